This is an optimization exercise on Yosys and OpenROAD, whose aim is small area, not a production implementation.
At most, simulation tests tie the RTL to the original design; equivalence was not proved.
Runs are listed by start time; runs that overlapped did not see each other's results, and the first one shown may already differ from the original design.
Not every run is shown, and edits may drop behaviour that the tests do not exercise.
Function not checked in run 11: the RTL went through the layout flow alone.
Power is estimated from default activity; no workload was simulated.

`design/flow/design.v`:
```
`timescale 1ns / 1ps
module clockdiv(
	input wire clk,		 
	input wire clr,		 
	output wire dclk,		 
	output wire segclk,	 
	output wire speed3,  
	output wire speed2,  
	output wire speed1,  
	output wire speed0   
	);
reg [10:0] q;
always @(posedge clk)
begin
	if (clr == 1)
		q <= 0;
	else
		q <= q + 1;
end
assign dclk   = (q[1:0]  == 2'b01);
assign segclk = (q[7:0]  == 8'b01111111);
assign speed3 = (q[7:0]  == 8'b01111111);
assign speed2 = (q[8:0]  == 9'b011111111);
assign speed1 = (q[9:0]  == 10'b0111111111);
assign speed0 = (q[10:0] == 11'b01111111111);
endmodule
`timescale 1ns / 1ps
module segdisplay(
	input wire clk,			 
	input wire segclk,		 
	input wire clr,			 
	output reg [6:0] seg,	 
	output reg [3:0] an		 
	);
parameter N = 7'b0001100;
parameter E = 7'b1000000;
parameter R = 7'b1001000;
parameter P = 7'b0010000;
parameter left = 2'b00;
parameter midleft = 2'b01;
parameter midright = 2'b10;
parameter right = 2'b11;
reg [1:0] state;
always @(posedge clk)
begin
	if (clr == 1)
	begin
		seg <= 7'b1111111;
		an <= 7'b1111;
		state <= left;
	end
	else if (segclk)
	begin
		case(state)
			left:
			begin
				seg <= N;
				an <= 4'b0111;
				state <= midleft;
			end
			midleft:
			begin
				seg <= E;
				an <= 4'b1011;
				state <= midright;
			end
			midright:
			begin
				seg <= R;
				an <= 4'b1101;
				state <= right;
			end
			right:
			begin
				seg <= P;
				an <= 4'b1110;
				state <= left;
			end
		endcase
	end
end
endmodule
`timescale 1ns / 1ps
module vga640x480(
	input wire clk,			 
	input wire dclk,			 
	input wire clr,			 
	input wire [6:0] score_l,
	input wire [6:0] score_r,
	input wire [9:0] ballx,
	input wire [9:0] bally,
	input wire [9:0] r_pos,
	input wire [9:0] l_pos,
	output wire hsync,		 
	output wire vsync,		 
	output reg [2:0] red,	 
	output reg [2:0] green,  
	output reg [1:0] blue	 
	);
parameter hpixels = 800; 
parameter vlines = 521;  
parameter hpulse = 96; 	 
parameter vpulse = 2; 	 
parameter hbp = 144; 	 
parameter hfp = 784; 	 
parameter vbp = 31; 		 
parameter vfp = 511; 	 
reg [9:0] hc;
reg [9:0] vc;
always @(posedge clk)
begin
	if (clr == 1)
	begin
		hc <= 0;
		vc <= 0;
	end
	else if (dclk)
	begin
		if (hc < hpixels - 1)
			hc <= hc + 1;
		else
		begin
			hc <= 0;
			if (vc < vlines - 1)
				vc <= vc + 1;
			else
				vc <= 0;
		end
	end
end
assign hsync = (hc < hpulse) ? 0:1;
assign vsync = (vc < vpulse) ? 0:1;
always @(*)
begin
	if (vc >= vbp && vc < vfp)
	begin
		if ( hc >= hbp + 40 && hc < (50 + hbp) && vc >= vbp+40 && vc < vbp+440)
		begin
			red = 3'b111;
			green = 3'b111;
			blue = 2'b11;
		end
		else if (hc >= (hbp+590) && hc < (hbp+600) && vc >= vbp+40 && vc < vbp+440)
		begin
			red = 3'b111;
			green = 3'b111;
			blue = 2'b11;
		end
		else if (vc >= vbp+40 && vc < vbp+50 && hc >= (hbp+50) && hc < (hbp+590))
		begin 
			red = 3'b111;
			green = 3'b111;
			blue = 2'b11;
		end
		else if (vc >= (vbp+430) && vc < (vbp+440) && hc >= (hbp+50) && hc < (hbp+590))
		begin
			red = 3'b111;
			green = 3'b111;
			blue = 2'b11;
		end
		else if (vc >= vbp+8 && vc < vbp+14 && hc >= (hbp+236) && hc < (hbp+249) && score_l[6] == 1)
		begin
			red = 3'b111;
			green = 3'b111;
			blue = 2'b11;
		end
		else if (vc >= vbp+8 && vc < vbp+26 && hc >= (hbp+249)  && hc < (hbp+255) && score_l[5] == 1)
		begin
			red = 3'b111;
			green = 3'b111;
			blue = 2'b11;
		end
		else if (vc >= vbp+8 && vc < vbp+26 && hc >= (hbp+230)  && hc < (hbp+236) && score_l[1] == 1)
		begin
			red = 3'b111;
			green = 3'b111;
			blue = 2'b11;
		end
		else if (vc >= vbp+20 && vc < vbp+26 && hc >= (hbp+236) && hc < (hbp+249) && score_l[0] == 1)
		begin
			red = 3'b111;
			green = 3'b111;
			blue = 2'b11;
		end
		else if (vc >= vbp+20 && vc < vbp+38 && hc >= (hbp+249) && hc < (hbp+255) && score_l[4] == 1)
		begin
			red = 3'b111;
			green = 3'b111;
			blue = 2'b11;
		end
		else if (vc >= vbp+20 && vc < vbp+38 && hc >= (hbp+230) && hc < (hbp+236) && score_l[2] == 1)
		begin
			red = 3'b111;
			green = 3'b111;
			blue = 2'b11;
		end
		else if (vc >= vbp+32 && vc < vbp+38 && hc >= (hbp+236) && hc < (hbp+249) && score_l[3] == 1)
		begin
			red = 3'b111;
			green = 3'b111;
			blue = 2'b11;
		end
		else if (vc >= vbp+8 && vc < vbp+14 && hc >= (hbp+392) && hc < (hbp+405) && score_r[6] == 1)
		begin
			red = 3'b111;
			green = 3'b111;
			blue = 2'b11;
		end
		else if (vc >= vbp+8 && vc < vbp+26 && hc >= (hbp+405) && hc < (hbp+411) && score_r[5] == 1)
		begin
			red = 3'b111;
			green = 3'b111;
			blue = 2'b11;
		end
		else if (vc >= vbp+8 && vc < vbp+26 && hc >= (hbp+386) && hc < (hbp+392) && score_r[1] == 1)
		begin
			red = 3'b111;
			green = 3'b111;
			blue = 2'b11;
		end
		else if (vc >= vbp+20 && vc < vbp+26 && hc >= (hbp+392) && hc < (hbp+405) && score_r[0] == 1)
		begin
			red = 3'b111;
			green = 3'b111;
			blue = 2'b11;
		end
		else if (vc >= vbp+20 && vc < vbp+38 && hc >= (hbp+405) && hc < (hbp+411) && score_r[4] == 1)
		begin
			red = 3'b111;
			green = 3'b111;
			blue = 2'b11;
		end
		else if (vc >= vbp+20 && vc < vbp+38 && hc >= (hbp+386) && hc < (hbp+392) && score_r[2] == 1)
		begin
			red = 3'b111;
			green = 3'b111;
			blue = 2'b11;
		end
		else if (vc >= vbp+32 && vc < vbp+38 && hc >= (hbp+392) && hc < (hbp+405) && score_r[3] == 1)
		begin
			red = 3'b111;
			green = 3'b111;
			blue = 2'b11;
		end
		else if (vc >= l_pos && vc < l_pos+100 && hc >= hbp+50 && hc < hbp+65)
		begin
			red = 3'b111;
			green = 3'b001;
			blue = 2'b01;
		end
		else if (vc >= r_pos && vc < r_pos+100 && hc >= hbp+575 && hc < hbp+590)
		begin
			red = 3'b001;
			green = 3'b111;
			blue = 2'b01;
		end
		else if (vc > bally-5 && vc <=bally+5 && hc > ballx-5 && hc <= ballx+5)
		begin
			red = 3'b111;
			green = 3'b111;
			blue = 2'b11;
		end
		else
		begin
			red = 0;
			green = 0;
			blue = 0;
		end
	end
	else
	begin
		red = 0;
		green = 0;
		blue = 0;
	end
end
endmodule
`timescale 1ns / 1ps
module gameplay(
					input wire clk,
					input wire dclk,
					input wire clr,
					input wire speed3,
					input wire speed2,
					input wire speed1,
					input wire speed0,
					input wire input_up,
					input wire input_down,
					output wire hsync,		 
					output wire vsync,		 
					output wire [2:0] red,	 
					output wire [2:0] green,  
					output wire [1:0] blue	 
					);
parameter hbp = 144; 	 
parameter hfp = 784; 	 
parameter vbp = 31; 		 
parameter vfp = 511; 	 
wire [6:0] score_l;
wire [6:0] score_r;
wire [9:0] l_pos;
wire [9:0] r_pos;
reg [9:0] r_lpos;
reg [9:0] r_rpos;
reg [3:0] lScore;
reg [3:0] rScore;
reg [6:0] r_score_l;
reg [6:0] r_score_r;
reg [9:0] ballx;
reg [9:0] bally;
integer rise;
integer run;
integer clk_choose;
reg [3:0] n_lScore;
reg [3:0] n_rScore;
reg [9:0] n_ballx;
reg [9:0] n_bally;
integer n_rise;
integer n_run;
reg [9:0] n_rpos;
reg [9:0] n_lpos;
assign score_l = r_score_l;
assign score_r = r_score_r;
assign l_pos = r_lpos;
assign r_pos = r_rpos;
wire b_clock;
wire [2:0] clocks;
assign clocks[2] = speed3;
assign clocks[1] = speed2;
assign clocks[0] = speed1;
assign b_clock = clocks[clk_choose];
wire e_clock;
wire [2:0] clocka;
assign clocka[2] = speed3;
assign clocka[1] = speed1;
assign clocka[0] = speed0;
assign e_clock = clocka[clk_choose];
always @(*)
begin
	case (lScore)
		4'b0000: r_score_l = 7'b1111110;
		4'b0001: r_score_l = 7'b0110000;
		4'b0010: r_score_l = 7'b1101101;
		4'b0011: r_score_l = 7'b1111001;
		4'b0100: r_score_l = 7'b0110011;
		4'b0101: r_score_l = 7'b1011011;
		4'b0110: r_score_l = 7'b1011111;
		4'b0111: r_score_l = 7'b1110000;
		4'b1000: r_score_l = 7'b1111111;
		4'b1001: r_score_l = 7'b1111011;
		default: r_score_l = 7'b1111011;
	endcase
	case (rScore)
		4'b0000: r_score_r = 7'b1111110;
		4'b0001: r_score_r = 7'b0110000;
		4'b0010: r_score_r = 7'b1101101;
		4'b0011: r_score_r = 7'b1111001;
		4'b0100: r_score_r = 7'b0110011;
		4'b0101: r_score_r = 7'b1011011;
		4'b0110: r_score_r = 7'b1011111;
		4'b0111: r_score_r = 7'b1110000;
		4'b1000: r_score_r = 7'b1111111;
		4'b1001: r_score_r = 7'b1111011;
		default: r_score_r = 7'b1111011;
	endcase
	if (rScore >= 4'd6)
		clk_choose = 2;
	else if (rScore >= 4'd3)
		clk_choose = 1;
	else
		clk_choose = 0;
end
always @(posedge clk)
begin
	n_lScore = lScore;
	n_rScore = rScore;
	n_ballx = ballx;
	n_bally = bally;
	n_rise = rise;
	n_run = run;
	if (clr == 1)
	begin
		lScore <= 4'b0000;
		rScore <= 4'b0000;
		ballx <= hbp + 320;
		bally <= vbp + 240;
		rise <= 1;
		run <= -1;
	end
	else if (b_clock)
	begin
	if (n_lScore == 4'b1010 || n_rScore == 4'b1010)
	begin
		n_lScore = 4'b0000;
		n_rScore = 4'b0000;
		n_ballx = hbp + 320;
		n_bally = vbp + 240;
	end
	if (n_ballx < hbp + 585 && n_ballx > hbp + 55 && n_bally < vbp+425 && n_bally > vbp+55)
	begin
		if (n_ballx <= hbp+70 && n_bally >= r_lpos && n_bally < r_lpos+100)
		begin
			if (n_bally < r_lpos+20)
				n_rise = -2;
			else if (n_bally >= r_lpos+20 && n_bally < r_lpos+40)
				n_rise = -1;
			else if (n_bally >= r_lpos+20 && n_bally < r_lpos+60)
				n_rise = 0;
			else if (n_bally >= r_lpos+20 && n_bally < r_lpos+80)
				n_rise = 1;
			else if (n_bally >= r_lpos+80 && n_bally < r_lpos+100)
				n_rise = 2;
			n_run = -n_run;
			n_ballx = n_ballx + n_run;
			n_bally = n_bally + n_rise;
		end
		else if (n_ballx >= hbp+570 && n_bally >= r_rpos && n_bally < r_rpos+100)
		begin
			if (n_bally < r_rpos+20)
				n_rise = -2;
			else if (n_bally >= r_rpos+20 && n_bally < r_rpos+40)
				n_rise = -1;
			else if (n_bally >= r_rpos+20 && n_bally < r_rpos+60)
				n_rise = 0;
			else if (n_bally >= r_rpos+20 && n_bally < r_rpos+80)
				n_rise = 1;
			else if (n_bally >= r_rpos+80 && n_bally < r_rpos+100)
				n_rise = 2;
			n_run = -n_run;
			n_ballx = n_ballx + n_run;
			n_bally = n_bally + n_rise;
		end
		else
		begin
			n_ballx = n_ballx + n_run;
			n_bally = n_bally + n_rise;
		end
	end
	else if (n_ballx >= hbp+585 && n_bally < vbp+425 && n_bally > vbp+55)
	begin 
		n_lScore = n_lScore + 1;
		n_run = -1;
		n_rise = 0;
		n_ballx = hbp + 320;
		n_bally = vbp + 240;
	end
	else if (n_ballx <= hbp+55 && n_bally < vbp+425 && n_bally > vbp+55)
	begin 
		n_rScore = n_rScore + 1;
		n_run = 1;
		n_rise = 0;
		n_ballx = hbp + 320;
		n_bally = vbp + 240;
	end
	else if (n_ballx < hbp+585 && n_ballx >= hbp+55 && (n_bally >= vbp+425 || n_bally <= vbp+55))
	begin
		n_rise = -n_rise;
		n_ballx = n_ballx + n_run;
		n_bally = n_bally + n_rise;
	end
	lScore <= n_lScore;
	rScore <= n_rScore;
	ballx <= n_ballx;
	bally <= n_bally;
	rise <= n_rise;
	run <= n_run;
	end
end
always @(posedge clk)
begin
	n_rpos = r_rpos;
	if (clr == 1)
		r_rpos <= vbp + 140;
	else if (speed2)
	begin
    if (lScore == 4'b1010 || rScore == 4'b1010)
        n_rpos = vbp + 140;
	if (input_up == 1 && n_rpos >= vbp+50)
	begin
		n_rpos = n_rpos - 1;
	end
	if (input_down == 1 && n_rpos < vbp+330)
	begin
		n_rpos = n_rpos + 1;
	end
	r_rpos <= n_rpos;
	end
end
always @(posedge clk)
begin
	n_lpos = r_lpos;
	if (clr == 1)
		r_lpos <= vbp + 140;
	else if (e_clock)
	begin
    if (lScore == 4'b1010 || rScore == 4'b1010)
        n_lpos = vbp + 140;
	if (n_lpos >= vbp+50 && n_lpos < vbp+330 && run == -1)
	begin
		if (bally > n_lpos+50)
			n_lpos = n_lpos + 1;
		else
			n_lpos = n_lpos - 1;
	end
	if (n_lpos == vbp+49)
	begin
		n_lpos = n_lpos + 1;
	end
	if(n_lpos == vbp+330)
	begin
		n_lpos = n_lpos - 1;
	end
	r_lpos <= n_lpos;
	end
end
vga640x480 disp(
	.clk(clk),
	.dclk(dclk),
	.clr(clr),
	.score_l(score_l),
	.score_r(score_r),
	.ballx(ballx),
	.bally(bally),
	.r_pos(r_pos),
	.l_pos(l_pos),
	.hsync(hsync),
	.vsync(vsync),
	.red(red),
	.green(green),
	.blue(blue)
	);
endmodule
`timescale 1ns / 1ps
module NERP_demo_top(
	input wire clk,			 
	input wire btns,			 
	input wire btnu,
	input wire btnd,
	output wire [7:0] seg,	 
	output wire [3:0] an,	 
	output wire dp,			 
	output wire [2:0] vgaRed,	 
	output wire [2:0] vgaGreen, 
	output wire [2:1] vgaBlue,	 
	output wire Hsync,		 
	output wire Vsync			 
	);
wire segclk;
wire dclk;
wire speed3;
wire speed2;
wire speed1;
wire speed0;
wire input_up;
wire input_down;
assign seg[7] = 1'b1;
assign dp = 1;
clockdiv U1(
	.clk(clk),
	.clr(btns),
	.segclk(segclk),
	.dclk(dclk),
	.speed3(speed3),
	.speed2(speed2),
	.speed1(speed1),
	.speed0(speed0)
	);
segdisplay U2(
	.clk(clk),
	.segclk(segclk),
	.clr(btns),
	.seg(seg[6:0]),
	.an(an)
	);
gameplay U3(
	.clk(clk),
	.dclk(dclk),
	.clr(btns),
	.speed3(speed3),
	.speed2(speed2),
	.speed1(speed1),
	.speed0(speed0),
	.input_up(btnu),
	.input_down(btnd),
	.hsync(Hsync),
	.vsync(Vsync),
	.red(vgaRed),
	.green(vgaGreen),
	.blue(vgaBlue)
	);
endmodule
```
`design/flow/run.sh`:
```
#!/bin/bash
# synth_recipe.tcl (not shown) runs the flow's synth.tcl, then flattens the netlist and writes it again
# the make line also repeats each setting of config.mk as NAME=value (left out here)
make -C /OpenROAD-flow-scripts/flow DESIGN_CONFIG=/design/flow/config.mk WORK_HOME=/design/flow/orfs CLKGATE_MAP_FILE= SYNTH_SCRIPT=/design/flow/synth_recipe.tcl finish
```
`design/flow/config.mk`:
```
export PLATFORM = sky130hd
export DESIGN_NAME = NERP_demo_top
export DESIGN_NICKNAME = NERP_demo_top
export VERILOG_FILES = /design/flow/design.v
export SDC_FILE = /design/flow/constraint.sdc
export NUM_CORES = 4
export LEC_CHECK = 0
export CAP_MARGIN = 20
export CORE_MARGIN = 2
export CORE_UTILIZATION = 40
export SLEW_MARGIN = 20
```
`design/flow/constraint.sdc`:
```
create_clock -name core_clock -period 10.0 [get_ports {clk}]
set_input_delay 2.0000 -clock core_clock [delete_from_list [all_inputs] [get_ports {clk}]]
set_output_delay 2.0000 -clock core_clock [all_outputs]
set_load 0.01 [all_outputs]
```
==> run notes, run 1 <==
status=no timing/DRC/antenna violations; Routed wire per std cell=19.2 um; hold-fix buffers at CTS=0; P per Cell Area=76.3 nW/um2; clock tree buffer depth=2; Area contributors post-synth=ha_1 20%, dfxtp_1 17%, xnor2_1 5.3%, a21oi_1 4.8%, nor2_1 4.3%; Setup crit start kind=flip-flop; Final Skew=0.0191 ns; first-pass GRT wire length=86.8 mm; reg2reg start=U3.lScore[2]$_SDFFE_PP0P_; Vias=16854; #FFs+latches synth=146; critical path's slowest cell=or4b_4; Antenna diodes=0; number of global-route vias before repair=15893; most frequent cells in the layout=280 x ha_1, 199 x nor2_1, 187 x nand2_1; ys flop type=dfxtp_1; max-cap viol count=0; top cell type's share of synthesized area=0.201; Vias/cell=5.94; final antenna-violating net count=0; most frequent CP cell=ha_1; final hold violation count=0; H-tree Lvls=4; Net count, final=2526; initial antenna violation count=0; Tot GR Track Use=0.243; Final setup violation count=0; DIE HEIGHT=213 um; worst-path fanout max=14; Worst-path clk slew=0.08 ns; Ys Warns=4; post-layout minimum cycle time=7.66 ns; Clock Latency Late Sink=0.49 ns; Slew headroom=0.305; crit-path max cell delay=0.52 ns; TritonCTS buffer count=17; crit path capture type=flip-flop; DP Wirelength=40.3 mm; Fillers=4324; Hold WC Path Type=flip-flop to flip-flop; io pins=27; unrepaired setup endpoints after global routing=false; First DRT Iteration DRCs=1354; clk root buf=clkbuf_16; Async SR Flop Fraction=0; pin count of the biggest net entering global routing=50; Post-CTS Resized=0; Crit path required time=10.33 ns; clock sink total=146; Worst-Margin Slew=1.04 ns; Synth area leader=ha_1; Min Hold Slack=0.477 ns; mapped cell area=17400 um2; Final period util=0.766; gr ovfl total=0; core area=43100 um2; EDFF count, synth=0; CTS tree=built; Leak=8.09 nW; critical path data arrival time=7.99 ns; HP Start=U2.an[3]$_SDFFE_PP1N_; cell count after synthesis=2296; Rows=76; DIE WIDTH=213 um; die footprint=45300 um2; Crit Path Category=flip-flop to flip-flop; Buffers on Ports=24; Slew Limit Fails=0; placer congestion estimate=0.942; Avg Cell Area, Syn=7.60 um2; most common cell after layout, fill and taps aside=ha_1; Routed WL=54.5 mm; setup TNS=0 ns; Seq/Total Area, Yosys=0.168; fmax=131 MHz; peak supply drop=0.115 mV; Initial Util=0.405; Residual DRC=0; Post-CTS Setup Inserts=0; layout cells sized above 1=0.0502; Worst Setup SP=U3.lScore[2]$_SDFFE_PP0P_; Area Overhead vs Synth=6.95%; drt first pass iters=5; Synth cell types=109
[path summary, 6_finish.rpt]
path / endpoint / slack (ns) / cells after the start
worst max-delay path: U3.r_lpos[3]$_SDFFE_PP1P_ / 2.34 / 29
worst min-delay path: U2.an[3]$_SDFFE_PP1N_ / 0.48 / 2
worst max register to register: U3.r_lpos[3]$_SDFFE_PP1P_ / 2.34 / 29
worst min register to register: U2.an[3]$_SDFFE_PP1N_ / 0.48 / 2
[critical path: cells and delay by family, from the launching register on]
family	cells	cell delay (ns)
flip-flops	1	0.43
AO/OA/AOI/OAI	9	1.79
buffers and inverters	1	0.12
multiplexers	2	0.44
adder cells (fa/ha/maj)	4	1.34
AND/OR/NAND/NOR	13	3.37
[registers in the layout, summed over array words and instances (netlist names)]
name / count
U1.q: 11
U2.an: 4
U2.seg: 5
U2.state: 2
U3.ballx: 10
U3.bally: 10
U3.disp.hc: 10
U3.disp.score_l: 7
U3.disp.score_r: 7
U3.disp.vc: 10
U3.lScore: 4
U3.rScore: 4
U3.r_lpos: 10
U3.r_rpos: 10
U3.rise: 10
U3.run: 32
[final cells by class]
type	instances	area (um2)	share of cell area
tap	585	732	0.0392
timing repair buffer	44	385	0.0207
clock buffer	17	425	0.0228
inverter	118	443	0.0237
multi-input combinational	1910	13600	0.727
clock inverter	15	180	0.00966
sequential	146	2920	0.157
[layer usage]
metal | vias to the layer above | global-route usage | part of all wire
li1 | 8292 | - | -
met1 | 7960 | 0.329 | 0.47
met2 | 505 | 0.381 | 0.44
met3 | 97 | 0.0446 | 0.063
met4 | 0 | 0.0960 | 0.032
met5 | - | 0 | 0
[cell usage after synthesis, types with 8 or more instances]
cell       instances
o311ai_0          10
a211oi_1          28
mux2i_1           14
o21a_1            26
or3_1             35
or2_2              9
and3_1            27
o31ai_1           10
o221ai_1           8
and2_1             9
o21bai_1          13
a21o_1            47
nand2_1          187
a221oi_1           9
nor4_1            25
a31oi_1           25
a22oi_1            8
buf_2             22
xnor2_1          105
a2111oi_0          9
nor2_1           200
o2111ai_1          9
nor3_1            71
dfxtp_1          146
o211ai_1          37
ha_1             280
inv_1            108
nand2b_1          23
o22ai_1           14
nand4_1           49
o21ai_0          143
a21oi_1          167
nand3_1           62
clkbuf_1          83
nor2b_1           23
xor2_1            66
o311ai_1           9
[logic make-up after synthesis]
logic type / after synthesis / share of synthesized area
AO/OA/AOI/OAI: 648 / 0.243
multiplexers: 20 / 0.0120
other: 1 / 0.000215
AND/OR/NAND/NOR: 784 / 0.228
buffers and inverters: 241 / 0.0567
XOR/XNOR: 171 / 0.0858
adder cells (fa/ha/maj): 285 / 0.207
flip-flops: 146 / 0.168
[power by group]
group | total [mW] | switching [mW] | internal, mW
clock network | 0.675 | 0.338 | 0.337
logic | 0.162 | 0.109 | 0.0526
registers | 0.587 | 0.00431 | 0.583
total | 1.42 | 0.451 | 0.973
[metrics by stage]
stage / cells / utilization / setup WS, ns / total power [mW] / instance area (um2)
floorplan: 2297 / - / 2.96 / 0.712 / 17500
global placement: 2803 / 0.419 / 2.66 / 0.755 / 18100
detailed placement: 2803 / 0.419 / 2.55 / 0.757 / 18100
CTS: 2835 / 0.433 / 2.48 / 1.43 / 18700
global route: 2835 / 0.433 / 1.58 / 1.47 / 18700
finish: 2835 / 0.433 / 2.34 / 1.42 / 18700
==> run 2: changes to the inputs <==
==> design/flow/design.v (replaced) <==
`timescale 1ns / 1ps
module NERP_demo_top(
	input wire clk,			 
	input wire btns,			 
	input wire btnu,
	input wire btnd,
	output wire [7:0] seg,	 
	output wire [3:0] an,	 
	output wire dp,			 
	output wire [2:0] vgaRed,
	output wire [2:0] vgaGreen,
	output wire [2:1] vgaBlue,
	output wire Hsync,
	output wire Vsync
	);
function ltc;
	input [9:0] x;
	input [9:0] k;
	integer i;
	reg r;
	begin
		r = 1'b0;
		for (i = 0; i < 10; i = i + 1)
			r = k[i] ? (~x[i] | r) : (~x[i] & r);
		ltc = r;
	end
endfunction
function inr;
	input [9:0] x;
	input [9:0] lo;
	input [9:0] hi;
	begin
		inr = ~ltc(x, lo) & ltc(x, hi);
	end
endfunction
function [9:0] sub10;
	input [9:0] a;
	input [9:0] b;
	integer i;
	reg c;
	begin
		c = 1'b1;
		for (i = 0; i < 10; i = i + 1)
		begin
			sub10[i] = a[i] ^ ~b[i] ^ c;
			c = (a[i] & ~b[i]) | (a[i] & c) | (~b[i] & c);
		end
	end
endfunction
function [9:0] step10;
	input [9:0] x;
	input en;
	input dn;
	integer i;
	reg t;
	begin
		t = en;
		for (i = 0; i < 10; i = i + 1)
		begin
			step10[i] = x[i] ^ t;
			t = t & (x[i] ^ dn);
		end
	end
endfunction
wire rst = btns;
reg [1:0] ph;		 
reg [3:0] qh;		 
reg [9:0] hc;		 
reg [9:0] vc;		 
wire h0 = (hc[4:0] == 5'd0);
wire dclk = ~ph[1] & ph[0];
wire tick = ph[1] & ph[0] & h0;		 
wire pre = ph[1] & ~ph[0] & h0;		 
wire sp3 = tick & ~qh[0];
wire sp2 = tick & ~qh[1] & qh[0];
wire sp1 = tick & ~qh[2] & qh[1] & qh[0];
wire sp0 = tick & ~qh[3] & qh[2] & qh[1] & qh[0];
wire hend = hc[9] & hc[8] & (hc[4:0] == 5'd31);	 
wire vend = vc[9] & vc[3];				 
always @(posedge clk)
begin
	ph <= rst ? 2'b00 : {ph[1] ^ ph[0], ~ph[0]};
	qh <= rst ? 4'd0 : step10({6'd0, qh}, tick, 1'b0);
	hc <= (rst | (dclk & hend)) ? 10'd0 : step10(hc, dclk, 1'b0);
	vc <= (rst | (dclk & hend & vend)) ? 10'd0 : step10(vc, dclk & hend, 1'b0);
end
reg st;
always @(posedge clk)
	st <= ~rst & (st | tick);
wire [1:0] sidx = {qh[2] ^ ~(qh[1] | qh[0]), ~(qh[1] ^ qh[0])};
reg [6:0] seg_r;
reg [3:0] an_r;
always @(*)
begin
	case (sidx)
		2'd0: begin seg_r = 7'b0001100; an_r = 4'b0111; end
		2'd1: begin seg_r = 7'b1000000; an_r = 4'b1011; end
		2'd2: begin seg_r = 7'b1001000; an_r = 4'b1101; end
		default: begin seg_r = 7'b0010000; an_r = 4'b1110; end
	endcase
	if (!st)
	begin
		seg_r = 7'b1111111;
		an_r = 4'b1111;
	end
end
assign seg = {1'b1, seg_r};
assign an = an_r;
assign dp = 1'b1;
reg [3:0] ls;		 
reg [3:0] rs;		 
reg [9:0] bx;		 
reg [8:0] by;		 
reg [2:0] rise;		 
reg runn;			 
reg [8:0] lp;		 
reg [8:0] rp;		 
reg below;			 
wire lvl2 = rs[3] | (rs[2] & rs[1]);			 
wire lvl1 = rs[3] | rs[2] | (rs[1] & rs[0]);	 
wire bclk = lvl2 ? sp3 : lvl1 ? sp2 : sp1;
wire eclk = lvl2 ? sp3 : lvl1 ? sp1 : sp0;
wire restart = (ls[3] & ls[1]) | (rs[3] & rs[1]);	 
wire nearl = ltc(bx, 10'd215);		 
wire nearr = ~ltc(bx, 10'd714);	 
wire win = ph[1] & h0;
wire usel = pre | (tick ? nearl : ~hc[9]);
wire [9:0] sa = win ? {1'b0, by} : vc;
wire [8:0] sb = usel ? lp : rp;
wire [9:0] d = sub10(sa, {1'b0, sb});
wire dpos = ~d[9];
wire din = dpos & ltc({1'b0, d[8:0]}, 10'd100);
wire yin = ~ltc({1'b0, by}, 10'd87) & ltc({1'b0, by}, 10'd456);
wire xge199 = ~ltc(bx, 10'd199);
wire xlt729 = ltc(bx, 10'd729);
wire xin = ~ltc(bx, 10'd200) & xlt729;
wire hit = ~restart & xin & yin & (nearl | nearr) & din;
wire [9:0] dz = {1'b0, d[8:0]};
wire [2:0] zone = ltc(dz, 10'd20) ? 3'b110 :
		ltc(dz, 10'd40) ? 3'b111 :
		ltc(dz, 10'd60) ? 3'b000 :
		ltc(dz, 10'd80) ? 3'b001 : 3'b010;
wire bounce = ~restart & ~yin & xge199 & xlt729;
wire fly = ~restart & xin & yin;
wire scl = ~restart & yin & ~xlt729;
wire scr = ~restart & yin & ltc(bx, 10'd200);
wire [2:0] rise_n = hit ? zone : bounce ? (3'd0 - rise) : rise;
wire runn_n = hit ? ~runn : runn;
wire bld = rst | (bclk & (restart | scl | scr));
wire bstep = ~rst & bclk & (restart | fly | bounce);
wire [9:0] bx0 = bld ? 10'd464 : bx;
wire [8:0] by0 = bld ? 9'd271 : by;
wire [2:0] dy = bstep ? rise_n : 3'd0;
always @(posedge clk)
begin
	bx <= step10(bx0, bstep, runn_n);
	by <= by0 + {{6{dy[2]}}, dy};
	if (rst | (bclk & restart))
	begin
		ls <= 0;
		rs <= 0;
	end
	else
	begin
		ls <= step10({6'd0, ls}, bclk & scl, 1'b0);
		rs <= step10({6'd0, rs}, bclk & scr, 1'b0);
	end
	if (rst)
	begin
		rise <= 3'd1;
		runn <= 1'b1;
	end
	else if (bclk & (scl | scr))
	begin
		rise <= 3'd0;
		runn <= scl;
	end
	else if (bstep)
	begin
		rise <= rise_n;
		runn <= runn_n;
	end
end
wire rpl = rst | (sp2 & restart);
wire [8:0] rp0 = rpl ? 9'd171 : rp;
wire upok = btnu & (rp0 != 9'd80);
wire rdec = upok & ~btnd;
wire rinc = ~upok & btnd & (rp0 != 9'd361);
always @(posedge clk)
	rp <= step10({1'b0, rp0}, ~rst & sp2 & (rinc | rdec), rdec);
always @(posedge clk)
	if (pre)
		below <= restart ? ~ltc({1'b0, by}, 10'd222) : (dpos & ~ltc({1'b0, d[8:0]}, 10'd51));
wire lpl = rst | (eclk & restart);
wire [8:0] lp0 = lpl ? 9'd171 : lp;
wire lmove = ~rst & eclk & runn & (below ? (lp0 != 9'd360) : (lp0 != 9'd81));
always @(posedge clk)
	lp <= step10({1'b0, lp0}, lmove, ~below);
assign Hsync = ~ltc(hc, 10'd96);
assign Vsync = ~ltc(vc, 10'd2);
wire vact = inr(vc, 10'd31, 10'd511);
wire vwall = inr(vc, 10'd71, 10'd471);
wire hwall = inr(vc, 10'd71, 10'd81) | inr(vc, 10'd461, 10'd471);
wire wall = (vwall & (inr(hc, 10'd184, 10'd194) | inr(hc, 10'd734, 10'd744)))
		| (hwall & inr(hc, 10'd194, 10'd734));
function [6:0] sevenseg;
	input [3:0] s;
	begin
		sevenseg[6] = s[3] | s[1] | ~(s[2] ^ s[0]);
		sevenseg[5] = ~(s[2] & (s[1] ^ s[0]));
		sevenseg[4] = s[3] | s[2] | ~s[1] | s[0];
		sevenseg[3] = s[3] | ~((~s[1] & (s[2] ^ s[0])) | (s[2] & s[1] & s[0]));
		sevenseg[2] = ~s[0] & ~(s[2] & ~s[1]) & ~(s[3] & s[1]);
		sevenseg[1] = s[3] | (~s[1] & ~s[0]) | (s[2] & ~(s[1] & s[0]));
		sevenseg[0] = s[3] | (s[2] ^ s[1]) | (s[1] & ~s[0]);
	end
endfunction
wire [6:0] sl = sevenseg(ls);
wire [6:0] sr = sevenseg(rs);
wire r_a = inr(vc, 10'd39, 10'd45);	 
wire r_g = inr(vc, 10'd51, 10'd57);	 
wire r_d = inr(vc, 10'd63, 10'd69);	 
wire r_u = inr(vc, 10'd39, 10'd57);	 
wire r_l = inr(vc, 10'd51, 10'd69);	 
wire cl_l = inr(hc, 10'd374, 10'd380);
wire cl_m = inr(hc, 10'd380, 10'd393);
wire cl_r = inr(hc, 10'd393, 10'd399);
wire cr_l = inr(hc, 10'd530, 10'd536);
wire cr_m = inr(hc, 10'd536, 10'd549);
wire cr_r = inr(hc, 10'd549, 10'd555);
wire digl = (r_a & cl_m & sl[6]) | (r_u & cl_r & sl[5]) | (r_u & cl_l & sl[1]) |
		(r_g & cl_m & sl[0]) | (r_l & cl_r & sl[4]) | (r_l & cl_l & sl[2]) |
		(r_d & cl_m & sl[3]);
wire digr = (r_a & cr_m & sr[6]) | (r_u & cr_r & sr[5]) | (r_u & cr_l & sr[1]) |
		(r_g & cr_m & sr[0]) | (r_l & cr_r & sr[4]) | (r_l & cr_l & sr[2]) |
		(r_d & cr_m & sr[3]);
wire white = wall | digl | digr;
wire lbar = din & inr(hc, 10'd194, 10'd209);
wire rbar = din & inr(hc, 10'd719, 10'd734);
wire [9:0] dby = sub10({1'b0, vc[8:0]}, {1'b0, by});
wire [9:0] dbx = sub10(hc, bx);
wire ball = ((dby[8:3] == 6'b111111 && dby[2]) || (dby[8:3] == 6'd0 && ltc({7'd0, dby[2:0]}, 10'd6))) &&
		((dbx[9:3] == 7'b1111111 && dbx[2]) || (dbx[9:3] == 7'd0 && ltc({7'd0, dbx[2:0]}, 10'd6)));
wire any = white | lbar | rbar | ball;
wire rhi = white | lbar | (ball & ~rbar);
wire ghi = white | rbar | (ball & ~lbar);
wire bhi = white | (ball & ~lbar & ~rbar);
assign vgaRed = vact ? {rhi, rhi, any} : 3'b000;
assign vgaGreen = vact ? {ghi, ghi, any} : 3'b000;
assign vgaBlue = vact ? {bhi, any} : 2'b00;
endmodule
==> run notes, run 2 <==
status=no timing/DRC/antenna violations; clock sink total=77; Slew headroom=0.459; initial antenna violation count=0; PnR worst setup slack=0.540 ns; hold-fix buffers at CTS=0; core area=16500 um2; Vias=5824; Synth cell types=90; post-layout minimum cycle time=9.46 ns; crit path capture type=output pin; Ys Warns=1; CTS tree=built; Post-CTS Setup Inserts=0; EDFF count, synth=1; DIE WIDTH=134 um; mapped cell area=6730 um2; gr ovfl total=0; Setup crit start kind=flip-flop; P per Cell Area=96.3 nW/um2; Slew Limit Fails=0; Post-CTS Resized=0; Area Overhead vs Synth=9.72%; Final Skew=0.00704 ns; Seq/Total Area, Yosys=0.230; Leak=2.96 nW; final antenna-violating net count=0; Crit path required time=8.00 ns; Post-Place Setup Slack=0.971 ns; Crit Path Category=flip-flop to output pin; Total Power=0.712 mW; pin count of the biggest net entering global routing=22; Worst-path clk slew=0.06 ns; Synth top cells by count=76 x dfxtp_1, 65 x nand2_1, 61 x nor2_1; sequential fraction of design power=0.443; max-cap viol count=0; Async SR Flop Fraction=0; crit-path max cell delay=0.58 ns; DP Wirelength=12.6 mm; most frequent CP cell=fa_1; most frequent cells in the layout=76 x dfxtp_1, 65 x nand2_1, 61 x nor2_1; io pins=27; placer congestion estimate=0.896; setup TNS=0 ns; Antenna diodes=0; Initial Util=0.407; ys flop type=dfxtp_1; H-tree Lvls=3; Logic pwr share=0.075; unrepaired setup endpoints after global routing=false; critical path data arrival time=7.46 ns; clock share of power=0.482; final hold violation count=0; Routed wire per std cell=16.4 um; first-pass GRT wire length=28.4 mm; Routed WL=16.9 mm; number of global-route vias before repair=5453; most common cell after layout, fill and taps aside=dfxtp_1; Psw=0.176 mW; Final period util=0.946; Worst-Margin Slew=0.806 ns; Net count, final=892; layout cells sized above 1=0.0727; Crit path max-delay family=adder cells; M1 wire length=8.02 mm; clock tree buffer depth=2; Final setup violation count=0; most frequent cell after synthesis=dfxtp_1; worst-path fanout max=10; clk root buf=clkbuf_16; internal power=0.536 mW; fmax=106 MHz; DIE HEIGHT=134 um; Rows=47; Synth area leader=dfxtp_1; Largest regs=bx: 10 flops, hc: 10 flops, vc: 10 flops; met3 routed WL=1.10 mm; Top Layer Used=met4; Residual DRC=0; die footprint=17900 um2; Buffers on Ports=24; critical path's slowest cell=clkdlybuf4s50_1; TritonCTS buffer count=9; Vias/cell=5.65; First DRT Iteration DRCs=370; Clock Latency Late Sink=0.35 ns; Hold WC Path Type=flip-flop to flip-flop; crit path buf inv count=6; Area contributors post-synth=dfxtp_1 23%, ha_1 11%, fa_1 7.1%, nand2_1 3.6%, a21oi_1 3.6%; Tot GR Track Use=0.198; peak supply drop=0.109 mV; drt first pass iters=5; met2 routed WL=7.51 mm; Avg Cell Area, Syn=8.33 um2; Net Sw Frac=0.247; top cell type's share of synthesized area=0.226; cell count after synthesis=808; Fillers=1660; #FFs+latches synth=77
## run 2: changes by cell type in the layout (fill, tap and decap cells not counted), moves of 43 or more
cell and delta:
nand2_1 -122, nor3_1 -45, a21oi_1 -119, nor2_1 -138, xnor2_1 -80, a21o_1 -43
o21ai_0 -114, inv_1 -62, xor2_1 -53, ha_1 -223, dfxtp_1 -70
## run 2: path summary, 6_finish.rpt
path                          from          endpoint  slack [ns]  cells after the start
setup / recovery  ph[1]$_SDFF_PP0_         vgaRed[0]        0.54                     29
hold / removal    ph[0]$_SDFF_PP0_  ph[0]$_SDFF_PP0_        0.46                      1
setup reg to reg  ph[1]$_SDFF_PP0_     by[8]$_DFF_P_        1.38                     36
hold reg to reg   ph[0]$_SDFF_PP0_  ph[0]$_SDFF_PP0_        0.46                      1
## run 2: layer usage
layer,vias to the layer above,GRT usage
li1,2898,-
met1,2727,0.275
met2,181,0.307
met3,18,0.0460
met4,0,0.0591
met5,-,0
## run 2: layout make-up
| cell class | count | area (um2) | area share |
|---|---|---|---|
| repair buffers | 31 | 293 | 0.0396 |
| inverters | 49 | 184 | 0.0249 |
| flip-flops and latches | 77 | 1550 | 0.210 |
| well taps | 220 | 275 | 0.0373 |
| clock buffers | 11 | 253 | 0.0342 |
| clock inverters | 4 | 46.3 | 0.00627 |
| multi-input cells | 639 | 4780 | 0.648 |
## run 2: metrics by stage
step | area [um2] | std cells | hold WS (ns) | util
3_3_place_gp | 7090 | 1016 | 0.438 | 0.429
5_1_grt | 7390 | 1031 | 0.469 | 0.447
2_1_floorplan | 6740 | 809 | 0.418 | -
3_5_place_dp | 7090 | 1016 | 0.440 | 0.429
6_report | 7390 | 1031 | 0.455 | 0.447
4_1_cts | 7390 | 1031 | 0.456 | 0.447
## run 2: cells by family (layout without fill, tap and decap cells)
family          Yosys count  count (layout)  share of synthesized area
fa+ha+maj                81              81                      0.177
mux                      21              21                     0.0346
simple gates            313             313                      0.249
buf+inv                  93              95                     0.0595
other cells               1               2                   0.000557
flops                    77              77                      0.230
xor+xnor                 40              40                     0.0559
compound gates          182             182                      0.192
## run 2: power by group through the flow
stage / combinational (mW) / sequential (mW) / clock, mW
5_1_grt: 0.0604 / 0.316 / 0.366
6_report: 0.0534 / 0.316 / 0.343
4_1_cts: 0.0533 / 0.315 / 0.353
3_5_place_dp: 0.0528 / 0.322 / 0
2_1_floorplan: 0.0406 / 0.319 / 0
3_3_place_gp: 0.0527 / 0.322 / 0
==> run 3: changes to the inputs <==
==> design/flow/flow/run.sh (new file) <==
#!/bin/bash
# Standard layout, unchanged; each tool's output goes to the ORFS logs.
set -e
bash standard.sh > standard.log 2>&1
==> design/flow/standard.sh (new file) <==
#!/bin/bash
# synth_recipe.tcl (not shown) runs the flow's synth.tcl, then flattens the netlist and writes it again
# the make line also repeats each setting of config.mk as NAME=value (left out here)
make -C /OpenROAD-flow-scripts/flow DESIGN_CONFIG=/design/flow/config.mk WORK_HOME=/design/flow/orfs CLKGATE_MAP_FILE= SYNTH_SCRIPT=/design/flow/synth_recipe.tcl "${@:-finish}"
removed: design/flow/run.sh
==> run notes, run 3 <==
status=no timing/DRC/antenna violations; Crit path required time=8.00 ns; P per Cell Area=96.3 nW/um2; most common cell after layout, fill and taps aside=dfxtp_1; fmax=106 MHz; Buffers on Ports=24; Logic pwr share=0.075; mapped cell area=6730 um2; top cell type's share of synthesized area=0.226; Routed wire per std cell=16.4 um; clk root buf=clkbuf_16; unrepaired setup endpoints after global routing=false; Routed WL=16.9 mm; Setup crit start kind=flip-flop; gr ovfl total=0; Final Skew=0.00704 ns; Antenna diodes=0; initial antenna violation count=0; critical path data arrival time=7.46 ns; most frequent cell after synthesis=dfxtp_1; Tot GR Track Use=0.198; first-pass GRT wire length=28.4 mm; Vias/cell=5.65; Crit Path Category=flip-flop to output pin; Net count, final=892; multi-input logic area=4780 um2; most frequent cells in the layout=76 x dfxtp_1, 65 x nand2_1, 61 x nor2_1; DIE HEIGHT=134 um; Reg area=1550 um2; crit-path max cell delay=0.58 ns; Fillers=1660; H-tree Lvls=3; Clock Latency Late Sink=0.35 ns; #FFs+latches synth=77; post-layout minimum cycle time=9.46 ns; peak supply drop=0.109 mV; Synth area leader=dfxtp_1; clock sink total=77; Synth top cells by count=76 x dfxtp_1, 65 x nand2_1, 61 x nor2_1; Initial Util=0.407; Post-CTS Resized=0; CTS tree=built; DP Wirelength=12.6 mm; Net Sw Frac=0.247; layout cells sized above 1=0.0727; clock share of power=0.482; Residual DRC=0; final hold violation count=0; First DRT Iteration DRCs=370; DIE WIDTH=134 um; cell count after synthesis=808; core area=16500 um2; sequential fraction of design power=0.443; hold-fix buffers at CTS=0; EDFF count, synth=1; Final Util=0.447; most frequent CP cell=fa_1; internal power=0.536 mW; Min Hold Slack=0.455 ns; setup TNS=0 ns; Largest regs=bx: 10 flops, hc: 10 flops, vc: 10 flops; R2R setup slack=1.38 ns; Area Overhead vs Synth=9.72%; Avg Cell Area, Syn=8.33 um2; ys flop type=dfxtp_1; Final setup violation count=0; Hold WC Path Type=flip-flop to flip-flop; Worst-path clk slew=0.06 ns; Worst-Margin Slew=0.806 ns; Slew headroom=0.459; Leak=2.96 nW; final antenna-violating net count=0; Post-CTS Setup Inserts=0; Synth cell types=90; TritonCTS buffer count=9; Ys Warns=1; Rows=47; drt first pass iters=5; Psw=0.176 mW; Seq/Total Area, Yosys=0.230; worst-path fanout max=10; Area contributors post-synth=dfxtp_1 23%, ha_1 11%, fa_1 7.1%, nand2_1 3.6%, a21oi_1 3.6%; die footprint=17900 um2; number of global-route vias before repair=5453; Async SR Flop Fraction=0; Vias=5824; io pins=27; Slew Limit Fails=0; crit path capture type=output pin; critical path's slowest cell=clkdlybuf4s50_1; max-cap viol count=0; pin count of the biggest net entering global routing=22; Final period util=0.946; clock tree buffer depth=2; placer congestion estimate=0.896
[run 3: cell counts after synthesis]
No cell type changed its count.
[run 3: power groups by stage]
stage          combinational (mW)  clock (mW)  sequential (mW)
2_1_floorplan              0.0406           0            0.319
3_3_place_gp               0.0527           0            0.322
3_5_place_dp               0.0528           0            0.322
4_1_cts                    0.0533       0.353            0.315
5_1_grt                    0.0604       0.366            0.316
6_report                   0.0534       0.343            0.316
[run 3: final cells by class]
cell class | instances | share of cell area
clock inverters | 4 | 0.00627
multi-input cells | 639 | 0.648
flip-flops and latches | 77 | 0.210
clock buffers | 11 | 0.0342
well taps | 220 | 0.0373
inverters | 49 | 0.0249
repair buffers | 31 | 0.0396
[run 3: kinds of logic after synthesis]
group                      Yosys count  share of synthesized area
adders and majority gates           81                      0.177
and+or+nand+nor                    313                      0.249
buffers and inverters               93                     0.0595
DFF                                 77                      0.230
muxes                               21                     0.0346
AOI/OAI and AO/OA                  182                      0.192
xor gates and xnor gates            40                     0.0559
other                                1                   0.000557
[run 3: final timing paths]
path         cells past startpoint              from               end
min                              1  ph[0]$_SDFF_PP0_  ph[0]$_SDFF_PP0_
max                             29  ph[1]$_SDFF_PP0_         vgaRed[0]
max reg2reg                     36  ph[1]$_SDFF_PP0_     by[8]$_DFF_P_
min reg2reg                      1  ph[0]$_SDFF_PP0_  ph[0]$_SDFF_PP0_
[run 3: metal layers]
layer  global-route usage  part of all wire  vias up
met2                0.307              0.44      181
met3               0.0460             0.065       18
met1                0.275              0.47     2727
li1                     -                 -     2898
met5                    0                 0        -
met4               0.0591             0.017        0
[run 3: worst max-delay path: cells and delay by family, from the launching register on]
kind | cells | cell delay [ns]
fa+ha+maj | 10 | 2.92
buf+inv | 6 | 1.01
simple gates | 9 | 1.76
flops | 1 | 0.40
mux | 1 | 0.36
compound gates | 3 | 0.65
[run 3: per-stage QoR]
step                instances  area [um2]  power (mW)  setup WS, ns
floorplan                 809        6740       0.360          1.62
global placement         1016        7090       0.375          1.08
detailed placement       1016        7090       0.375         0.971
CTS                      1031        7390       0.722         0.550
global route             1031        7390       0.743         0.103
finish                   1031        7390       0.712         0.540
==> run 4: changes to the inputs <==
--- a/design/flow/design.v
+++ b/design/flow/design.v
@@ -45,4 +45,18 @@
 			sub10[i] = a[i] ^ ~b[i] ^ c;
 			c = (a[i] & ~b[i]) | (a[i] & c) | (~b[i] & c);
+		end
+	end
+endfunction
+function [9:0] add10;
+	input [9:0] a;
+	input [9:0] b;
+	integer i;
+	reg c;
+	begin
+		c = 1'b0;
+		for (i = 0; i < 10; i = i + 1)
+		begin
+			add10[i] = a[i] ^ b[i] ^ c;
+			c = (a[i] & b[i]) | (a[i] & c) | (b[i] & c);
 		end
 	end
@@ -155,5 +169,5 @@
 begin
 	bx <= step10(bx0, bstep, runn_n);
-	by <= by0 + {{6{dy[2]}}, dy};
+	by <= add10({1'b0, by0}, {{7{dy[2]}}, dy});
 	if (rst | (bclk & restart))
 	begin
@@ -199,9 +213,18 @@
 assign Hsync = ~ltc(hc, 10'd96);
 assign Vsync = ~ltc(vc, 10'd2);
-wire vact = inr(vc, 10'd31, 10'd511);
 wire vwall = inr(vc, 10'd71, 10'd471);
 wire hwall = inr(vc, 10'd71, 10'd81) | inr(vc, 10'd461, 10'd471);
 wire wall = (vwall & (inr(hc, 10'd184, 10'd194) | inr(hc, 10'd734, 10'd744)))
 		| (hwall & inr(hc, 10'd194, 10'd734));
+wire lbar = din & inr(hc, 10'd194, 10'd209);
+wire rbar = din & inr(hc, 10'd719, 10'd734);
+wire drow = inr(vc, 10'd39, 10'd69);
+wire [9:0] bxs = drow ? (hc[9] ? 10'd530 : 10'd374) : bx;
+wire [8:0] bys = drow ? 9'd39 : by;
+wire [9:0] dbx = sub10(hc, bxs);
+wire [9:0] dby = sub10({1'b0, vc[8:0]}, {1'b0, bys});
+wire ball = ~drow &
+		((dby[8:3] == 6'b111111 && dby[2]) || (dby[8:3] == 6'd0 && ltc({7'd0, dby[2:0]}, 10'd6))) &&
+		((dbx[9:3] == 7'b1111111 && dbx[2]) || (dbx[9:3] == 7'd0 && ltc({7'd0, dbx[2:0]}, 10'd6)));
 function [6:0] sevenseg;
 	input [3:0] s;
@@ -216,36 +239,26 @@
 	end
 endfunction
-wire [6:0] sl = sevenseg(ls);
-wire [6:0] sr = sevenseg(rs);
-wire r_a = inr(vc, 10'd39, 10'd45);	 
-wire r_g = inr(vc, 10'd51, 10'd57);	 
-wire r_d = inr(vc, 10'd63, 10'd69);	 
-wire r_u = inr(vc, 10'd39, 10'd57);	 
-wire r_l = inr(vc, 10'd51, 10'd69);	 
-wire cl_l = inr(hc, 10'd374, 10'd380);
-wire cl_m = inr(hc, 10'd380, 10'd393);
-wire cl_r = inr(hc, 10'd393, 10'd399);
-wire cr_l = inr(hc, 10'd530, 10'd536);
-wire cr_m = inr(hc, 10'd536, 10'd549);
-wire cr_r = inr(hc, 10'd549, 10'd555);
-wire digl = (r_a & cl_m & sl[6]) | (r_u & cl_r & sl[5]) | (r_u & cl_l & sl[1]) |
-		(r_g & cl_m & sl[0]) | (r_l & cl_r & sl[4]) | (r_l & cl_l & sl[2]) |
-		(r_d & cl_m & sl[3]);
-wire digr = (r_a & cr_m & sr[6]) | (r_u & cr_r & sr[5]) | (r_u & cr_l & sr[1]) |
-		(r_g & cr_m & sr[0]) | (r_l & cr_r & sr[4]) | (r_l & cr_l & sr[2]) |
-		(r_d & cr_m & sr[3]);
-wire white = wall | digl | digr;
-wire lbar = din & inr(hc, 10'd194, 10'd209);
-wire rbar = din & inr(hc, 10'd719, 10'd734);
-wire [9:0] dby = sub10({1'b0, vc[8:0]}, {1'b0, by});
-wire [9:0] dbx = sub10(hc, bx);
-wire ball = ((dby[8:3] == 6'b111111 && dby[2]) || (dby[8:3] == 6'd0 && ltc({7'd0, dby[2:0]}, 10'd6))) &&
-		((dbx[9:3] == 7'b1111111 && dbx[2]) || (dbx[9:3] == 7'd0 && ltc({7'd0, dbx[2:0]}, 10'd6)));
+wire [6:0] sg = sevenseg(hc[9] ? rs : ls);
+wire [9:0] dr5 = {5'd0, dby[4:0]};	 
+wire r_a = ltc(dr5, 10'd6);			 
+wire r_g = inr(dr5, 10'd12, 10'd18);	 
+wire r_d = ~ltc(dr5, 10'd24);			 
+wire r_u = ltc(dr5, 10'd18);			 
+wire r_l = ~ltc(dr5, 10'd12);			 
+wire [9:0] dc5 = {5'd0, dbx[4:0]};
+wire cin = (dbx[9:5] == 5'd0);
+wire c_l = cin & ltc(dc5, 10'd6);
+wire c_m = cin & inr(dc5, 10'd6, 10'd19);
+wire c_r = cin & inr(dc5, 10'd19, 10'd25);
+wire digit = drow & ((r_a & c_m & sg[6]) | (r_u & c_r & sg[5]) | (r_u & c_l & sg[1]) |
+		(r_g & c_m & sg[0]) | (r_l & c_r & sg[4]) | (r_l & c_l & sg[2]) |
+		(r_d & c_m & sg[3]));
+wire white = wall | digit;
 wire any = white | lbar | rbar | ball;
 wire rhi = white | lbar | (ball & ~rbar);
 wire ghi = white | rbar | (ball & ~lbar);
 wire bhi = white | (ball & ~lbar & ~rbar);
-assign vgaRed = vact ? {rhi, rhi, any} : 3'b000;
-assign vgaGreen = vact ? {ghi, ghi, any} : 3'b000;
-assign vgaBlue = vact ? {bhi, any} : 2'b00;
+assign vgaRed = {rhi, rhi, any};
+assign vgaGreen = {ghi, ghi, any};
+assign vgaBlue = {bhi, any};
 endmodule
==> design/flow/flow/run.sh (replaced) <==
#!/bin/bash
# Layout flow: the standard synthesis (standard.sh), then the
# combinational gates are mapped again by ABC with stronger area scripts
# (flow/pp.sh keeps every register, adder cell and tie cell as it is and
# keeps a result only if yosys proves it equivalent), then the standard
# ORFS steps from floorplan to finish, with the port buffers made of
# sky130_fd_sc_hd__buf_1. Each tool's output goes to a log file here.
set -euo pipefail
W=$PWD
R=$W/orfs/results/sky130hd/NERP_demo_top/base
bash standard.sh $R/1_2_yosys.v > synth.log 2>&1
cp $R/1_2_yosys.v $W/synth_std.v
bash flow/pp.sh $W/synth_std.v $W/synth_pp.v $W/pp > pp.log 2>&1
cp $W/synth_pp.v $R/1_2_yosys.v
bash standard.sh BUFFER_PORTS_ARGS="-buffer_cell sky130_fd_sc_hd__buf_1" finish > layout.log 2>&1
==> design/flow/flow/pp.sh (new file) <==
#!/bin/bash
# Re-optimise the combinational logic of a mapped netlist with ABC.
# usage: pp.sh in.v out.v workdir
# Registers, adder cells and tie cells are kept as they are (same instance
# names and cell types); the remaining gates are flattened to logic and
# mapped again with several ABC scripts, keeping the smallest result that
# yosys proves equivalent to the input.
set -uo pipefail
IN=$1; OUT=$2; WD=$3
mkdir -p $WD
FH=${FLOW_HOME:-/OpenROAD-flow-scripts/flow}
YOSYS=${YOSYS_EXE:-$FH/../tools/install/yosys/bin/yosys}
LIB=$FH/platforms/sky130hd/lib/sky130_fd_sc_hd__tt_025C_1v80.lib
KEEP=$(grep -o "sky130_fd_sc_hd__[a-z0-9_]*" $IN | sort -u | grep -E "__(df|edf|sdf|fa_|ha_|conb)" | tr '\n' ' ')
DU=""
for c in $(sed -n '/DONT_USE_CELLS/,/^$/p' $FH/platforms/sky130hd/config.mk | grep -o "sky130_fd_sc_hd__[a-z0-9_]*"); do DU="$DU -dont_use $c"; done
SCRIPTS=(
"strash;&get,-n;&dch,-f;&nf,-R,1000;&put"
"strash;dc2;&get,-n;&dch,-f;&nf,-R,1000;&put"
"strash;&get,-n;&deepsyn,-T,20;&put;dch,-f;amap"
"strash;&get,-n;&deepsyn,-T,20;&dch,-f;&nf,-R,1000;&put"
"strash;ifraig;dc2;dch,-f;map,-a;strash;dch,-f;map,-a"
)
best=""; besta=1e18
i=0
for S in "${SCRIPTS[@]}"; do
  i=$((i+1))
  cat > $WD/pp$i.ys <<EOY
read_liberty -ignore_miss_func $LIB
setattr -mod -set keep_hierarchy 1 $KEEP
read_verilog $IN
hierarchy -top NERP_demo_top
flatten
opt_clean
abc -liberty $LIB $DU -script +$S
opt_clean -purge
splitnets
insbuf -buf sky130_fd_sc_hd__buf_1 A X
opt_clean -purge
hierarchy -top NERP_demo_top
blackbox $KEEP
tee -o $WD/stat$i.txt stat -liberty $LIB
write_verilog -noattr -nohex -nodec $WD/out$i.v
EOY
  rm -f $WD/out$i.v $WD/stat$i.txt
  timeout 300 $YOSYS -q -l $WD/pp$i.log $WD/pp$i.ys > /dev/null 2>&1 || { echo "script $i failed"; continue; }
  a=$(grep "Chip area" $WD/stat$i.txt | awk '{print $NF}')
  # equivalence with the input netlist
  cat > $WD/eq$i.ys <<EOY
read_liberty -ignore_miss_func $LIB
read_verilog $IN
rename NERP_demo_top gold
read_verilog $WD/out$i.v
rename NERP_demo_top gate
hierarchy -check
flatten
opt_clean
equiv_make gold gate eq
hierarchy -top eq
equiv_simple -seq 2
equiv_induct -seq 2
equiv_status -assert
EOY
  if timeout 600 $YOSYS -q -l $WD/eq$i.log $WD/eq$i.ys > /dev/null 2>&1; then
    echo "script $i: area $a, equivalent"
    if python3 -c "import sys; sys.exit(0 if $a < $besta else 1)"; then best=$i; besta=$a; fi
  else
    echo "script $i: area $a, NOT proven equivalent"
  fi
done
if [ -n "$best" ]; then cp $WD/out$best.v $OUT; echo "chose script $best: $besta"; else cp $IN $OUT; echo "kept input"; fi
==> run notes, run 4 <==
status=no timing/DRC/antenna violations; Worst-Margin Slew=0.801 ns; max-cap viol count=0; P per Cell Area=116 nW/um2; crit path capture type=output pin; Net count, final=829; crit path buf inv count=7; First DRT Iteration DRCs=390; TritonCTS buffer count=9; Largest regs=bx: 10 flops, hc: 10 flops, vc: 10 flops; clock sink total=77; Routed WL=13.9 mm; initial antenna violation count=0; pin count of the biggest net entering global routing=17; most frequent CP cell=fa_1; drt first pass iters=6; Total Power=0.722 mW; post-layout minimum cycle time=9.25 ns; Clock Latency Late Sink=0.35 ns; Initial Util=0.404; final antenna-violating net count=0; die footprint=14800 um2; placer congestion estimate=0.913; Crit path required time=8.00 ns; layout cells sized above 1=0.0279; critical path data arrival time=7.25 ns; met1 global-route usage=0.251; unrepaired setup endpoints after global routing=false; cell count after synthesis=716; met3 Resource Use GR=0.0276; Slew Limit Fails=0; crit-path max cell delay=0.63 ns; clk root buf=clkbuf_16; Tot GR Track Use=0.199; Crit path max-delay family=adder cells; worst-path fanout max=13; Routed wire per std cell=14.9 um; number of global-route vias before repair=4842; gr ovfl total=0; Worst-path clk slew=0.06 ns; critical path's slowest cell=dfxtp_1; core area=13700 um2; most common cell after layout, fill and taps aside=clkinv_1; Slew headroom=0.460; clock tree buffer depth=2; Area after DPL=5870 um2; Final Skew=0.00817 ns; most frequent cells in the layout=116 x clkinv_1, 95 x nor2_1, 76 x dfxtp_1; mapped cell area=5550 um2; Residual DRC=0; final instance area=6210 um2; first-pass GRT wire length=23.0 mm; met2 Use GR=0.336; Final period util=0.925; GR peak layer=met2; Final setup violation count=0; DP Wirelength=11.2 mm; Area Overhead vs Synth=11.9%; io pins=27; H-tree Lvls=3; setup TNS=0 ns; fmax=108 MHz; Leak=2.36 nW; Avg Cell Area, Syn=7.74 um2; DIE HEIGHT=122 um; Buffers on Ports=24; Rows=43; peak supply drop=0.0838 mV; Setup crit start kind=flip-flop; final hold violation count=0; Antenna diodes=0; Vias=5083; Vias/cell=5.44; Hold WC Path Type=flip-flop to flip-flop; DIE WIDTH=122 um; Ys Warns=1; Crit Path Category=flip-flop to output pin; CTS tree=built
==> run 4: cell types whose count changed in the layout (fill, tap and decap cells not counted), sizes merged, moves of 15 or more <==
cell / change
o22ai: +20
nand3: -17
or2: +15
inv: -49
a21oi: -22
clkinv: +114
nor2: +34
buf: +21
xnor2: -25
and2: -32
clkdlybuf4s50: -24
==> run 4: cell type report <==
cell class | instances | area, um2
Fill cell | 1376 | 7510
Tap cell | 180 | 225
Inverter | 116 | 435
Sequential cell | 77 | 1550
Timing Repair Buffer | 28 | 120
Clock inverter | 5 | 83.8
Clock buffer | 11 | 243
Multi-Input combinational cell | 517 | 3550
==> run 4: path summary, 6_finish.rpt <==
path / start / end / slack [ns] / cells after the start
worst max-delay path: hc[9]$_SDFF_PP0_ / vgaRed[0] / 0.75 / 28
worst min-delay path: ph[0]$_SDFF_PP0_ / ph[0]$_SDFF_PP0_ / 0.47 / 1
worst max register to register: hc[9]$_SDFF_PP0_ / by[8]$_DFF_P_ / 1.16 / 34
worst min register to register: ph[0]$_SDFF_PP0_ / ph[0]$_SDFF_PP0_ / 0.47 / 1
==> run 4: per-layer routing <==
metal  vias to the layer above  routed length, um
met3                        33                667
li1                       2567                  -
met5                         -                  0
met4                         0                439
met1                      2325               6260
met2                       158               6540
==> run 4: timing repair <==
item | in CTS | in global routing
setup buffers | 0 | 0
hold buffers | 0 | 0
endpoints found under the setup margin | 0 | 3
gates resized for setup | 0 | 2
==> run 4: worst reg2reg max path: cells and delay by family (launching register included) <==
| family | cells | cell delay (ns) |
|---|---|---|
| adder cells (fa/ha/maj) | 12 | 4.22 |
| buffers and inverters | 8 | 1.60 |
| AO/OA/AOI/OAI | 7 | 1.30 |
| AND/OR/NAND/NOR | 6 | 0.82 |
| flip-flops | 1 | 0.63 |
| XOR/XNOR | 1 | 0.20 |
==> run 4: metrics by stage <==
stage	utilization	instances	hold slack (ns)	worst slack [ns]
global route	0.452	934	0.501	0.161
CTS	0.452	934	0.472	0.489
detailed placement	0.428	918	0.456	0.885
global placement	0.428	918	0.450	1.13
floorplan	-	717	0.432	0.956
finish	0.452	934	0.467	0.745
==> run 4: report_power, final <==
part | switching [mW] | internal, mW
registers | 0.00250 | 0.310
logic | 0.0328 | 0.0162
clock network | 0.134 | 0.226
total | 0.170 | 0.552
==> run 5: changes to the inputs <==
==> design/flow/run.sh (new file) <==
#!/bin/bash
# synth_recipe.tcl (not shown) runs the flow's synth.tcl, then flattens the netlist and writes it again
# the make line also repeats each setting of config.mk as NAME=value (left out here)
make -C /OpenROAD-flow-scripts/flow DESIGN_CONFIG=/design/flow/config.mk WORK_HOME=/design/flow/orfs CLKGATE_MAP_FILE= SYNTH_SCRIPT=/design/flow/synth_recipe.tcl finish
--- a/design/flow/config.mk
+++ b/design/flow/config.mk
@@ -9,3 +9,4 @@
 export CORE_MARGIN = 2
 export CORE_UTILIZATION = 40
+export CTS_BUF_LIST = sky130_fd_sc_hd__clkbuf_8
 export SLEW_MARGIN = 20
removed: design/flow/flow/run.sh
removed: design/flow/flow/pp.sh
removed: design/flow/standard.sh
==> run notes, run 5 <==
Residual DRC=0; Hold WC Path Type=flip-flop to flip-flop; clk root buf=clkbuf_8; clock tree buffer depth=2; Net count, final=832; most frequent cells in the layout=76 x dfxtp_1, 59 x nand2_1, 51 x nor2_1; P per Cell Area=87.5 nW/um2; reg2reg start=ph[1]$_SDFF_PP0_; Worst-path clk slew=0.09 ns; io pins=27; Ys Warns=1; most frequent CP cell=fa_1; Slew headroom=0.367; HP Start=ph[0]$_SDFF_PP0_; critical path's slowest cell=nor4_1; Initial Util=0.410; critical path data arrival time=7.41 ns; most frequent cell after synthesis=dfxtp_1; CTS tree=built; Min Hold Slack=0.479 ns; most common cell after layout, fill and taps aside=dfxtp_1; Avg Cell Area, Syn=8.58 um2; Synth area leader=dfxtp_1; Largest regs=bx: 10 flops, hc: 10 flops, vc: 10 flops; Final period util=0.941; Crit path max-delay family=adder cells; initial antenna violation count=0; final hold violation count=0; #FFs+latches synth=77; Area contributors post-synth=dfxtp_1 23%, fa_1 9.2%, ha_1 8.8%, nand2_1 3.4%, and2_1 3.2%; Final setup violation count=0; die footprint=17300 um2; DP Wirelength=12.1 mm; fmax=106 MHz; top cell type's share of synthesized area=0.233; RR Endpoint=by[8]$_DFF_P_; First DRT Iteration DRCs=433; Routed WL=15.7 mm; max-cap viol count=0; Tot GR Track Use=0.184; DIE HEIGHT=132 um; peak supply drop=0.0687 mV; Hold Crit Depth=1; clock sink total=77; Async SR Flop Fraction=0; worst-path fanout max=10; drt first pass iters=5; Synth cell types=80; Post-CTS Resized=0; unrepaired setup endpoints after global routing=false; Final Skew=0.0139 ns; Buffers on Ports=24; EDFF count, synth=1; Clock Latency Late Sink=0.38 ns; Crit path required time=8.00 ns; cell count after synthesis=760; first-pass GRT wire length=25.9 mm; setup TNS=0 ns; R2R setup slack=0.77 ns; Setup crit start kind=flip-flop; TritonCTS buffer count=9; Worst Hold Path EP=ph[0]$_SDFF_PP0_; placer congestion estimate=0.949; Area Overhead vs Synth=7.87%; pin count of the biggest net entering global routing=21; Slew Limit Fails=0; Fillers=1574; crit-path max cell delay=0.58 ns; reg2reg path depth=33; layout cells sized above 1=0.0713; gr ovfl total=0; Vias=5453; Rows=46; crit path capture type=output pin; core area=15900 um2; Leak=2.92 nW; Vias/cell=5.60; crit path buf inv count=4; DIE WIDTH=132 um; Post-CTS Setup Inserts=0; final instance area=7030 um2; Seq/Total Area, Yosys=0.238; post-layout minimum cycle time=9.41 ns; Area after DPL=6830 um2; Routed wire per std cell=16.2 um; ys flop type=dfxtp_1; Worst-Margin Slew=0.948 ns; mapped cell area=6520 um2; H-tree Lvls=3; final antenna-violating net count=0; Antenna diodes=0; Crit Path Category=flip-flop to output pin; status=no timing/DRC/antenna violations; hold-fix buffers at CTS=0; number of global-route vias before repair=5138; Synth top cells by count=76 x dfxtp_1, 59 x nand2_1, 51 x nor2_1
## run 5: area by class of cell
| type | instances | area, um2 | share of cell area |
|---|---|---|---|
| Multi-Input combinational cell | 584 | 4530 | 0.645 |
| Clock buffer | 10 | 138 | 0.0196 |
| Sequential cell | 77 | 1550 | 0.221 |
| Tap cell | 216 | 270 | 0.0384 |
| Clock inverter | 6 | 62.6 | 0.00890 |
| Inverter | 49 | 184 | 0.0262 |
| Timing Repair Buffer | 31 | 293 | 0.0416 |
## run 5: report_power, final
part	internal (mW)	switching, mW
combinational	0.0224	0.0331
sequential	0.310	0.00436
clock	0.122	0.124
total	0.454	0.162
## run 5: per-layer routing
layer	wire length [um]	part of all wire	vias up	global-route usage
met3	670	0.043	24	0.0285
met4	351	0.022	0	0.0658
met1	7320	0.47	2631	0.246
met5	0	0	-	0
li1	-	-	2676	-
met2	7390	0.47	122	0.300
## run 5: worst max path at each step
stage | to | startpoint | slack (ns) | depth (start not counted)
floorplan | by[8]$_DFF_P_ | ph[1]$_SDFF_PP0_ | 1.53 | 37
global placement | by[8]$_DFF_P_ | bx[5]$_DFF_P_ | 1.13 | 29
detailed placement | by[8]$_DFF_P_ | ph[1]$_SDFF_PP0_ | 0.78 | 33
CTS | vgaGreen[1] | ph[1]$_SDFF_PP0_ | 0.65 | 25
global route | vgaRed[1] | ph[1]$_SDFF_PP0_ | 0.10 | 25
finish | vgaRed[2] | ph[1]$_SDFF_PP0_ | 0.59 | 25
## run 5: kinds of logic (layout without fill, tap and decap cells)
kind of cell / count (synthesis) / after routing / synth area share
buffers and inverters: 100 / 96 / 0.0672
AOI/OAI and AO/OA: 156 / 156 / 0.172
muxes: 35 / 35 / 0.0568
adders and majority gates: 77 / 77 / 0.182
DFF: 77 / 77 / 0.238
xor gates and xnor gates: 34 / 34 / 0.0486
and+or+nand+nor: 280 / 280 / 0.235
other: 1 / 2 / 0.000575
## run 5: metrics by stage
step | instances | power, mW | setup slack, ns | util
final | 973 | 0.615 | 0.588 | 0.443
after global routing | 973 | 0.641 | 0.104 | 0.443
after CTS | 973 | 0.621 | 0.646 | 0.443
after detailed placement | 957 | 0.376 | 0.783 | 0.430
after global placement | 957 | 0.375 | 1.13 | 0.430
after floorplan | 761 | 0.360 | 1.53 | -
==> run 6: changes to the inputs <==
==> design/flow/flow/run.sh (new file) <==
#!/bin/bash
# Layout flow: the standard synthesis (standard.sh), then the
# combinational gates are mapped again by ABC with stronger area scripts
# (flow/pp.sh keeps every register and tie cell as it is and
# keeps a result only if yosys proves it equivalent), then the standard
# ORFS steps from floorplan to finish, with the port buffers made of
# sky130_fd_sc_hd__buf_1. Each tool's output goes to a log file here.
set -euo pipefail
W=$PWD
R=$W/orfs/results/sky130hd/NERP_demo_top/base
bash standard.sh $R/1_2_yosys.v > synth.log 2>&1
cp $R/1_2_yosys.v $W/synth_std.v
bash flow/pp.sh $W/synth_std.v $W/synth_pp.v $W/pp > pp.log 2>&1
cp $W/synth_pp.v $R/1_2_yosys.v
bash standard.sh BUFFER_PORTS_ARGS="-buffer_cell sky130_fd_sc_hd__buf_1" finish > layout.log 2>&1
==> design/flow/flow/pp.sh (new file) <==
#!/bin/bash
# Re-optimise the combinational logic of a mapped netlist with ABC.
# usage: pp.sh in.v out.v workdir
# Registers and tie cells are kept as they are (same instance names and
# cell types); all other gates are flattened to logic and mapped again
# with several ABC scripts run side by side. The smallest result that
# yosys proves equivalent to the input is kept (else the input itself).
set -uo pipefail
IN=$1; OUT=$2; WD=$3
mkdir -p $WD
FH=${FLOW_HOME:-/OpenROAD-flow-scripts/flow}
YOSYS=${YOSYS_EXE:-$FH/../tools/install/yosys/bin/yosys}
LIB=$FH/platforms/sky130hd/lib/sky130_fd_sc_hd__tt_025C_1v80.lib
KEEP=$(grep -o "sky130_fd_sc_hd__[a-z0-9_]*" $IN | sort -u | grep -E "__(df|edf|sdf|conb)" | tr '\n' ' ')
DU=""
for c in $(sed -n '/DONT_USE_CELLS/,/^$/p' $FH/platforms/sky130hd/config.mk | grep -o "sky130_fd_sc_hd__[a-z0-9_]*"); do DU="$DU -dont_use $c"; done
R="strash;dch,-f;amap"
SCRIPTS=(
"strash;&get,-n;&deepsyn,-T,30;&put;dch,-f;amap;$R;$R;$R;$R"
"strash;&get,-n;&deepsyn,-T,30,-S,7;&put;dch,-f;amap;$R;$R;$R;$R"
"strash;&get,-n;&deepsyn,-T,30,-S,13;&put;dch,-f;amap;$R;$R;$R;$R"
"strash;&get,-n;&dch,-f;&nf,-R,1000;&put"
)
run_one() {
  local i=$1 S=$2
  cat > $WD/pp$i.ys <<EOY
read_liberty -ignore_miss_func $LIB
setattr -mod -set keep_hierarchy 1 $KEEP
read_verilog $IN
hierarchy -top NERP_demo_top
flatten
opt_clean
abc -liberty $LIB $DU -script +$S
opt_clean -purge
splitnets
insbuf -buf sky130_fd_sc_hd__buf_1 A X
opt_clean -purge
hierarchy -top NERP_demo_top
blackbox $KEEP
tee -o $WD/stat$i.txt stat -liberty $LIB
write_verilog -noattr -nohex -nodec $WD/out$i.v
EOY
  rm -f $WD/out$i.v $WD/stat$i.txt
  timeout 600 $YOSYS -q -l $WD/pp$i.log $WD/pp$i.ys > /dev/null 2>&1 || { echo "script $i failed" > $WD/res$i; return; }
  local a=$(grep "Chip area" $WD/stat$i.txt | awk '{print $NF}')
  cat > $WD/eq$i.ys <<EOY
read_liberty -ignore_miss_func $LIB
read_verilog $IN
rename NERP_demo_top gold
read_verilog $WD/out$i.v
rename NERP_demo_top gate
hierarchy -check
flatten
opt_clean
equiv_make gold gate eq
hierarchy -top eq
equiv_simple -seq 2
equiv_induct -seq 2
equiv_status -assert
EOY
  if timeout 900 $YOSYS -q -l $WD/eq$i.log $WD/eq$i.ys > /dev/null 2>&1; then
    echo "$a $i equivalent" > $WD/res$i
  else
    echo "script $i: area $a, NOT proven equivalent" > $WD/res$i
  fi
}
i=0
for S in "${SCRIPTS[@]}"; do
  i=$((i+1))
  echo "script $i: $S"
  run_one $i "$S" &
done
wait
cat $WD/res*
best=$(cat $WD/res* | grep " equivalent$" | sort -g | head -1 | awk '{print $2}')
if [ -n "$best" ]; then cp $WD/out$best.v $OUT; echo "chose script $best"; else cp $IN $OUT; echo "kept input"; fi
==> design/flow/standard.sh (new file) <==
#!/bin/bash
# synth_recipe.tcl (not shown) runs the flow's synth.tcl, then flattens the netlist and writes it again
# the make line also repeats each setting of config.mk as NAME=value (left out here)
make -C /OpenROAD-flow-scripts/flow DESIGN_CONFIG=/design/flow/config.mk WORK_HOME=/design/flow/orfs CLKGATE_MAP_FILE= SYNTH_SCRIPT=/design/flow/synth_recipe.tcl "${@:-finish}"
--- a/design/flow/config.mk
+++ b/design/flow/config.mk
@@ -8,5 +8,5 @@
 export CAP_MARGIN = 20
 export CORE_MARGIN = 2
-export CORE_UTILIZATION = 40
+export CORE_UTILIZATION = 60
 export CTS_BUF_LIST = sky130_fd_sc_hd__clkbuf_8
 export SLEW_MARGIN = 20
removed: design/flow/run.sh
==> run notes, run 6 <==
status=no timing/DRC/antenna violations; first-pass GRT wire length=25.5 mm; reg2reg path depth=42; Area after DPL=5550 um2; Leak=1.88 nW; post-layout minimum cycle time=8.79 ns; Hold WC Path Type=flip-flop to flip-flop; Post-Place Cells=990; Setup crit start kind=flip-flop; Slew Limit Fails=0; Initial Util=0.615; Antenna diodes=0; post-route insts no fill=1006; Vias/cell=6.15; H-tree Lvls=3; drt first pass iters=5; Hold Crit Depth=1; io pins=27; Final period util=0.879; most common cell after layout, fill and taps aside=nor2_1; setup TNS=0 ns; core area=8680 um2; mapped cell area=5340 um2; unrepaired setup endpoints after global routing=false; TritonCTS buffer count=9; DIE HEIGHT=98.3 um; Crit path required time=8.00 ns; Worst-path clk slew=0.09 ns; Slew headroom=0.348; peak supply drop=0.0806 mV; Largest regs=bx: 10 flops, hc: 10 flops, vc: 10 flops; Crit Path Category=flip-flop to output pin; final hold violation count=0; P per Cell Area=110 nW/um2; Net count, final=897; Buffers on Ports=24; clock sink total=77; DP Wirelength=11.5 mm; Final setup violation count=0; layout cells sized above 1=0.0223; number of global-route vias before repair=5614; cell count after synthesis=862; Routed WL=15.1 mm; clk root buf=clkbuf_8; most frequent cells in the layout=191 x nor2_1, 117 x clkinv_1, 90 x o21ai_0; Tot GR Track Use=0.317; Vias=6191; worst-path fanout max=12; pin count of the biggest net entering global routing=18; Min Hold Slack=0.472 ns; final antenna-violating net count=0; Routed wire per std cell=15.0 um; Area Overhead vs Synth=8.63%; Clock Latency Late Sink=0.36 ns; Avg Cell Area, Syn=6.19 um2; Final Skew=0.0130 ns; fmax=114 MHz; Worst-Margin Slew=0.967 ns; die footprint=9660 um2; max-cap viol count=0; Rows=34; DIE WIDTH=98.3 um; initial antenna violation count=0; placer congestion estimate=0.950; Post-CTS Setup Inserts=0; critical path data arrival time=6.79 ns; Residual DRC=0; gr ovfl total=0; Ys Warns=1; CTS tree=built; clock tree buffer depth=2; critical path's slowest cell=o22ai_2; crit-path max cell delay=0.43 ns; crit path capture type=output pin; First DRT Iteration DRCs=453; final instance area=5800 um2
## run 6: layout make-up
| cell class | instances | area, um2 |
|---|---|---|
| Multi-Input combinational cell | 662 | 3330 |
| Tap cell | 108 | 135 |
| Inverter | 117 | 439 |
| Clock buffer | 10 | 138 |
| Sequential cell | 77 | 1550 |
| Clock inverter | 6 | 93.8 |
| Fill cell | 803 | 2880 |
| Timing Repair Buffer | 26 | 105 |
## run 6: final timing paths
kind | start | endpoint | slack (ns)
worst min register to register | qh[3]$_SDFF_PP0_ | qh[3]$_SDFF_PP0_ | 0.47
worst max-delay path | hc[1]$_SDFF_PP0_ | vgaRed[2] | 1.21
worst max register to register | hc[1]$_SDFF_PP0_ | by[8]$_DFF_P_ | 2.09
worst min-delay path | qh[3]$_SDFF_PP0_ | qh[3]$_SDFF_PP0_ | 0.47
## run 6: metal layers
layer	global-route usage	share of wire	vias up
met1	0.431	0.45	2758
met4	0.140	0.030	0
met2	0.492	0.44	251
li1	-	-	3144
met3	0.0573	0.076	38
met5	0	0	-
## run 6: timing repair
item | 4_1_cts | 5_1_grt
resized for setup | 0 | 1
hold buffers | 0 | 0
setup endpoints to repair | 0 | 5
hold endpoints to repair | 0 | 0
## run 6: critical path: cells and delay by family, from the launching register on
kind	cells	cell delay, ns
simple gates	15	2.76
flops	1	0.36
compound gates	13	2.41
buf+inv	4	0.89
## run 6: stage by stage
step                      setup WS, ns  utilization  power [mW]
after detailed placement          1.45        0.640       0.359
after global placement            1.88        0.640       0.358
after CTS                         1.04        0.667       0.634
final                             1.21        0.668       0.635
after floorplan                   2.28            -       0.348
after global routing             0.243        0.668       0.652
## run 6: power breakdown
part / switching (mW) / leakage, nW / internal [mW]
logic: 0.0308 / 1.15 / 0.0124
clock network: 0.132 / 0.113 / 0.149
registers: 0.00199 / 0.624 / 0.309
total: 0.164 / 1.88 / 0.470
==> run 7: changes to the inputs <==
--- a/design/flow/flow/run.sh
+++ b/design/flow/flow/run.sh
@@ -5,5 +5,6 @@
 # keeps a result only if yosys proves it equivalent), then the standard
 # ORFS steps from floorplan to finish, with the port buffers made of
-# sky130_fd_sc_hd__buf_1. Each tool's output goes to a log file here.
+# sky130_fd_sc_hd__buf_1 and a clock tree of sky130_fd_sc_hd__clkbuf_8
+# without dummy loads. Each tool's output goes to a log file here.
 set -euo pipefail
 W=$PWD
@@ -13,3 +14,4 @@
 bash flow/pp.sh $W/synth_std.v $W/synth_pp.v $W/pp > pp.log 2>&1
 cp $W/synth_pp.v $R/1_2_yosys.v
-bash standard.sh BUFFER_PORTS_ARGS="-buffer_cell sky130_fd_sc_hd__buf_1" finish > layout.log 2>&1
+export CTS_ARGS="-sink_clustering_enable -repair_clock_nets -buf_list sky130_fd_sc_hd__clkbuf_8 -dont_use_dummy_load"
+bash standard.sh BUFFER_PORTS_ARGS="-buffer_cell sky130_fd_sc_hd__buf_1" "CTS_ARGS=$CTS_ARGS" finish > layout.log 2>&1
--- a/design/flow/flow/pp.sh
+++ b/design/flow/flow/pp.sh
@@ -17,7 +17,7 @@
 R="strash;dch,-f;amap"
 SCRIPTS=(
-"strash;&get,-n;&deepsyn,-T,30;&put;dch,-f;amap;$R;$R;$R;$R"
-"strash;&get,-n;&deepsyn,-T,30,-S,7;&put;dch,-f;amap;$R;$R;$R;$R"
-"strash;&get,-n;&deepsyn,-T,30,-S,13;&put;dch,-f;amap;$R;$R;$R;$R"
+"strash;&get,-n;&deepsyn,-T,60;&put;dch,-f;amap;$R;$R;$R;$R"
+"strash;&get,-n;&deepsyn,-T,60,-S,7;&put;dch,-f;amap;$R;$R;$R;$R"
+"strash;&get,-n;&deepsyn,-T,60,-S,13;&put;dch,-f;amap;$R;$R;$R;$R"
 "strash;&get,-n;&dch,-f;&nf,-R,1000;&put"
 )
==> run notes, run 7 <==
first-pass GRT wire length=25.1 mm; sequential fraction of design power=0.574; Logic pwr share=0.079; clock tree buffer depth=2; Final Skew=0.0240 ns; number of global-route vias before repair=5530; drt first pass iters=6; clk root buf=clkbuf_8; clock share of power=0.347; Worst-Margin Slew=0.984 ns; Hold WC Path Type=flip-flop to flip-flop; Crit path max-delay family=simple AND/OR/NAND/NOR gates; Antenna diodes=0; fmax=114 MHz; unrepaired setup endpoints after global routing=false; Routed wire per std cell=15.0 um; clock sink total=77; Worst-path clk slew=0.09 ns; H-tree Lvls=3; Worst Hold Path EP=qh[3]$_SDFF_PP0_; layout cells sized above 1=0.0146; Leak=1.83 nW; Hold Crit Depth=1; internal power=0.402 mW; Final setup violation count=0; io pins=27; placer congestion estimate=0.950; post-layout minimum cycle time=8.79 ns; crit path capture type=output pin; reg2reg start=hc[1]$_SDFF_PP0_; Slew Limit Fails=0; final hold violation count=0; Net count, final=897; R2R setup slack=2.13 ns; Setup crit start kind=flip-flop; WP depth=32; cell count after synthesis=862; setup TNS=0 ns; RR Endpoint=by[8]$_DFF_P_; Clock Latency Late Sink=0.36 ns; CTS tree=built; Post-Place Setup Slack=1.45 ns; Crit Path Category=flip-flop to output pin; pin count of the biggest net entering global routing=18; Routed WL=14.9 mm; TritonCTS buffer count=9; Final period util=0.879; DIE HEIGHT=98.3 um; Residual DRC=0; DIE WIDTH=98.3 um; reg2reg path depth=42; core area=8680 um2; most common cell after layout, fill and taps aside=nor2_1; Net Sw Frac=0.258; P per Cell Area=95.3 nW/um2; max-cap viol count=0; Tot GR Track Use=0.312; most frequent cells in the layout=191 x nor2_1, 117 x clkinv_1, 90 x o21ai_0; peak supply drop=0.0558 mV; Rows=34; Vias/cell=6.18; final antenna-violating net count=0; Crit path required time=8.00 ns; Vias=6176; HP Start=qh[3]$_SDFF_PP0_; critical path data arrival time=6.79 ns; gr ovfl total=0; initial antenna violation count=0; Slew headroom=0.337; Avg Cell Area, Syn=6.19 um2; Largest regs=bx: 10 flops, hc: 10 flops, vc: 10 flops; Post-CTS Setup Inserts=0; Ys Warns=1; die footprint=9660 um2; First DRT Iteration DRCs=400; worst-path fanout max=12; critical path's slowest cell=o22ai_2; crit path buf inv count=4; mapped cell area=5340 um2; Area Overhead vs Synth=6.61%; DP Wirelength=11.5 mm; PnR worst setup slack=1.21 ns; Psw=0.140 mW; Initial Util=0.615; Buffers on Ports=24; crit-path max cell delay=0.42 ns; status=no timing/DRC/antenna violations
[run 7: area by class of cell]
| type | instances | area, um2 |
|---|---|---|
| Inverter | 117 | 439 |
| Sequential cell | 77 | 1550 |
| Fill cell | 827 | 2990 |
| Timing Repair Buffer | 26 | 105 |
| Multi-Input combinational cell | 662 | 3330 |
| Tap cell | 108 | 135 |
| Clock buffer | 9 | 124 |
[run 7: how the worst max path moves through the flow]
stage	end	from	slack, ns
detailed placement	vgaBlue[1]	hc[1]$_SDFF_PP0_	1.45
CTS	vgaBlue[1]	hc[1]$_SDFF_PP0_	1.07
floorplan	vgaGreen[0]	hc[1]$_SDFF_PP0_	2.28
global placement	vgaBlue[1]	hc[3]$_SDFF_PP0_	1.88
global route	vgaRed[2]	hc[1]$_SDFF_PP0_	0.26
finish	vgaRed[2]	hc[1]$_SDFF_PP0_	1.21
[run 7: power by group through the flow]
stage | clock [mW] | combinational [mW] | sequential, mW
floorplan | 0 | 0.0311 | 0.317
global placement | 0 | 0.0399 | 0.318
detailed placement | 0 | 0.0412 | 0.318
CTS | 0.190 | 0.0414 | 0.311
global route | 0.199 | 0.0485 | 0.311
finish | 0.188 | 0.0429 | 0.311
[run 7: routing by layer]
metal / vias to the layer above / routed length [um] / track usage
met4: 0 / 462 / 0.136
met2: 261 / 6560 / 0.480
met1: 2731 / 6880 / 0.434
met5: - / 0 / 0
met3: 49 / 1050 / 0.0494
li1: 3135 / - / -
[run 7: worst register-to-register path, delay by kind of cell, from the launching register on]
kind,cells,cell delay (ns)
compound gates,17,3.39
simple gates,20,2.97
buf+inv,5,1.03
flops,1,0.36
[run 7: timing repair]
| action | in CTS | in global routing |
|---|---|---|
| setup endpoints to repair | 0 | 5 |
| resized for setup | 0 | 1 |
| hold endpoints to repair | 0 | 0 |
| hold buffers | 0 | 0 |
[run 7: per-stage QoR]
stage | cell area, um2 | hold WS (ns) | instances | util | total power, mW
3_5_place_dp | 5550 | 0.456 | 990 | 0.640 | 0.359
4_1_cts | 5680 | 0.473 | 999 | 0.654 | 0.543
5_1_grt | 5690 | 0.488 | 999 | 0.655 | 0.559
3_3_place_gp | 5550 | 0.449 | 990 | 0.640 | 0.358
2_1_floorplan | 5340 | 0.430 | 863 | - | 0.348
6_report | 5690 | 0.471 | 999 | 0.655 | 0.542
==> run 8: changes to the inputs <==
--- a/design/flow/design.v
+++ b/design/flow/design.v
@@ -124,5 +124,5 @@
 reg [3:0] ls;		 
 reg [3:0] rs;		 
-reg [9:0] bx;		 
+reg [9:0] bxm;		 
 reg [8:0] by;		 
 reg [2:0] rise;		 
@@ -136,6 +136,6 @@
 wire eclk = lvl2 ? sp3 : lvl1 ? sp1 : sp0;
 wire restart = (ls[3] & ls[1]) | (rs[3] & rs[1]);	 
-wire nearl = ltc(bx, 10'd215);		 
-wire nearr = ~ltc(bx, 10'd714);	 
+wire nearl = ltc(bxm, 10'd211);		 
+wire nearr = ~ltc(bxm, 10'd710);	 
 wire win = ph[1] & h0;
 wire usel = pre | (tick ? nearl : ~hc[9]);
@@ -146,7 +146,7 @@
 wire din = dpos & ltc({1'b0, d[8:0]}, 10'd100);
 wire yin = ~ltc({1'b0, by}, 10'd87) & ltc({1'b0, by}, 10'd456);
-wire xge199 = ~ltc(bx, 10'd199);
-wire xlt729 = ltc(bx, 10'd729);
-wire xin = ~ltc(bx, 10'd200) & xlt729;
+wire xge199 = ~ltc(bxm, 10'd195);	 
+wire xlt729 = ltc(bxm, 10'd725);	 
+wire xin = ~ltc(bxm, 10'd196) & xlt729;	 
 wire hit = ~restart & xin & yin & (nearl | nearr) & din;
 wire [9:0] dz = {1'b0, d[8:0]};
@@ -158,15 +158,15 @@
 wire fly = ~restart & xin & yin;
 wire scl = ~restart & yin & ~xlt729;
-wire scr = ~restart & yin & ltc(bx, 10'd200);
+wire scr = ~restart & yin & ltc(bxm, 10'd196);
 wire [2:0] rise_n = hit ? zone : bounce ? (3'd0 - rise) : rise;
 wire runn_n = hit ? ~runn : runn;
 wire bld = rst | (bclk & (restart | scl | scr));
 wire bstep = ~rst & bclk & (restart | fly | bounce);
-wire [9:0] bx0 = bld ? 10'd464 : bx;
+wire [9:0] bx0 = bld ? 10'd460 : bxm;
 wire [8:0] by0 = bld ? 9'd271 : by;
 wire [2:0] dy = bstep ? rise_n : 3'd0;
 always @(posedge clk)
 begin
-	bx <= step10(bx0, bstep, runn_n);
+	bxm <= step10(bx0, bstep, runn_n);
 	by <= add10({1'b0, by0}, {{7{dy[2]}}, dy});
 	if (rst | (bclk & restart))
@@ -220,5 +220,5 @@
 wire rbar = din & inr(hc, 10'd719, 10'd734);
 wire drow = inr(vc, 10'd39, 10'd69);
-wire [9:0] bxs = drow ? (hc[9] ? 10'd530 : 10'd374) : bx;
+wire [9:0] bxs = drow ? (hc[9] ? 10'd530 : 10'd374) : bxm;
 wire [8:0] bys = drow ? 9'd39 : by;
 wire [9:0] dbx = sub10(hc, bxs);
@@ -226,5 +226,5 @@
 wire ball = ~drow &
 		((dby[8:3] == 6'b111111 && dby[2]) || (dby[8:3] == 6'd0 && ltc({7'd0, dby[2:0]}, 10'd6))) &&
-		((dbx[9:3] == 7'b1111111 && dbx[2]) || (dbx[9:3] == 7'd0 && ltc({7'd0, dbx[2:0]}, 10'd6)));
+		(dbx[9:4] == 6'd0) && ltc({6'd0, dbx[3:0]}, 10'd10);
 function [6:0] sevenseg;
 	input [3:0] s;
--- a/design/flow/flow/pp.sh
+++ b/design/flow/flow/pp.sh
@@ -2,6 +2,6 @@
 # Re-optimise the combinational logic of a mapped netlist with ABC.
 # usage: pp.sh in.v out.v workdir
-# Registers and tie cells are kept as they are (same instance names and
-# cell types); all other gates are flattened to logic and mapped again
+# Registers and tie cells (and, for some scripts, full-adder cells) are
+# kept as they are (same instance names and cell types); all other gates are flattened to logic and mapped again
 # with several ABC scripts run side by side. The smallest result that
 # yosys proves equivalent to the input is kept (else the input itself).
@@ -12,16 +12,19 @@
 YOSYS=${YOSYS_EXE:-$FH/../tools/install/yosys/bin/yosys}
 LIB=$FH/platforms/sky130hd/lib/sky130_fd_sc_hd__tt_025C_1v80.lib
-KEEP=$(grep -o "sky130_fd_sc_hd__[a-z0-9_]*" $IN | sort -u | grep -E "__(df|edf|sdf|conb)" | tr '\n' ' ')
 DU=""
 for c in $(sed -n '/DONT_USE_CELLS/,/^$/p' $FH/platforms/sky130hd/config.mk | grep -o "sky130_fd_sc_hd__[a-z0-9_]*"); do DU="$DU -dont_use $c"; done
 R="strash;dch,-f;amap"
+D="&put;dch,-f;amap;$R;$R;$R;$R"
+# each entry: which cells to keep besides registers and tie cells | ABC script
 SCRIPTS=(
-"strash;&get,-n;&deepsyn,-T,60;&put;dch,-f;amap;$R;$R;$R;$R"
-"strash;&get,-n;&deepsyn,-T,60,-S,7;&put;dch,-f;amap;$R;$R;$R;$R"
-"strash;&get,-n;&deepsyn,-T,60,-S,13;&put;dch,-f;amap;$R;$R;$R;$R"
-"strash;&get,-n;&dch,-f;&nf,-R,1000;&put"
+"|strash;&get,-n;&deepsyn,-T,60;$D"
+"fa_|strash;&get,-n;&deepsyn,-T,60;$D"
+"fa_|strash;&get,-n;&deepsyn,-T,60,-S,7;$D"
+"|strash;&get,-n;&deepsyn,-T,60,-S,7;$D"
+"|strash;&get,-n;&dch,-f;&nf,-R,1000;&put"
 )
 run_one() {
-  local i=$1 S=$2
+  local i=$1 K=${2%%|*} S=${2#*|}
+  local KEEP=$(grep -o "sky130_fd_sc_hd__[a-z0-9_]*" $IN | sort -u | grep -E "__(df|edf|sdf|conb${K:+|$K})" | tr '\n' ' ')
   cat > $WD/pp$i.ys <<EOY
 read_liberty -ignore_miss_func $LIB
==> run notes, run 8 <==
drt first pass iters=5; post-layout minimum cycle time=8.86 ns; max-cap viol count=0; clk root buf=clkbuf_8; Vias=5941; Post-Place Setup Slack=1.70 ns; Final period util=0.886; Routed wire per std cell=15.5 um; Post-CTS Setup Inserts=0; clock sink total=77; crit-path max cell delay=0.58 ns; Routed WL=14.8 mm; Buffers on Ports=24; worst-path fanout max=13; Fillers=757; Clock Latency Late Sink=0.36 ns; Hold Crit Depth=1; P per Cell Area=99.8 nW/um2; Avg Cell Area, Syn=6.32 um2; Antenna diodes=0; crit path capture type=output pin; status=no timing/DRC/antenna violations; clock tree buffer depth=2; unrepaired setup endpoints after global routing=false; post-route insts no fill=950; TritonCTS buffer count=9; Crit path required time=8.00 ns; Slew headroom=0.317; Residual DRC=0; CTS tree=built; Final setup violation count=0; first-pass GRT wire length=24.1 mm; Min Hold Slack=0.462 ns; Worst Hold Path EP=ph[0]$_SDFF_PP0_; Area Overhead vs Synth=6.55%; pin count of the biggest net entering global routing=18; most frequent cells in the layout=197 x nor2_1, 107 x clkinv_1, 81 x nand2_1; DP Wirelength=11.4 mm; Worst-path clk slew=0.07 ns; Final Util=0.665; peak supply drop=0.0536 mV; fmax=113 MHz; Post-CTS Resized=0; Rows=33; H-tree Lvls=3; Largest regs=bxm: 10 flops, hc: 10 flops, vc: 10 flops; Leak=1.82 nW; First DRT Iteration DRCs=396; layout cells sized above 1=0.0130; final hold violation count=0; reg2reg start=hc[1]$_SDFF_PP0_; Hold WC Path Type=flip-flop to flip-flop; core area=8260 um2; Worst Setup SP=hc[1]$_SDFF_PP0_; final antenna-violating net count=0; hold-fix buffers at CTS=0; gr ovfl total=0; most common cell after layout, fill and taps aside=nor2_1; setup TNS=0 ns; Ys Warns=1; critical path data arrival time=6.86 ns; Crit Path Category=flip-flop to output pin; reg2reg path depth=42; HP Start=ph[0]$_SDFF_PP0_; Setup crit start kind=flip-flop; io pins=27; DIE HEIGHT=96.7 um; die footprint=9350 um2; placer congestion estimate=0.934; RR Endpoint=by[8]$_DFF_P_; DIE WIDTH=96.7 um; number of global-route vias before repair=5222; Vias/cell=6.25; Initial Util=0.624; Final Skew=0.0286 ns; R2R setup slack=1.91 ns; Net count, final=851; Tot GR Track Use=0.309; initial antenna violation count=0; mapped cell area=5150 um2; Post-Place Cells=941; Slew Limit Fails=0; cell count after synthesis=816; Worst-Margin Slew=1.01 ns; PnR worst setup slack=1.14 ns; critical path's slowest cell=o22ai_1
run 8: through the flow:
stage | area [um2] | total power, mW
finish | 5490 | 0.548
global route | 5490 | 0.570
CTS | 5490 | 0.548
detailed placement | 5370 | 0.368
global placement | 5370 | 0.366
floorplan | 5160 | 0.356
run 8: how the worst max path moves through the flow:
stage,cells after the start,to
3_5_place_dp,34,vgaGreen[0]
4_1_cts,34,vgaGreen[0]
5_1_grt,34,vgaGreen[0]
6_report,34,vgaGreen[0]
2_1_floorplan,33,vgaGreen[0]
3_3_place_gp,34,vgaRed[0]
run 8: per-layer routing:
| metal | track usage | wire, um | up-vias |
|---|---|---|---|
| met5 | 0 | 0 | - |
| met4 | 0.103 | 318 | 0 |
| met3 | 0.0462 | 1090 | 28 |
| met2 | 0.513 | 6810 | 271 |
| met1 | 0.412 | 6540 | 2674 |
| li1 | - | - | 2968 |
run 8: area by class of cell:
type                            count  area, um2  share of cell area
Clock buffer                        9        124              0.0226
Inverter                          107        402              0.0731
Multi-Input combinational cell    626       3180               0.579
Sequential cell                    77       1550               0.282
Tap cell                          105        131              0.0239
Timing Repair Buffer               26        105              0.0191
run 8: power breakdown:
group / total [mW] / switching [mW] / leakage (nW) / internal [mW]
Combinational: 0.0508 / 0.0364 / 1.13 / 0.0145
Clock: 0.185 / 0.105 / 0.0647 / 0.0805
Sequential: 0.312 / 0.00277 / 0.624 / 0.309
run 8: critical path: cells and delay by family, from the launching register on:
family,cells,cell delay (ns)
and+or+nand+nor,21,3.21
AOI/OAI and AO/OA,9,2.04
buffers and inverters,4,0.92
DFF,1,0.34
==> run 9: changes to the inputs <==
--- a/design/flow/design.v
+++ b/design/flow/design.v
@@ -150,5 +150,5 @@
 wire xin = ~ltc(bxm, 10'd196) & xlt729;	 
 wire hit = ~restart & xin & yin & (nearl | nearr) & din;
-wire [9:0] dz = {1'b0, d[8:0]};
+wire [9:0] dz = {3'b0, d[6:0]};	 
 wire [2:0] zone = ltc(dz, 10'd20) ? 3'b110 :
 		ltc(dz, 10'd40) ? 3'b111 :
@@ -198,7 +198,7 @@
 wire rpl = rst | (sp2 & restart);
 wire [8:0] rp0 = rpl ? 9'd171 : rp;
-wire upok = btnu & (rp0 != 9'd80);
+wire upok = btnu & ~(~rp0[8] & ~rp0[7] & ~rp0[5] & ~rp0[3] & ~rp0[2] & ~rp0[1] & ~rp0[0]);
 wire rdec = upok & ~btnd;
-wire rinc = ~upok & btnd & (rp0 != 9'd361);
+wire rinc = ~upok & btnd & ~(rp0[8] & rp0[6] & rp0[5] & rp0[3] & rp0[0]);
 always @(posedge clk)
 	rp <= step10({1'b0, rp0}, ~rst & sp2 & (rinc | rdec), rdec);
@@ -208,5 +208,6 @@
 wire lpl = rst | (eclk & restart);
 wire [8:0] lp0 = lpl ? 9'd171 : lp;
-wire lmove = ~rst & eclk & runn & (below ? (lp0 != 9'd360) : (lp0 != 9'd81));
+wire lmove = ~rst & eclk & runn & (below ? ~(lp0[8] & lp0[6] & lp0[5] & lp0[3]) :
+		~(~lp0[8] & ~lp0[7] & ~lp0[5] & ~lp0[3] & ~lp0[2] & ~lp0[1]));
 always @(posedge clk)
 	lp <= step10({1'b0, lp0}, lmove, ~below);
--- a/design/flow/flow/run.sh
+++ b/design/flow/flow/run.sh
@@ -5,5 +5,5 @@
 # keeps a result only if yosys proves it equivalent), then the standard
 # ORFS steps from floorplan to finish, with the port buffers made of
-# sky130_fd_sc_hd__buf_1 and a clock tree of sky130_fd_sc_hd__clkbuf_8
+# sky130_fd_sc_hd__buf_1 and a clock tree of sky130_fd_sc_hd__clkbuf_4 (root clkbuf_8)
 # without dummy loads. Each tool's output goes to a log file here.
 set -euo pipefail
@@ -14,4 +14,4 @@
 bash flow/pp.sh $W/synth_std.v $W/synth_pp.v $W/pp > pp.log 2>&1
 cp $W/synth_pp.v $R/1_2_yosys.v
-export CTS_ARGS="-sink_clustering_enable -repair_clock_nets -buf_list sky130_fd_sc_hd__clkbuf_8 -dont_use_dummy_load"
+export CTS_ARGS="-sink_clustering_enable -repair_clock_nets -buf_list sky130_fd_sc_hd__clkbuf_4 -root_buf sky130_fd_sc_hd__clkbuf_8 -dont_use_dummy_load"
 bash standard.sh BUFFER_PORTS_ARGS="-buffer_cell sky130_fd_sc_hd__buf_1" "CTS_ARGS=$CTS_ARGS" finish > layout.log 2>&1
--- a/design/flow/config.mk
+++ b/design/flow/config.mk
@@ -8,5 +8,5 @@
 export CAP_MARGIN = 20
 export CORE_MARGIN = 2
-export CORE_UTILIZATION = 60
+export CORE_UTILIZATION = 75
 export CTS_BUF_LIST = sky130_fd_sc_hd__clkbuf_8
 export SLEW_MARGIN = 20
==> run notes, run 9 <==
final hold violation count=0; Worst-Margin Slew=0.914 ns; Net Sw Frac=0.251; DIE HEIGHT=86.5 um; Routed wire per std cell=16.8 um; Buffers on Ports=24; Final setup violation count=0; sequential fraction of design power=0.580; Psw=0.135 mW; Residual DRC=0; Routed WL=13.9 mm; Worst Setup SP=bxm[7]$_DFF_P_; RR Endpoint=by[8]$_DFF_P_; number of global-route vias before repair=4841; status=no timing/DRC/antenna violations; Leak=1.79 nW; most frequent cells in the layout=145 x nor2_1, 122 x clkinv_1, 76 x dfxtp_1; initial antenna violation count=0; Ys Warns=1; most frequent CP cell=fa_1; clock sink total=77; Crit path required time=8.00 ns; mapped cell area=5100 um2; Total Power=0.537 mW; clock share of power=0.345; Slew headroom=0.389; layout cells sized above 1=0.0228; Avg Cell Area, Syn=7.13 um2; fmax=106 MHz; Rows=30; setup TNS=0 ns; Net count, final=783; P per Cell Area=98.5 nW/um2; pin count of the biggest net entering global routing=16; Clock Latency Late Sink=0.36 ns; Area after DPL=5290 um2; Antenna diodes=0; first-pass GRT wire length=22.4 mm; io pins=27; Vias=5402; hold-fix buffers at CTS=0; drt first pass iters=8; Final period util=0.944; R2R setup slack=0.61 ns; internal power=0.402 mW; critical path's slowest cell=nor4_1; reg2reg start=bxm[7]$_DFF_P_; reg2reg path depth=42; Logic pwr share=0.075; critical path data arrival time=7.44 ns; Tot GR Track Use=0.382; Initial Util=0.764; crit path capture type=output pin; Setup crit start kind=flip-flop; Final Util=0.816; final antenna-violating net count=0; gr ovfl total=0; CTS tree=built; Hold WC Path Type=flip-flop to flip-flop; Worst-path clk slew=0.08 ns; die footprint=7480 um2; clk root buf=clkbuf_8; core area=6680 um2; Crit Path Category=flip-flop to output pin; cell count after synthesis=716; Largest regs=bxm: 10 flops, hc: 10 flops, vc: 10 flops; peak supply drop=0.105 mV; Slew Limit Fails=0; max-cap viol count=0; TritonCTS buffer count=9; Vias/cell=6.53; DP Wirelength=10.6 mm; final instance area=5460 um2; most common cell after layout, fill and taps aside=nor2_1; H-tree Lvls=3; Final Skew=0.0163 ns; Area Overhead vs Synth=6.86%; clock tree buffer depth=2; DIE WIDTH=86.5 um; First DRT Iteration DRCs=611; placer congestion estimate=1.01; Min Hold Slack=0.447 ns; worst-path fanout max=10; post-layout minimum cycle time=9.44 ns; crit-path max cell delay=0.58 ns; worst setup path endpoint=vgaBlue[1]
-- run 9: power by group through the flow --
stage / sequential (mW) / clock (mW) / combinational, mW
floorplan: 0.318 / 0 / 0.0273
finish: 0.312 / 0.185 / 0.0404
global placement: 0.318 / 0 / 0.0361
detailed placement: 0.319 / 0 / 0.0379
CTS: 0.312 / 0.182 / 0.0384
global route: 0.312 / 0.199 / 0.0447
-- run 9: worst min-delay path by stage --
stage                      from                to  slack (ns)  cells past startpoint
2_1_floorplan  ph[0]$_SDFF_PP0_  ph[0]$_SDFF_PP0_        0.40                      1
3_3_place_gp   ph[0]$_SDFF_PP0_  ph[0]$_SDFF_PP0_        0.42                      1
3_5_place_dp   ph[0]$_SDFF_PP0_  ph[0]$_SDFF_PP0_        0.43                      1
4_1_cts        ph[0]$_SDFF_PP0_  ph[0]$_SDFF_PP0_        0.45                      1
5_1_grt        ph[0]$_SDFF_PP0_  ph[0]$_SDFF_PP0_        0.47                      1
6_report       ph[0]$_SDFF_PP0_  ph[0]$_SDFF_PP0_        0.45                      1
-- run 9: through the flow --
stage	cells	worst slack, ns
global route	827	-0.0379
CTS	825	0.0804
finish	827	0.560
global placement	816	0.574
floorplan	717	1.04
detailed placement	816	-0.152
-- run 9: repair_timing --
item,in CTS,in global routing
gates cloned,0,0
setup endpoints to repair,2,10
gates resized for setup,1,4
buffers inserted,0,2
pin swaps,0,1
-- run 9: final cells by class --
class | count | area, um2
multi-input combinational | 510 | 3090
fill | 479 | 1230
timing repair buffer | 28 | 120
clock buffer | 9 | 124
sequential | 77 | 1550
inverter | 123 | 465
tap | 80 | 100
-- run 9: worst max-delay path: cells and delay by family, from the launching register on --
kind            cells  cell delay [ns]
flops               1             0.36
buf+inv             6             0.85
fa+ha+maj           8             2.48
compound gates      9             1.78
simple gates        6             1.58
-- run 9: per-layer routing --
layer | up-vias | global-route usage | wire (um)
met4 | 0 | 0.125 | 510
met3 | 71 | 0.112 | 1500
li1 | 2537 | - | -
met1 | 2430 | 0.504 | 5570
met2 | 364 | 0.606 | 6280
met5 | - | 0 | 0
==> run 10: changes to the inputs <==
--- a/design/flow/flow/run.sh
+++ b/design/flow/flow/run.sh
@@ -14,4 +14,4 @@
 bash flow/pp.sh $W/synth_std.v $W/synth_pp.v $W/pp > pp.log 2>&1
 cp $W/synth_pp.v $R/1_2_yosys.v
-export CTS_ARGS="-sink_clustering_enable -repair_clock_nets -buf_list sky130_fd_sc_hd__clkbuf_4 -root_buf sky130_fd_sc_hd__clkbuf_8 -dont_use_dummy_load"
+export CTS_ARGS="-sink_clustering_enable -sink_clustering_size 80 -sink_clustering_max_diameter 1000 -repair_clock_nets -buf_list sky130_fd_sc_hd__clkbuf_16 -root_buf sky130_fd_sc_hd__clkbuf_16 -dont_use_dummy_load"
 bash standard.sh BUFFER_PORTS_ARGS="-buffer_cell sky130_fd_sc_hd__buf_1" "CTS_ARGS=$CTS_ARGS" finish > layout.log 2>&1
--- a/design/flow/flow/pp.sh
+++ b/design/flow/flow/pp.sh
@@ -22,4 +22,6 @@
 "fa_|strash;&get,-n;&deepsyn,-T,60,-S,7;$D"
 "|strash;&get,-n;&deepsyn,-T,60,-S,7;$D"
+"fa_|strash;&get,-n;&deepsyn,-T,60,-S,13;$D"
+"fa_|strash;&get,-n;&deepsyn,-T,60,-S,21;$D"
 "|strash;&get,-n;&dch,-f;&nf,-R,1000;&put"
 )
==> run notes, run 10 <==
DIE WIDTH=86.5 um; Final Util=0.834; critical path's slowest cell=fa_1; Vias/cell=6.60; number of global-route vias before repair=4975; Slew Limit Fails=0; Ys Warns=1; initial antenna violation count=0; Crit path required time=10.22 ns; first-pass GRT wire length=23.0 mm; Antenna diodes=0; crit path buf inv count=6; DIE HEIGHT=86.5 um; Crit Path Category=flip-flop to flip-flop; Hold WC Path Type=flip-flop to flip-flop; clock sink total=77; Routed wire per std cell=17.3 um; critical path data arrival time=9.64 ns; Routed WL=14.3 mm; layout cells sized above 1=0.0254; Slew headroom=0.365; most frequent cells in the layout=145 x nor2_1, 122 x clkinv_1, 76 x dfxtp_1; peak supply drop=0.112 mV; Rows=30; post-route insts no fill=829; Psw=0.148 mW; Worst-Margin Slew=0.949 ns; most common cell after layout, fill and taps aside=nor2_1; Leak=1.84 nW; Vias=5474; Final Skew=0.0112 ns; hold-fix buffers at CTS=0; First DRT Iteration DRCs=724; P per Cell Area=113 nW/um2; clock share of power=0.437; setup TNS=0 ns; Setup crit start kind=flip-flop; Clock Latency Late Sink=0.34 ns; Total Power=0.628 mW; mapped cell area=5100 um2; H-tree Lvls=3; Area Overhead vs Synth=9.09%; worst-path fanout max=9; Tot GR Track Use=0.393; most frequent CP cell=fa_1; fmax=106 MHz; sequential fraction of design power=0.497; crit path capture type=flip-flop; cell count after synthesis=716; gr ovfl total=0; TritonCTS buffer count=9; crit-path max cell delay=0.41 ns; post-layout minimum cycle time=9.42 ns; internal power=0.480 mW; io pins=27; Largest regs=bxm: 10 flops, hc: 10 flops, vc: 10 flops; Post-Place Cells=816; Logic pwr share=0.065; placer congestion estimate=1.01; final antenna-violating net count=0; CTS tree=built; DP Wirelength=10.6 mm; Worst-path clk slew=0.06 ns; Initial Util=0.764; final hold violation count=0; clk root buf=clkbuf_16; Final setup violation count=0; core area=6680 um2; Net Sw Frac=0.235; Crit path max-delay family=adder cells; Buffers on Ports=24; max-cap viol count=0; pin count of the biggest net entering global routing=16; clock tree buffer depth=2; drt first pass iters=7; Avg Cell Area, Syn=7.13 um2; die footprint=7480 um2; status=no timing/DRC/antenna violations; Final period util=0.942; Net count, final=785; Residual DRC=0
run 10: cell count changes in the layout (fill, tap and decap cells not counted):
cell,before,now
clkbuf_16,0,9
clkbuf_8,9,0
buf_4,4,5
clkbuf_2,0,1
run 10: layer usage:
layer,wire [um],vias up,part of all wire,global-route usage
met5,0,-,0,0
met4,623,0,0.043,0.149
met3,1680,88,0.12,0.114
met2,6440,395,0.45,0.619
met1,5600,2452,0.39,0.515
li1,-,2539,-,-
run 10: path summary, 6_finish.rpt:
kind | from | to | slack (ns) | cells after the start
worst max-delay path | bxm[7]$_DFF_P_ | by[8]$_DFF_P_ | 0.58 | 42
worst min-delay path | ph[0]$_SDFF_PP0_ | ph[0]$_SDFF_PP0_ | 0.44 | 1
worst max register to register | bxm[7]$_DFF_P_ | by[8]$_DFF_P_ | 0.58 | 42
worst min register to register | ph[0]$_SDFF_PP0_ | ph[0]$_SDFF_PP0_ | 0.44 | 1
run 10: cell type report:
class                      instances  area [um2]
multi-input combinational        510        3090
sequential                        77        1550
fill                             456        1110
inverter                         123         465
clock buffer                       9         225
timing repair buffer              30         133
tap                               80         100
run 10: what timing repair did:
action | in CTS | in global routing
pin swaps | 0 | 2
resized for setup | 1 | 4
endpoints found under the setup margin | 2 | 9
endpoints found under the hold margin | 0 | 0
setup buffers | 0 | 4
run 10: power groups by stage:
stage	clock [mW]	sequential (mW)	combinational (mW)
2_1_floorplan	0	0.318	0.0273
3_3_place_gp	0	0.318	0.0361
3_5_place_dp	0	0.319	0.0379
4_1_cts	0.271	0.312	0.0387
5_1_grt	0.287	0.312	0.0454
6_report	0.275	0.312	0.0411
run 10: through the flow:
step	setup WS (ns)	instance area [um2]	hold WS [ns]
after detailed placement	-0.152	5290	0.435
after global placement	0.574	5290	0.417
after floorplan	1.04	5110	0.402
after CTS	0.0193	5520	0.441
after global routing	-0.00779	5570	0.467
final	0.583	5570	0.443
==> run 11: changes to the inputs <==
--- a/design/flow/design.v
+++ b/design/flow/design.v
@@ -126,5 +126,6 @@
 reg [9:0] bxm;		 
 reg [8:0] by;		 
-reg [2:0] rise;		 
+reg rneg;			 
+reg [1:0] rmag;		 
 reg runn;			 
 reg [8:0] lp;		 
@@ -151,13 +152,15 @@
 wire hit = ~restart & xin & yin & (nearl | nearr) & din;
 wire [9:0] dz = {3'b0, d[6:0]};	 
-wire [2:0] zone = ltc(dz, 10'd20) ? 3'b110 :
-		ltc(dz, 10'd40) ? 3'b111 :
-		ltc(dz, 10'd60) ? 3'b000 :
-		ltc(dz, 10'd80) ? 3'b001 : 3'b010;
+wire zneg = ltc(dz, 10'd40);
+wire [1:0] zmag = ltc(dz, 10'd20) ? 2'd2 :
+		ltc(dz, 10'd40) ? 2'd1 :
+		ltc(dz, 10'd60) ? 2'd0 :
+		ltc(dz, 10'd80) ? 2'd1 : 2'd2;
 wire bounce = ~restart & ~yin & xge199 & xlt729;
 wire fly = ~restart & xin & yin;
 wire scl = ~restart & yin & ~xlt729;
 wire scr = ~restart & yin & ltc(bxm, 10'd196);
-wire [2:0] rise_n = hit ? zone : bounce ? (3'd0 - rise) : rise;
+wire rneg_n = hit ? zneg : (bounce ^ rneg);
+wire [1:0] rmag_n = hit ? zmag : rmag;
 wire runn_n = hit ? ~runn : runn;
 wire bld = rst | (bclk & (restart | scl | scr));
@@ -165,9 +168,15 @@
 wire [9:0] bx0 = bld ? 10'd460 : bxm;
 wire [8:0] by0 = bld ? 9'd271 : by;
-wire [2:0] dy = bstep ? rise_n : 3'd0;
+wire [9:0] dyc;
+assign dyc[0] = bstep & rmag_n[0];
+assign dyc[1] = (bstep & rmag_n[1]) | (dyc[0] & (by0[0] ^ rneg_n));
+genvar yi;
+generate for (yi = 1; yi < 9; yi = yi + 1) begin : ych
+	assign dyc[yi+1] = dyc[yi] & (by0[yi] ^ rneg_n);
+end endgenerate
 always @(posedge clk)
 begin
 	bxm <= step10(bx0, bstep, runn_n);
-	by <= add10({1'b0, by0}, {{7{dy[2]}}, dy});
+	by <= by0 ^ dyc[8:0];
 	if (rst | (bclk & restart))
 	begin
@@ -182,15 +191,18 @@
 	if (rst)
 	begin
-		rise <= 3'd1;
+		rneg <= 1'b0;
+		rmag <= 2'd1;
 		runn <= 1'b1;
 	end
 	else if (bclk & (scl | scr))
 	begin
-		rise <= 3'd0;
+		rneg <= 1'b0;
+		rmag <= 2'd0;
 		runn <= scl;
 	end
 	else if (bstep)
 	begin
-		rise <= rise_n;
+		rneg <= rneg_n;
+		rmag <= rmag_n;
 		runn <= runn_n;
 	end
--- a/design/flow/flow/run.sh
+++ b/design/flow/flow/run.sh
@@ -14,4 +14,4 @@
 bash flow/pp.sh $W/synth_std.v $W/synth_pp.v $W/pp > pp.log 2>&1
 cp $W/synth_pp.v $R/1_2_yosys.v
-export CTS_ARGS="-sink_clustering_enable -sink_clustering_size 80 -sink_clustering_max_diameter 1000 -repair_clock_nets -buf_list sky130_fd_sc_hd__clkbuf_16 -root_buf sky130_fd_sc_hd__clkbuf_16 -dont_use_dummy_load"
+export CTS_ARGS="-sink_clustering_enable -repair_clock_nets -buf_list sky130_fd_sc_hd__clkbuf_4 -root_buf sky130_fd_sc_hd__clkbuf_8 -dont_use_dummy_load"
 bash standard.sh BUFFER_PORTS_ARGS="-buffer_cell sky130_fd_sc_hd__buf_1" "CTS_ARGS=$CTS_ARGS" finish > layout.log 2>&1
==> run notes, run 11 <==
Leak=1.83 nW; Tot GR Track Use=0.370; post-layout minimum cycle time=9.62 ns; Routed WL=13.4 mm; First DRT Iteration DRCs=438; max-cap viol count=0; P per Cell Area=101 nW/um2; R2R setup slack=1.02 ns; Net Sw Frac=0.258; crit-path max cell delay=0.56 ns; met1 global-route usage=0.436; io pins=27; final antenna-violating net count=0; Worst-Margin Slew=0.954 ns; most frequent CP cell=fa_1; Vias/cell=6.33; H-tree Lvls=3; number of global-route vias before repair=4962; Crit Path Category=flip-flop to output pin; gr ovfl total=0; met2 Use GR=0.634; Ys Warns=1; Worst-path clk slew=0.07 ns; layout cells sized above 1=0.0286; Setup crit start kind=flip-flop; Final setup violation count=0; most common cell after layout, fill and taps aside=nor2_1; Slew headroom=0.357; Clock Latency Late Sink=0.36 ns; Slew Limit Fails=0; met3 Resource Use GR=0.105; Vias=5376; internal power=0.410 mW; cell count after synthesis=732; fmax=104 MHz; Final period util=0.962; CTS tree=built; Final Skew=0.0219 ns; Logic pwr share=0.097; clock share of power=0.335; Residual DRC=0; Initial Util=0.761; Antenna diodes=0; Total Power=0.552 mW; pin count of the biggest net entering global routing=20; DIE HEIGHT=86.4 um; GR peak layer=met2; final hold violation count=0; TritonCTS buffer count=9; die footprint=7460 um2; DIE WIDTH=86.4 um; Largest regs=bxm: 10 flops, hc: 10 flops, vc: 10 flops; Avg Cell Area, Syn=6.95 um2; drt first pass iters=6; unrepaired setup endpoints after global routing=false; placer congestion estimate=1.00; Hold WC Path Type=flip-flop to flip-flop; clk root buf=clkbuf_8; Net count, final=798; Psw=0.142 mW; Rows=30; Area Overhead vs Synth=7.67%; critical path's slowest cell=or4_1; clock tree buffer depth=2; first-pass GRT wire length=22.0 mm; Crit path required time=8.00 ns; status=no timing/DRC/antenna violations; hold-fix buffers at CTS=0; worst-path fanout max=12; mapped cell area=5090 um2; most frequent cells in the layout=155 x nor2_1, 116 x clkinv_1, 76 x dfxtp_1; initial antenna violation count=0; crit path capture type=output pin; setup TNS=0 ns; core area=6680 um2; Routed wire per std cell=15.8 um; DP Wirelength=10.2 mm; critical path data arrival time=7.62 ns; peak supply drop=0.0747 mV; clock sink total=77; Buffers on Ports=24; sequential fraction of design power=0.568
## run 11: what timing repair did
action,CTS,global route
setup buffers,0,4
endpoints found under the setup margin,0,7
resized for setup,0,5
## run 11: final timing paths
kind | end | depth (start not counted) | from
max | vgaBlue[1] | 31 | hc[3]$_SDFF_PP0_
min | rmag[1]$_SDFFE_PP0P_ | 2 | rmag[1]$_SDFFE_PP0P_
max reg2reg | by[8]$_DFF_P_ | 35 | hc[3]$_SDFF_PP0_
min reg2reg | rmag[1]$_SDFFE_PP0P_ | 2 | rmag[1]$_SDFFE_PP0P_
## run 11: power by group through the flow
stage,sequential [mW],combinational (mW),clock (mW)
2_1_floorplan,0.319,0.0362,0
3_3_place_gp,0.320,0.0472,0
3_5_place_dp,0.320,0.0487,0
4_1_cts,0.313,0.0491,0.183
5_1_grt,0.313,0.0582,0.200
6_report,0.313,0.0537,0.185
## run 11: critical path, delay by kind of cell (launching register included)
family,cells,cell delay [ns]
adders and majority gates,8,2.58
and+or+nand+nor,12,2.90
DFF,1,0.38
buffers and inverters,6,0.76
AOI/OAI and AO/OA,5,0.62
## run 11: per-layer routing
metal / wire length [um] / share of wire / up-vias
met5: 0 / 0 / -
met4: 470 / 0.035 / 0
met3: 1160 / 0.087 / 57
met2: 6530 / 0.49 / 284
met1: 5220 / 0.39 / 2411
li1: - / - / 2624
## run 11: per-stage QoR
stage	instance area [um2]	util	hold slack (ns)	worst slack (ns)	cells
floorplan	5090	-	0.430	0.684	733
global placement	5300	0.793	0.452	0.759	836
detailed placement	5300	0.793	0.467	0.490	836
CTS	5420	0.812	0.475	0.0916	845
global route	5480	0.820	0.508	0.0140	849
finish	5480	0.820	0.476	0.381	849
## run 11: final cells by class
type                       count  area, um2
clock buffer                   9        124
fill                         460       1200
inverter                     117        443
multi-input combinational    532       3090
sequential                    77       1550
tap                           80        100
timing repair buffer          34        165
==> run 12: changes to the inputs <==
--- a/design/flow/design.v
+++ b/design/flow/design.v
@@ -124,11 +124,14 @@
 reg [3:0] ls;		 
 reg [3:0] rs;		 
-reg [9:0] bxm;		 
-reg [8:0] by;		 
-reg rneg;			 
-reg [1:0] rmag;		 
+reg [9:0] bxm_n;		 
+wire [9:0] bxm = ~bxm_n;
+reg [8:0] by_n;		 
+wire [8:0] by = ~by_n;
+reg [2:0] rise;		 
 reg runn;			 
-reg [8:0] lp;		 
-reg [8:0] rp;		 
+reg [8:0] lp_n;		 
+wire [8:0] lp = ~lp_n;
+reg [8:0] rp_n;		 
+wire [8:0] rp = ~rp_n;
 reg below;			 
 wire lvl2 = rs[3] | (rs[2] & rs[1]);			 
@@ -152,15 +155,13 @@
 wire hit = ~restart & xin & yin & (nearl | nearr) & din;
 wire [9:0] dz = {3'b0, d[6:0]};	 
-wire zneg = ltc(dz, 10'd40);
-wire [1:0] zmag = ltc(dz, 10'd20) ? 2'd2 :
-		ltc(dz, 10'd40) ? 2'd1 :
-		ltc(dz, 10'd60) ? 2'd0 :
-		ltc(dz, 10'd80) ? 2'd1 : 2'd2;
+wire [2:0] zone = ltc(dz, 10'd20) ? 3'b110 :
+		ltc(dz, 10'd40) ? 3'b111 :
+		ltc(dz, 10'd60) ? 3'b000 :
+		ltc(dz, 10'd80) ? 3'b001 : 3'b010;
 wire bounce = ~restart & ~yin & xge199 & xlt729;
 wire fly = ~restart & xin & yin;
 wire scl = ~restart & yin & ~xlt729;
 wire scr = ~restart & yin & ltc(bxm, 10'd196);
-wire rneg_n = hit ? zneg : (bounce ^ rneg);
-wire [1:0] rmag_n = hit ? zmag : rmag;
+wire [2:0] rise_n = hit ? zone : bounce ? (3'd0 - rise) : rise;
 wire runn_n = hit ? ~runn : runn;
 wire bld = rst | (bclk & (restart | scl | scr));
@@ -168,15 +169,9 @@
 wire [9:0] bx0 = bld ? 10'd460 : bxm;
 wire [8:0] by0 = bld ? 9'd271 : by;
-wire [9:0] dyc;
-assign dyc[0] = bstep & rmag_n[0];
-assign dyc[1] = (bstep & rmag_n[1]) | (dyc[0] & (by0[0] ^ rneg_n));
-genvar yi;
-generate for (yi = 1; yi < 9; yi = yi + 1) begin : ych
-	assign dyc[yi+1] = dyc[yi] & (by0[yi] ^ rneg_n);
-end endgenerate
+wire [2:0] dy = bstep ? rise_n : 3'd0;
 always @(posedge clk)
 begin
-	bxm <= step10(bx0, bstep, runn_n);
-	by <= by0 ^ dyc[8:0];
+	bxm_n <= ~(step10(bx0, bstep, runn_n));
+	by_n <= ~(add10({1'b0, by0}, {{7{dy[2]}}, dy}));
 	if (rst | (bclk & restart))
 	begin
@@ -191,18 +186,15 @@
 	if (rst)
 	begin
-		rneg <= 1'b0;
-		rmag <= 2'd1;
+		rise <= 3'd1;
 		runn <= 1'b1;
 	end
 	else if (bclk & (scl | scr))
 	begin
-		rneg <= 1'b0;
-		rmag <= 2'd0;
+		rise <= 3'd0;
 		runn <= scl;
 	end
 	else if (bstep)
 	begin
-		rneg <= rneg_n;
-		rmag <= rmag_n;
+		rise <= rise_n;
 		runn <= runn_n;
 	end
@@ -214,5 +206,5 @@
 wire rinc = ~upok & btnd & ~(rp0[8] & rp0[6] & rp0[5] & rp0[3] & rp0[0]);
 always @(posedge clk)
-	rp <= step10({1'b0, rp0}, ~rst & sp2 & (rinc | rdec), rdec);
+	rp_n <= ~(step10({1'b0, rp0}, ~rst & sp2 & (rinc | rdec), rdec));
 always @(posedge clk)
 	if (pre)
@@ -223,5 +215,5 @@
 		~(~lp0[8] & ~lp0[7] & ~lp0[5] & ~lp0[3] & ~lp0[2] & ~lp0[1]));
 always @(posedge clk)
-	lp <= step10({1'b0, lp0}, lmove, ~below);
+	lp_n <= ~(step10({1'b0, lp0}, lmove, ~below));
 assign Hsync = ~ltc(hc, 10'd96);
 assign Vsync = ~ltc(vc, 10'd2);
==> run notes, run 12 <==
Initial Util=0.786; Final period util=0.956; unrepaired setup endpoints after global routing=false; H-tree Lvls=3; DIE WIDTH=86.3 um; Rows=29; Worst-Margin Slew=0.902 ns; critical path data arrival time=7.56 ns; post-layout minimum cycle time=9.56 ns; initial antenna violation count=0; Buffers on Ports=24; Routed wire per std cell=16.6 um; met3 routed WL=1.42 mm; cell count after synthesis=712; clock sink total=77; hold-fix buffers at CTS=0; multi-input logic area=3090 um2; Vias=5382; most frequent cells in the layout=146 x nor2_1, 111 x clkinv_1, 76 x dfxtp_1; TritonCTS buffer count=9; pin count of the biggest net entering global routing=18; Final setup violation count=0; clock share of power=0.341; P per Cell Area=99.4 nW/um2; Final Util=0.835; drt first pass iters=6; Fillers=440; Area Overhead vs Synth=6.26%; Residual DRC=0; DIE HEIGHT=86.3 um; Ys Warns=1; fmax=105 MHz; Vias/cell=6.57; placer congestion estimate=0.984; Crit Path Category=flip-flop to output pin; gr ovfl total=0; worst-path fanout max=15; sequential fraction of design power=0.582; die footprint=7440 um2; Avg Cell Area, Syn=7.13 um2; Worst-path clk slew=0.07 ns; critical path's slowest cell=dfxtp_1; status=no timing/DRC/antenna violations; post-route insts no fill=819; Leak=1.76 nW; Min Hold Slack=0.464 ns; Crit path required time=8.00 ns; Post-CTS Resized=0; Slew Limit Fails=0; layout cells sized above 1=0.0189; CTS tree=built; peak supply drop=0.0981 mV; most frequent CP cell=fa_1; core area=6460 um2; final hold violation count=0; max-cap viol count=0; Setup crit start kind=flip-flop; Post-Place Cells=809; Net count, final=778; crit-path max cell delay=0.45 ns; number of global-route vias before repair=4944; first-pass GRT wire length=22.4 mm; Total Power=0.536 mW; Net Sw Frac=0.250; Antenna diodes=0; met2 routed WL=6.10 mm; Slew headroom=0.392; Tot GR Track Use=0.381; internal power=0.402 mW; Final Skew=0.0163 ns; DP Wirelength=10.3 mm; setup TNS=0 ns; clk root buf=clkbuf_8; Clock Latency Late Sink=0.36 ns; First DRT Iteration DRCs=651; Post-CTS Setup Inserts=0; crit path capture type=output pin; mapped cell area=5080 um2; clock tree buffer depth=2; io pins=27; Top Layer Used=met4; Reg area=1550 um2; most common cell after layout, fill and taps aside=nor2_1; Largest regs=bxm_n: 10 flops, hc: 10 flops, vc: 10 flops; Hold WC Path Type=flip-flop to flip-flop; Psw=0.134 mW; Routed WL=13.6 mm; M1 wire length=5.59 mm; final antenna-violating net count=0; Logic pwr share=0.077
[run 12: cell count changes in the layout (fill, tap and decap cells not counted), moves of 4 or more]
cell      change
a31oi_1       -4
buf_4         -8
clkinv_1      -5
fa_1          +7
nand2_1       +8
nor2_1        -9
nor3_1        +9
o21a_1        +4
o21ai_0       -5
o22ai_1      -10
o32ai_1       -4
or3_1         -4
[run 12: per-stage QoR]
step	setup slack [ns]	instance area (um2)
final	0.439	5390
after global routing	0.0578	5390
after CTS	0.512	5380
after detailed placement	0.870	5260
after global placement	1.31	5260
after floorplan	1.54	5080
[run 12: cell type report]
class / instances / share of cell area
multi-input cells: 517 / 0.572
flip-flops and latches: 77 / 0.288
inverters: 112 / 0.0786
clock buffers: 9 / 0.0230
repair buffers: 27 / 0.0204
well taps: 77 / 0.0179
[run 12: layer usage]
layer / GRT usage / up-vias
li1: - / 2519
met1: 0.506 / 2457
met2: 0.611 / 346
met3: 0.0990 / 60
met4: 0.128 / 0
met5: 0 / -
[run 12: critical path: cells and delay by family, from the launching register on]
| kind | cells | cell delay, ns |
|---|---|---|
| and+or+nand+nor | 11 | 2.53 |
| adders and majority gates | 8 | 2.49 |
| AOI/OAI and AO/OA | 5 | 0.93 |
| buffers and inverters | 5 | 0.83 |
| DFF | 1 | 0.45 |
[run 12: worst paths after layout]
kind / from / endpoint / slack, ns / depth (start not counted)
max: hc[3]$_SDFF_PP0_ / vgaRed[0] / 0.44 / 29
max reg2reg: hc[3]$_SDFF_PP0_ / by_n[8]$_DFF_P_ / 0.73 / 41
min reg2reg: ph[0]$_SDFF_PP0_ / ph[0]$_SDFF_PP0_ / 0.46 / 1
min: ph[0]$_SDFF_PP0_ / ph[0]$_SDFF_PP0_ / 0.46 / 1
[run 12: power by group through the flow]
stage               sequential, mW  clock, mW  combinational [mW]
global placement             0.319          0              0.0372
detailed placement           0.319          0              0.0387
CTS                          0.312      0.181              0.0391
finish                       0.312      0.183              0.0412
floorplan                    0.318          0              0.0282
global route                 0.312      0.193              0.0455

## afterwards: timing with drivers on the ports
The flow's constraints put no driver on any port. The routed layouts listed below were extracted and timed again, unchanged, in two steps.
Step 1, drivers: a clkbuf_16 drives clk and a buf_2 each remaining input, both assumed.
Step 2, shift: input delay + t, output delay - t, t = (earliest + latest rising clock arrival at the registers) / 2. This alone moves slack from input paths to output paths.
a / b / c = ideal ports / drivers / drivers and shift; a / b = the first two.
run	t (ns)	setup WS [ns]	worst slew at a driven data input, ns
run 1	0.540	2.342 / 2.342 / 2.342	0.03
run 2	0.391	0.540 / 0.496 / 0.886	0.03
run 3	0.391	0.540 / 0.496 / 0.886	0.03
run 4	0.390	0.745 / 0.704 / 1.094	0.03
run 5	0.407	0.588 / 0.550 / 0.766	0.03
run 6	0.394	1.205 / 1.167 / 1.561	0.03
run 7	0.383	1.210 / 1.173 / 1.556	0.03
run 8	0.380	1.139 / 1.104 / 1.484	0.03
run 9	0.387	0.560 / 0.526 / 0.610	0.03
run 10	0.371	0.583 / 0.557 / 0.583	0.03
run 11	0.381	0.381 / 0.349 / 0.730	0.03
run 12	0.382	0.439 / 0.405 / 0.733	0.03
After both steps setup and hold are still met in every run listed.
